Background: an optimization exercise with open tools, aiming at a short achievable clock period and few clock cycles. Do not read the settings as production practice.
RTL that was checked went through simulation tests only; none was proved equivalent to the original.
The runs stand in the order in which they began. Some may have run side by side, so a run need not build on the results above it, and the first need not be the original design.
Not every run is shown, and edits may drop behaviour that the tests do not exercise.
Function not checked in run 2: the RTL went through the layout flow alone.
No activity file was given, so power comes from the tool's default toggle rates.

==> flow/design.v <==
`timescale 1ns / 1ps
module alu(a, b, fn_sub, fn_and, fn_xor, valE, newCC);
    input  [63:0] a;
    input  [63:0] b;
    input         fn_sub;
    input         fn_and;
    input         fn_xor;
    output [63:0] valE;
    output [2:0]  newCC;      
    wire [63:0] sum = b + (fn_sub ? ~a : a) + {63'd0, fn_sub};
    assign valE = fn_and ? (a & b) : fn_xor ? (a ^ b) : sum;
    assign newCC[2] = (valE == 64'd0);
    assign newCC[1] = valE[63];
    assign newCC[0] = !fn_and && !fn_xor &&
                      (fn_sub ? (a[63] != b[63]) && (valE[63] != b[63])
                              : (a[63] == b[63]) && (valE[63] != b[63]));
endmodule
`timescale 1ns / 1ps
module cond(ifun, cc, Cnd);
    input  [3:0] ifun;
    input  [2:0] cc;
    output       Cnd;
    wire zf = cc[2];
    wire sf = cc[1];
    wire of = cc[0];
    assign Cnd = (ifun == 4'h0) |
                 (ifun == 4'h1) & ((sf ^ of) | zf) |
                 (ifun == 4'h2) & (sf ^ of) |
                 (ifun == 4'h3) & zf |
                 (ifun == 4'h4) & ~zf |
                 (ifun == 4'h5) & ~(sf ^ of) |
                 (ifun == 4'h6) & ~(sf ^ of) & ~zf;
endmodule
`timescale 1ns / 1ps
module registerFile(clock, reset, srcA, srcB, valA, valB, dstE, valE, dstM, valM);
    input         clock;
    input         reset;       
    input  [3:0]  srcA;
    input  [3:0]  srcB;
    output [63:0] valA;
    output [63:0] valB;
    input  [3:0]  dstE;
    input  [63:0] valE;
    input  [3:0]  dstM;
    input  [63:0] valM;
    wire [64*16-1:0] rv;
    assign rv[64*15 +: 64] = 64'd0;
    genvar g;
    generate
        for (g = 0; g < 15; g = g + 1) begin : gr
            reg [63:0] q;
            always @(posedge clock) begin
                if (!reset)
                    q <= (g == 4) ? 64'd8 : 64'd0;
                else if (dstM == g)
                    q <= valM;
                else if (dstE == g)
                    q <= valE;
            end
            assign rv[64*g +: 64] = q;
        end
    endgenerate
    assign valA = rv[64*srcA +: 64];
    assign valB = rv[64*srcB +: 64];
endmodule
`timescale 1ns / 1ps
module y86_64
(
    input  wire         clk,
    input  wire         rst,             
    output wire [63:0]  instr_addr,
    input  wire [79:0]  instr_din,
    output wire [63:0]  data_addr,
    input  wire [63:0]  data_din,
    output wire [63:0]  data_dout,
    output wire         data_we,
    output wire [3:0]   stat
);
localparam  IHALT   = 4'h0,
            INOP    = 4'h1,
            IRRMOVQ = 4'h2,
            IIRMOVQ = 4'h3,
            IRMMOVQ = 4'h4,
            IMRMOVQ = 4'h5,
            IOPQ    = 4'h6,
            IJXX    = 4'h7,
            ICALL   = 4'h8,
            IRET    = 4'h9,
            IPUSHQ  = 4'hA,
            IPOPQ   = 4'hB;
localparam  RRSP    = 4'h4,
            RNONE   = 4'hF;
localparam  SAOK    = 4'h1,
            SADR    = 4'h2,
            SINS    = 4'h3,
            SHLT    = 4'h4;
localparam  [13:0] FETCH_MAX = 14'd8182;    
localparam  [12:0] DATA_MAX  = 13'd8184;    
reg  [12:0]  F_pc;
reg          F_bad;
reg  [13:0]  ras;           
reg          D_valid;
reg  [3:0]   D_stat;
reg  [3:0]   D_icode;
reg  [3:0]   D_ifun;
reg  [3:0]   D_rA;
reg  [3:0]   D_rB;
reg  [63:0]  D_valC;
reg  [13:0]  D_valP;        
reg  [13:0]  D_target;      
reg          D_jxx;         
reg          D_taken;       
reg          D_resolved;    
reg          E_valid;
reg  [3:0]   E_stat;
reg  [3:0]   E_icode;
reg  [3:0]   E_ifun;
reg  [63:0]  E_a;
reg  [63:0]  E_b;
reg  [63:0]  E_d;
reg          E_bypA;
reg          E_bypB;
reg          E_bypDe;
reg          E_bypDm;
reg          E_sub;
reg          E_and;
reg          E_xor;
reg  [3:0]   E_dstE;
reg  [3:0]   E_dstM;
reg  [13:0]  E_valP;
reg  [13:0]  E_target;
reg  [13:0]  E_retpred;     
reg          E_jxx;
reg          E_taken;
reg          E_resolved;
reg          M_valid;
reg  [63:0]  M_valE;
reg  [12:0]  M_addr;
reg          M_we;
reg  [63:0]  M_wdata;
reg  [3:0]   M_dstE;
reg  [3:0]   M_dstM;
reg          M_ret;
reg  [13:0]  M_retpred;
reg  [2:0]   CC;            
reg  [3:0]   S_stat;
wire         done = S_stat != SAOK;
assign stat       = S_stat;
assign instr_addr = {51'd0, F_pc};
assign data_addr  = {51'd0, M_addr};
assign data_dout  = M_wdata;
assign data_we    = M_we;
wire [3:0]   f_icode = F_bad ? INOP : instr_din[7:4];
wire [3:0]   f_ifun  = instr_din[3:0];
reg          f_valid_ins;
always @(*) begin
    case (f_icode)
        IOPQ   : f_valid_ins = f_ifun <= 4'h3;
        IJXX   : f_valid_ins = f_ifun <= 4'h6;
        4'hD   : f_valid_ins = 1'b0;
        4'hE   : f_valid_ins = 1'b0;
        4'hF   : f_valid_ins = 1'b0;
        default: f_valid_ins = 1'b1;
    endcase
end
wire [3:0]   f_stat = F_bad ? SADR : !f_valid_ins ? SINS : f_icode == IHALT ? SHLT : SAOK;
wire f_need_regids = f_icode == IRRMOVQ || f_icode == IIRMOVQ || f_icode == IRMMOVQ || f_icode == IMRMOVQ ||
                     f_icode == IOPQ || f_icode == IPUSHQ || f_icode == IPOPQ;
wire f_need_valC   = f_icode == IIRMOVQ || f_icode == IRMMOVQ || f_icode == IMRMOVQ ||
                     f_icode == IJXX || f_icode == ICALL;
wire [13:0]  pc1  = {1'b0, F_pc} + 14'd1;
wire [13:0]  pc2  = {1'b0, F_pc} + 14'd2;
wire [13:0]  pc9  = {1'b0, F_pc} + 14'd9;
wire [13:0]  pc10 = {1'b0, F_pc} + 14'd10;
wire [13:0]  f_valP = f_need_valC ? (f_need_regids ? pc10 : pc9) : (f_need_regids ? pc2 : pc1);
wire         f_valP_bad = f_valP > FETCH_MAX;
wire [63:0]  f_valC = f_need_regids ? instr_din[79:16] : instr_din[71:8];
wire         f_tgt_bad = (|instr_din[71:21]) || ({1'b0, instr_din[20:8]} > FETCH_MAX);
wire [13:0]  f_target = {f_tgt_bad, instr_din[20:8]};
wire         f_jxx  = !F_bad && f_icode == IJXX && f_ifun <= 4'h6;
wire         f_call = !F_bad && f_icode == ICALL;
wire         f_ret  = !F_bad && f_icode == IRET;
wire         cc_busy = (D_valid && D_icode == IOPQ) || (E_valid && E_icode == IOPQ);
wire         f_cnd;
cond f_cond(.ifun(f_ifun), .cc(CC), .Cnd(f_cnd));
wire         f_resolved = f_ifun == 4'h0 || !cc_busy;
wire         f_backward = instr_din[20:8] <= F_pc;
wire         f_guess    = f_backward || f_ifun == 4'h4 || f_ifun == 4'h5 || f_ifun == 4'h6;
wire         f_taken    = f_resolved ? f_cnd : f_guess;
wire [13:0]  f_pred = (f_jxx && f_taken) || f_call ? f_target :
                      f_ret ? ras :
                      {f_valP_bad, f_valP[12:0]};
wire [3:0] d_srcA = (D_icode == IRRMOVQ || D_icode == IRMMOVQ || D_icode == IOPQ || D_icode == IPUSHQ) ? D_rA : RNONE;
wire [3:0] d_srcB = (D_icode == IRMMOVQ || D_icode == IMRMOVQ || D_icode == IOPQ) ? D_rB :
                    (D_icode == ICALL || D_icode == IRET || D_icode == IPUSHQ || D_icode == IPOPQ) ? RRSP :
                    RNONE;
wire [3:0] d_dstE = (D_icode == IRRMOVQ || D_icode == IIRMOVQ || D_icode == IOPQ) ? D_rB :
                    (D_icode == ICALL || D_icode == IRET || D_icode == IPUSHQ || D_icode == IPOPQ) ? RRSP :
                    RNONE;
wire [3:0] d_dstM = (D_icode == IMRMOVQ || D_icode == IPOPQ) ? D_rA : RNONE;
wire       d_a_alu = D_icode == IRRMOVQ || D_icode == IOPQ;
wire [63:0] rf_valA, rf_valB;
wire [3:0]  e_dstE;
wire        m_fwdA_M = d_srcA != RNONE && d_srcA == M_dstM;
wire        m_fwdA_E = d_srcA != RNONE && d_srcA == M_dstE;
wire        m_fwdB_M = d_srcB != RNONE && d_srcB == M_dstM;
wire        m_fwdB_E = d_srcB != RNONE && d_srcB == M_dstE;
wire [63:0] d_valA = m_fwdA_M ? data_din : m_fwdA_E ? M_valE : rf_valA;
wire [63:0] d_valB = m_fwdB_M ? data_din : m_fwdB_E ? M_valE : rf_valB;
wire        e_hitA_M = d_srcA != RNONE && d_srcA == E_dstM;
wire        e_hitA_E = d_srcA != RNONE && d_srcA == e_dstE;
wire        e_hitB_M = d_srcB != RNONE && d_srcB == E_dstM;
wire        e_hitB_E = d_srcB != RNONE && d_srcB == e_dstE;
wire        load_use = D_valid && ((d_a_alu && e_hitA_M) || e_hitB_M);
wire        d_resolvable = D_jxx && !D_resolved && !(E_valid && E_icode == IOPQ);
wire        d_cnd;
cond d_cond(.ifun(D_ifun), .cc(CC), .Cnd(d_cnd));
wire [63:0] e_a = E_bypA ? M_valE : E_a;
wire [63:0] e_b = E_bypB ? M_valE : E_b;
wire [63:0] e_valE;
wire [2:0]  e_newCC;
alu alu(
    .a(e_a),
    .b(e_b),
    .fn_sub(E_sub),
    .fn_and(E_and),
    .fn_xor(E_xor),
    .valE(e_valE),
    .newCC(e_newCC)
);
wire        e_cnd;
cond e_cond(.ifun(E_ifun), .cc(CC), .Cnd(e_cnd));
assign      e_dstE = (E_icode == IRRMOVQ && !e_cnd) ? RNONE : E_dstE;
wire        e_addr_from_b = E_icode == IRET || E_icode == IPOPQ;
wire [63:0] e_addr  = e_addr_from_b ? e_b : e_valE;
wire        e_mem   = E_icode == IRMMOVQ || E_icode == IMRMOVQ || E_icode == ICALL ||
                      E_icode == IRET || E_icode == IPUSHQ || E_icode == IPOPQ;
wire        e_store = E_icode == IRMMOVQ || E_icode == ICALL || E_icode == IPUSHQ;
wire        e_addr_ok = ~|e_addr[63:13] && e_addr[12:0] <= DATA_MAX;
wire        e_dfault = E_stat == SAOK && e_mem && !e_addr_ok;
wire [3:0]  e_stat  = e_dfault ? SADR : E_stat;
wire        e_mispredict = E_valid && E_jxx && !E_resolved && e_cnd != E_taken;
wire [13:0] e_redirect_pc = e_cnd ? E_target : E_valP;
wire [63:0] e_wdata = E_bypDm ? data_din : E_bypDe ? M_valE : E_d;
wire        m_ret_bad  = (|data_din[63:13]) || ({1'b0, data_din[12:0]} > FETCH_MAX);
wire        m_ret_hit  = !M_retpred[13] && ~|data_din[63:13] && data_din[12:0] == M_retpred[12:0];
wire        redir_M    = M_valid && M_ret && !m_ret_hit;
wire        redir_E    = !redir_M && e_mispredict;
wire        redir_D    = !redir_M && !e_mispredict && D_valid && d_resolvable && d_cnd != D_taken;
wire        stall      = load_use;
wire        e_declare = E_valid && e_stat != SAOK && !redir_M;
wire        d_declare = D_valid && D_stat != SAOK && !redir_M && !e_mispredict &&
                        !(E_valid && E_icode == IRET);
always @(posedge clk) begin
    if (!rst)
        S_stat <= SAOK;
    else if (!done) begin
        if (e_declare)
            S_stat <= e_stat;
        else if (d_declare)
            S_stat <= D_stat;
    end
end
always @(posedge clk) begin
    if (!rst) begin
        F_pc  <= 13'd0;
        F_bad <= 1'b0;
    end else if (redir_M) begin
        F_pc  <= data_din[12:0];
        F_bad <= m_ret_bad;
    end else if (redir_E) begin
        F_pc  <= e_redirect_pc[12:0];
        F_bad <= e_redirect_pc[13];
    end else if (redir_D) begin
        F_pc  <= d_cnd ? D_target[12:0] : D_valP[12:0];
        F_bad <= d_cnd ? D_target[13] : (D_valP > FETCH_MAX);
    end else if (!stall) begin
        F_pc  <= f_pred[12:0];
        F_bad <= f_pred[13];
    end
end
always @(posedge clk) begin
    if (!rst)
        ras <= 14'd0;
    else if (f_call && !stall)
        ras <= {f_valP_bad, f_valP[12:0]};
end
always @(posedge clk) begin
    if (!rst || redir_M || redir_E || redir_D) begin
        D_valid    <= 1'b0;
        D_stat     <= SAOK;
        D_icode    <= INOP;
        D_ifun     <= 4'h0;
        D_rA       <= RNONE;
        D_rB       <= RNONE;
        D_jxx      <= 1'b0;
        D_taken    <= 1'b0;
        D_resolved <= 1'b0;
    end else if (!stall) begin
        D_valid    <= 1'b1;
        D_stat     <= f_stat;
        D_icode    <= f_icode;
        D_ifun     <= f_ifun;
        D_rA       <= f_need_regids ? instr_din[15:12] : RNONE;
        D_rB       <= f_need_regids ? instr_din[11:8] : RNONE;
        D_jxx      <= f_jxx;
        D_taken    <= f_taken;
        D_resolved <= f_resolved;
    end
end
always @(posedge clk) begin
    if (!stall) begin
        D_valC   <= f_valC;
        D_valP   <= f_valP;
        D_target <= f_target;
    end
end
always @(posedge clk) begin
    if (!rst || redir_M || redir_E || stall) begin
        E_valid    <= 1'b0;
        E_stat     <= SAOK;
        E_icode    <= INOP;
        E_ifun     <= 4'h0;
        E_dstE     <= RNONE;
        E_dstM     <= RNONE;
        E_jxx      <= 1'b0;
        E_resolved <= 1'b0;
        E_bypA     <= 1'b0;
        E_bypB     <= 1'b0;
        E_bypDe    <= 1'b0;
        E_bypDm    <= 1'b0;
        E_sub      <= 1'b0;
        E_and      <= 1'b0;
        E_xor      <= 1'b0;
    end else begin
        E_valid    <= D_valid;
        E_stat     <= D_stat;
        E_icode    <= D_icode;
        E_ifun     <= D_ifun;
        E_dstE     <= d_dstE;
        E_dstM     <= d_dstM;
        E_jxx      <= D_jxx;
        E_resolved <= D_resolved || d_resolvable;
        E_bypA     <= d_a_alu && e_hitA_E;
        E_bypB     <= e_hitB_E;
        E_bypDe    <= !d_a_alu && e_hitA_E && !e_hitA_M;
        E_bypDm    <= !d_a_alu && e_hitA_M;
        E_sub      <= D_icode == IOPQ && D_ifun == 4'h1;
        E_and      <= D_icode == IOPQ && D_ifun == 4'h2;
        E_xor      <= D_icode == IOPQ && D_ifun == 4'h3;
    end
end
always @(posedge clk) begin
    E_a <= d_a_alu ? d_valA :
           (D_icode == IIRMOVQ || D_icode == IRMMOVQ || D_icode == IMRMOVQ) ? D_valC :
           (D_icode == ICALL || D_icode == IPUSHQ) ? 64'hFFFF_FFFF_FFFF_FFF8 :
           (D_icode == IRET || D_icode == IPOPQ) ? 64'd8 :
           64'd0;
    E_b <= (D_icode == IRRMOVQ || D_icode == IIRMOVQ) ? 64'd0 : d_valB;
    E_d <= D_icode == ICALL ? {50'd0, D_valP} : d_valA;
    E_valP    <= {D_valP > FETCH_MAX, D_valP[12:0]};
    E_target  <= D_target;
    E_taken   <= D_taken ^ (d_resolvable && d_cnd != D_taken);
end
reg [13:0] d_retpred;
always @(posedge clk) begin
    if (!stall)
        d_retpred <= f_pred;
end
always @(posedge clk) begin
    E_retpred <= d_retpred;
end
always @(posedge clk) begin
    if (!rst || redir_M) begin
        M_valid <= 1'b0;
        M_dstE  <= RNONE;
        M_dstM  <= RNONE;
        M_we    <= 1'b0;
        M_ret   <= 1'b0;
    end else begin
        M_valid <= E_valid;
        M_dstE  <= E_valid ? e_dstE : RNONE;
        M_dstM  <= E_valid ? E_dstM : RNONE;
        M_we    <= E_valid && e_store && E_stat == SAOK && e_addr_ok && !done;
        M_ret   <= E_valid && E_icode == IRET && E_stat == SAOK;
    end
end
always @(posedge clk) begin
    M_valE    <= e_valE;
    M_addr    <= e_addr[12:0];
    M_wdata   <= e_wdata;
    M_retpred <= E_retpred;
end
always @(posedge clk) begin
    if (!rst)
        CC <= 3'b100;
    else if (E_valid && E_icode == IOPQ && E_stat == SAOK && !redir_M)
        CC <= e_newCC;
end
registerFile rf(
    .clock(clk),
    .reset(rst),
    .srcA(d_srcA),
    .srcB(d_srcB),
    .valA(rf_valA),
    .valB(rf_valB),
    .dstE(M_dstE),
    .valE(M_valE),
    .dstM(M_dstM),
    .valM(data_din)
);
endmodule
`timescale 1ns / 1ps
module y86_64_top
(
    input  wire         clk,
    input  wire         rst_n,           
    output wire [63:0]  imem_addr,       
    input  wire [79:0]  imem_data,       
    output wire [63:0]  dmem_addr,       
    input  wire [63:0]  dmem_rdata,      
    output wire [63:0]  dmem_wdata,      
    output wire         dmem_we,         
    output wire [3:0]   stat             
);
y86_64 y86_64_pipe (
    .clk(clk),
    .rst(rst_n),
    .instr_addr(imem_addr),
    .instr_din(imem_data),
    .data_addr(dmem_addr),
    .data_din(dmem_rdata),
    .data_dout(dmem_wdata),
    .data_we(dmem_we),
    .stat(stat)
);
endmodule
==> flow/run.sh <==
#!/bin/bash
# synth_recipe.tcl (not shown) runs the flow's synth.tcl, then flattens the netlist and writes it again
# the make line also repeats each setting of config.mk as NAME=value (left out here)
make -C /OpenROAD-flow-scripts/flow DESIGN_CONFIG=/design/flow/config.mk WORK_HOME=/design/flow/orfs CLKGATE_MAP_FILE= SYNTH_SCRIPT=/design/flow/synth_recipe.tcl finish
==> flow/config.mk <==
export PLATFORM = sky130hd
export DESIGN_NAME = y86_64_top
export DESIGN_NICKNAME = y86_64_top
export VERILOG_FILES = /design/flow/design.v
export SDC_FILE = /design/flow/constraint.sdc
export NUM_CORES = 4
export LEC_CHECK = 0
export CAP_MARGIN = 20
export CORE_MARGIN = 2
export CORE_UTILIZATION = 40
export PLACE_DENSITY = 0.6
export SLEW_MARGIN = 20
==> flow/constraint.sdc <==
create_clock -name core_clock -period 10.0 [get_ports {clk}]
set_input_delay 2.0000 -clock core_clock [delete_from_list [all_inputs] [get_ports {clk}]]
set_output_delay 2.0000 -clock core_clock [all_outputs]
set_load 0.01 [all_outputs]
==> metrics.cfg, run 1 <==
[hold_path]
hp-start = y86_64_pipe.E_retpred[5]
min_path_type = flop to flop
whs_endpoint = y86_64_pipe.M_retpred[5]
hold_path_depth = 0

[sta]
fin_crit_ns = 7.25
fin_setup_tns_ns = 0
final_max_slew_viol_count = 0
fmax_ghz = 0.138
rsz0062_at_grt = false
fin_skew_ns = 0.0393
finalHoldViolations = 0
max-slew-margin-rel_pct = 13.6
tightest_slew_ns = 1.29
hold_slack_ns = 0.325
setup_viol = 0
period_share_pct = 72.5

[clock_network]
clkSinkCount = 1553
cts_resized = 0
cts_setup_buffers = 0
cts_tree = done
ctsHtreeMaxLevel = 4
cts.clk_slew.worst_paths_ns = 0.07
cts_root_buffer = clkbuf_16
clock_latency_ns = 0.90
cts_buffers = 180
clk_path_buf_depth = 3
holdBufCountCts = 0

[layout]
fillers = 21937
syn2layout_area_growth_pct = 10.8
final_util_pct = 44.6
regArea_um2 = 32200
drive_gt1_share_pct = 8.30
multi_input_area_um2 = 54500
layout.nets = 10737
final_area_um2 = 101000

[synth]
synth.top_cells.by_count = mux2i_1 (1467), dfxtp_1 (1447), nor2_1 (1352)
ys_warn_count = 2
syn_avg_cell_area_um2 = 8.29
synth_seq_cells = 1553
syn_inst = 11054
async_flop_share_pct = 0
synthTopCellsByArea = dfxtp_1 (32%), mux2i_1 (16%), a211oi_1 (8.3%)
synth_edf_count = 106
yosysMostFrequentCell = mux2i_1
ys.flop_type = dfxtp_1
synth_cell_types = 101
yosys.area.top_type = dfxtp_1
synth_top_area_share_pct = 31.6
syn_area_um2 = 91600
ys_seq_area_share_pct = 35.1

[drt]
wl_per_cell_um = 31.8
drc = 0
drt-total-wl_mm = 434
drtIter0Drc = 13002
viasPerCell = 6.64
vias = 90599
drt-pass1-iter-count = 8
drtAntennaViolNets = 0

[setup_path]
r2r_start = y86_64_pipe.M_valE[0]
required_ns = 10.76
crit_type = flop to flop
critical_path_arrival_ns = 8.02
critPathLaunchType = flop
critPathCaptureType = flop
ff2ff_setup_slack_ns = 2.75
crit_fanout = 21
r2r-end = y86_64_pipe.S_stat[1]
rr_worst_depth = 19

[floorplan]
core_um2 = 227000
io_pins = 343
dieWidth_um = 483
die_area_um2 = 233000
start_util_pct = 40.3
dieHeight_um = 483
num_rows = 175

[global_route]
grt_max_degree = 190
grt_usage_pct = 35.6
antenna_found_initial = 29
grt_pass1_vias = 85204
grt_overflow = 0
grt_pass1_wl_mm = 612

[placed_design]
place_congestion = 1.01
place_area_um2 = 95100
io_buffer_count = 239
hpwl_mm = 263

[power_and_ir_drop]
p_per_area_nw_per_um2 = 192
leakage_nw = 36.8
ir_drop_uv = 170
total_power_mw = 19.5

[outcome]
outcome = timing/DRC/antenna clean

[flow_run]
maxCapViolations = 0

[registers in the layout, indices dropped and copies added (netlist names), 13 cells and up]
name / cells
y86_64_pipe.D_valC: 64
y86_64_pipe.D_valP: 14
y86_64_pipe.M_addr: 13
y86_64_pipe.M_wdata: 64
y86_64_pipe.E_b: 64
y86_64_pipe.E_target: 14
y86_64_pipe.ras: 14
y86_64_pipe.F_pc: 13
y86_64_pipe.rf.gr.q: 960
y86_64_pipe.M_valE: 64
y86_64_pipe.d_retpred: 14
y86_64_pipe.E_d: 64
y86_64_pipe.E_a: 64
y86_64_pipe.D_target: 14
y86_64_pipe.M_retpred: 14
y86_64_pipe.E_retpred: 14
y86_64_pipe.E_valP: 14
[cells in the final DEF, fill, tap and decap left out, drive strengths merged, types with 53 or more instances in the layout]
cell | netlist | final
a211oi | 1014 | 1014
a21oi | 574 | 574
a311oi | 75 | 75
a31oi | 217 | 217
and3 | 79 | 79
buf | 341 | 223
clkbuf | 1006 | 255
clkdlybuf4s50 | 0 | 239
conb | 1 | 103
dfxtp | 1447 | 1447
edfxtp | 106 | 106
ha | 137 | 137
inv | 106 | 120
mux2 | 182 | 182
mux2i | 1468 | 1468
nand2 | 1133 | 1133
nand3 | 53 | 53
nor2 | 1352 | 1352
nor3 | 255 | 255
nor4 | 67 | 67
o21ai | 277 | 277
o221ai | 251 | 251
o22ai | 165 | 165
o32ai | 66 | 66
xnor2 | 94 | 94
xor2 | 112 | 112
[worst max path at each step]
stage | startpoint | endpoint | cells past startpoint | slack [ns]
after detailed placement | dmem_rdata[21] | y86_64_pipe.M_we | 10 | 2.44
after floorplan | y86_64_pipe.E_bypB | y86_64_pipe.S_stat[1] | 23 | 3.64
final | y86_64_pipe.M_valE[0] | y86_64_pipe.S_stat[1] | 19 | 2.75
after global routing | y86_64_pipe.M_valE[0] | y86_64_pipe.S_stat[1] | 19 | 2.34
after global placement | dmem_rdata[21] | y86_64_pipe.CC[2] | 11 | 2.39
after CTS | y86_64_pipe.E_bypB | y86_64_pipe.S_stat[1] | 19 | 2.86
[where the power goes]
part	switching [mW]	leakage (nW)	internal [mW]	total, mW
clock network	3.04	3.03	4.02	7.06
logic	3.00	20.9	1.53	4.53
registers	1.14	12.9	6.76	7.90
[stage by stage]
| stage | cells | setup slack, ns |
|---|---|---|
| floorplan | 11156 | 3.64 |
| global placement | 13278 | 2.39 |
| detailed placement | 13278 | 2.44 |
| CTS | 13611 | 2.86 |
| global route | 13642 | 2.34 |
| finish | 13647 | 2.75 |
[cells by family after synthesis]
| logic type | Yosys count | share of synthesized area (%) |
|---|---|---|
| simple gates | 3159 | 14.6 |
| xor+xnor | 207 | 1.99 |
| mux | 1650 | 18.3 |
| compound gates | 2889 | 21.6 |
| fa+ha+maj | 141 | 1.93 |
| flops | 1553 | 35.1 |
| other cells | 1 | 0.00409 |
| buf+inv | 1454 | 6.45 |
[critical path, cell delays in order (launching register included)]
cell and delay (ns):
dfxtp_1 0.93, mux2_2 0.40, mux2_2 0.38, fa_1 0.47
a21o_1 0.19, a221oi_1 0.78, nor2_1 0.13, o311a_1 0.39
o2111ai_1 0.27, nand3_1 0.25, a31oi_1 0.55, o21ai_0 0.22
xnor2_1 0.17, a21oi_1 0.15, or4_1 0.57, or4b_1 0.49
nor4_2 0.18, buf_4 0.24, nand2_1 0.09, o211a_1 0.24
[layout make-up]
| class | instances | share of cell area [%] |
|---|---|---|
| antenna | 34 | 0.0838 |
| clock buffer | 255 | 5.15 |
| clock inverter | 78 | 1.01 |
| inverter | 107 | 0.403 |
| multi-input combinational | 8149 | 53.7 |
| sequential | 1553 | 31.7 |
| tap | 3009 | 3.71 |
| timing repair buffer | 462 | 4.24 |
[metal layers]
metal	vias to the layer above	track usage, %	part of all wire [%]
li1	38906	-	-
met1	43538	45.0	39
met2	6439	53.1	42
met3	1704	8.11	11
met4	12	25.9	8.3
met5	-	0	0.018
Testbench counts, summed over its fixed seeds: cycles 121,568.
==> run 2: changes to the inputs <==
--- a/flow/design.v
+++ b/flow/design.v
@@ -8,11 +8,16 @@
     output [63:0] valE;
     output [2:0]  newCC;      
-    wire [63:0] sum = b + (fn_sub ? ~a : a) + {63'd0, fn_sub};
+    wire [63:0] ai = fn_sub ? ~a : a;
+    wire [64:0] s65 = {b, 1'b1} + {ai, fn_sub};
+    wire [63:0] sum = s65[64:1];
     assign valE = fn_and ? (a & b) : fn_xor ? (a ^ b) : sum;
-    assign newCC[2] = (valE == 64'd0);
+    wire zf_add = ((a ^ b) ^ {(a[62:0] | b[62:0]), 1'b0}) == 64'd0;
+    wire zf_eq  = (a ^ b) == 64'd0;
+    wire zf_and = (a & b) == 64'd0;
+    assign newCC[2] = fn_and ? zf_and : (fn_sub | fn_xor) ? zf_eq : zf_add;
     assign newCC[1] = valE[63];
     assign newCC[0] = !fn_and && !fn_xor &&
-                      (fn_sub ? (a[63] != b[63]) && (valE[63] != b[63])
-                              : (a[63] == b[63]) && (valE[63] != b[63]));
+                      (fn_sub ? (a[63] != b[63]) && (sum[63] != b[63])
+                              : (a[63] == b[63]) && (sum[63] != b[63]));
 endmodule
 `timescale 1ns / 1ps
@@ -121,4 +126,6 @@
 reg          E_bypA;
 reg          E_bypB;
+reg          E_bypAm;
+reg          E_bypBm;
 reg          E_bypDe;
 reg          E_bypDm;
@@ -151,4 +158,7 @@
 assign data_dout  = M_wdata;
 assign data_we    = M_we;
+wire [2:0]   e_newCC;
+wire         e_sets_cc = E_valid && E_icode == IOPQ;
+wire [2:0]   d_cc = e_sets_cc ? {e_newCC[2], CC[1:0]} : CC;
 wire [3:0]   f_icode = F_bad ? INOP : instr_din[7:4];
 wire [3:0]   f_ifun  = instr_din[3:0];
@@ -181,8 +191,8 @@
 wire         f_call = !F_bad && f_icode == ICALL;
 wire         f_ret  = !F_bad && f_icode == IRET;
-wire         cc_busy = (D_valid && D_icode == IOPQ) || (E_valid && E_icode == IOPQ);
 wire         f_cnd;
-cond f_cond(.ifun(f_ifun), .cc(CC), .Cnd(f_cnd));
-wire         f_resolved = f_ifun == 4'h0 || !cc_busy;
+cond f_cond(.ifun(f_ifun), .cc(d_cc), .Cnd(f_cnd));
+wire         f_resolved = f_ifun == 4'h0 ||
+                          (!(D_valid && D_icode == IOPQ) && (!e_sets_cc || f_ifun == 4'h3 || f_ifun == 4'h4));
 wire         f_backward = instr_din[20:8] <= F_pc;
 wire         f_guess    = f_backward || f_ifun == 4'h4 || f_ifun == 4'h5 || f_ifun == 4'h6;
@@ -212,12 +222,11 @@
 wire        e_hitB_M = d_srcB != RNONE && d_srcB == E_dstM;
 wire        e_hitB_E = d_srcB != RNONE && d_srcB == e_dstE;
-wire        load_use = D_valid && ((d_a_alu && e_hitA_M) || e_hitB_M);
-wire        d_resolvable = D_jxx && !D_resolved && !(E_valid && E_icode == IOPQ);
+wire        d_zf_only = D_ifun == 4'h3 || D_ifun == 4'h4;
+wire        d_resolvable = D_jxx && !D_resolved && (!e_sets_cc || d_zf_only);
 wire        d_cnd;
-cond d_cond(.ifun(D_ifun), .cc(CC), .Cnd(d_cnd));
-wire [63:0] e_a = E_bypA ? M_valE : E_a;
-wire [63:0] e_b = E_bypB ? M_valE : E_b;
+cond d_cond(.ifun(D_ifun), .cc(d_cc), .Cnd(d_cnd));
+wire [63:0] e_a = E_bypAm ? data_din : E_bypA ? M_valE : E_a;
+wire [63:0] e_b = E_bypBm ? data_din : E_bypB ? M_valE : E_b;
 wire [63:0] e_valE;
-wire [2:0]  e_newCC;
 alu alu(
     .a(e_a),
@@ -233,9 +242,17 @@
 assign      e_dstE = (E_icode == IRRMOVQ && !e_cnd) ? RNONE : E_dstE;
 wire        e_addr_from_b = E_icode == IRET || E_icode == IPOPQ;
-wire [63:0] e_addr  = e_addr_from_b ? e_b : e_valE;
+wire        e_addr_down   = E_icode == ICALL || E_icode == IPUSHQ;
+wire [12:0] e_addr  = e_addr_from_b ? e_b[12:0] : e_valE[12:0];
 wire        e_mem   = E_icode == IRMMOVQ || E_icode == IMRMOVQ || E_icode == ICALL ||
                       E_icode == IRET || E_icode == IPUSHQ || E_icode == IPOPQ;
 wire        e_store = E_icode == IRMMOVQ || E_icode == ICALL || E_icode == IPUSHQ;
-wire        e_addr_ok = ~|e_addr[63:13] && e_addr[12:0] <= DATA_MAX;
+wire [13:0] e_lo    = {1'b0, e_b[12:0]} + {1'b0, E_a[12:0]};
+wire [50:0] e_hx    = e_b[63:13] ^ E_a[63:13];
+wire [50:0] e_ho    = e_b[63:13] | E_a[63:13];
+wire        e_hi_zero = (e_hx ^ {e_ho[49:0], e_lo[13]}) == 51'd0;
+wire        e_ok_disp = e_hi_zero && e_lo[12:0] <= DATA_MAX;
+wire        e_ok_down = ~|e_b[63:14] && (e_b[13] ? e_b[12:0] == 13'd0 : e_b[12:3] != 10'd0);
+wire        e_ok_b    = ~|e_b[63:13] && e_b[12:0] <= DATA_MAX;
+wire        e_addr_ok = e_addr_from_b ? e_ok_b : e_addr_down ? e_ok_down : e_ok_disp;
 wire        e_dfault = E_stat == SAOK && e_mem && !e_addr_ok;
 wire [3:0]  e_stat  = e_dfault ? SADR : E_stat;
@@ -248,5 +265,5 @@
 wire        redir_E    = !redir_M && e_mispredict;
 wire        redir_D    = !redir_M && !e_mispredict && D_valid && d_resolvable && d_cnd != D_taken;
-wire        stall      = load_use;
+wire        stall      = 1'b0;
 wire        e_declare = E_valid && e_stat != SAOK && !redir_M;
 wire        d_declare = D_valid && D_stat != SAOK && !redir_M && !e_mispredict &&
@@ -328,4 +345,6 @@
         E_bypA     <= 1'b0;
         E_bypB     <= 1'b0;
+        E_bypAm    <= 1'b0;
+        E_bypBm    <= 1'b0;
         E_bypDe    <= 1'b0;
         E_bypDm    <= 1'b0;
@@ -342,6 +361,8 @@
         E_jxx      <= D_jxx;
         E_resolved <= D_resolved || d_resolvable;
-        E_bypA     <= d_a_alu && e_hitA_E;
-        E_bypB     <= e_hitB_E;
+        E_bypA     <= d_a_alu && e_hitA_E && !e_hitA_M;
+        E_bypB     <= e_hitB_E && !e_hitB_M;
+        E_bypAm    <= d_a_alu && e_hitA_M;
+        E_bypBm    <= e_hitB_M;
         E_bypDe    <= !d_a_alu && e_hitA_E && !e_hitA_M;
         E_bypDm    <= !d_a_alu && e_hitA_M;
@@ -388,5 +409,5 @@
 always @(posedge clk) begin
     M_valE    <= e_valE;
-    M_addr    <= e_addr[12:0];
+    M_addr    <= e_addr;
     M_wdata   <= e_wdata;
     M_retpred <= E_retpred;
==> flow/flow/run.sh (new file) <==
#!/bin/bash
set -euo pipefail
MARGIN=${MARGIN:-6.5}
bash standard.sh SETUP_SLACK_MARGIN=$MARGIN finish > standard_make.log 2>&1
==> flow/standard.sh (new file) <==
#!/bin/bash
# synth_recipe.tcl (not shown) runs the flow's synth.tcl, then flattens the netlist and writes it again
# the make line also repeats each setting of config.mk as NAME=value (left out here)
make -C /OpenROAD-flow-scripts/flow DESIGN_CONFIG=/design/flow/config.mk WORK_HOME=/design/flow/orfs CLKGATE_MAP_FILE= SYNTH_SCRIPT=/design/flow/synth_recipe.tcl "${@:-finish}"
--- a/flow/config.mk
+++ b/flow/config.mk
@@ -6,4 +6,5 @@
 export NUM_CORES = 4
 export LEC_CHECK = 0
+export ABC_CLOCK_PERIOD_IN_PS = 3500
 export CAP_MARGIN = 20
 export CORE_MARGIN = 2
removed: flow/run.sh
==> run 2 against run 1 <==
Still clean on timing, DRC and antenna. Die area grew 2.5%. Sequential cell count increased by 2. Register-to-register slack better by 2.1 ns. Design area up 14%. Combinational power up 46%. Final cell count grew 8.0%. Non-clock buffer count is 427 higher. Sequential share of layout area shrank 4.6 points. Largest cell class unchanged.
==> metrics.cfg, run 2 <==
[sta]
final_max_slew_viol_count = 0  ; unchanged
finalHoldViolations = 0  ; unchanged
fin_ws_ns = 4.81  ; +2.06 ns
rsz0062_at_grt = true
fin_setup_tns_ns = 0  ; unchanged
fmax_ghz = 0.193  ; +40%
setup_viol = 0  ; unchanged
hold_slack_ns = 0.332  ; +0.00704 ns
period_share_pct = 51.9  ; -21 points
max-slew-margin-rel_pct = 2.14  ; -12 points
fin_skew_ns = 0.0817  ; +0.0424 ns
tightest_slew_ns = 1.46  ; +0.166 ns
fin_crit_ns = 5.19  ; -2.06 ns

[floorplan]
io_pins = 343  ; unchanged
core_um2 = 233000  ; +2.4%
dieWidth_um = 489  ; +1.2%
num_rows = 177  ; +1.1%
dieHeight_um = 489  ; +1.2%
die_area_um2 = 239000  ; +2.5%
start_util_pct = 40.3  ; about the same

[synth]
synth_seq_cells = 1555  ; +0.13%
ys_seq_area_share_pct = 33.1  ; -1.9 points
synth_cell_types = 96  ; -5.0%
yosys.area.top_type = dfxtp_1
syn_inst = 11590  ; +4.8%
synthTopCellsByArea = dfxtp_1 (33%), mux2i_1 (16%), a211oi_1 (8.9%)
ys.flop_type = dfxtp_1
synth.top_cells.by_count = dfxtp_1 (1555), mux2i_1 (1506), nor2_1 (1280)
synth_top_area_share_pct = 33.1  ; +1.5 points
yosysMostFrequentCell = dfxtp_1
synth_edf_count = 0  ; -100%
async_flop_share_pct = 0  ; unchanged
syn_area_um2 = 93900  ; +2.5%
ys_warn_count = 2  ; unchanged
syn_avg_cell_area_um2 = 8.10  ; -2.2%

[hold_path]
min_path_type = flop to flop
hold_path_depth = 0  ; unchanged

[layout]
top_register = y86_64_pipe.rf.gr.q
final_common_cell = dfxtp_1
fin_cells = 14735  ; +8.0%
final_util_pct = 49.5  ; +4.9 points
syn2layout_area_growth_pct = 22.9
layout.nets = 11823  ; +10%
drive_gt1_share_pct = 16.0  ; +7.7 points
fillers = 21938  ; +0.0046%
largest_register_ffs = 960  ; unchanged
final_cell_mix = dfxtp_1 (1504), mux2i_1 (1500), nor2_1 (1248), nand2_1 (1247), a211oi_1 (1094)

[placed_design]
pre_cts_slack_ns = 2.09  ; -0.348 ns
hpwl_mm = 292  ; +11%
io_buffer_count = 239  ; unchanged
placed_cells_incl_taps = 13911  ; +4.8%
place_congestion = 1.01  ; +0.16%

[drt]
vias = 98493  ; +8.7%
wl_per_cell_um = 34.8  ; +9.3%
drt-total-wl_mm = 512  ; +18%
viasPerCell = 6.68  ; +0.69%
drc = 0  ; unchanged
drt-pass1-iter-count = 9  ; +1
drtIter0Drc = 15390  ; +18%
drtAntennaViolNets = 0  ; unchanged

[setup_path]
crit_fanout = 13  ; -38%
critPathMaxStageDelay_ns = 0.57  ; -0.36 ns
critPathCaptureType = flop
crit_chain = buf_12 -> buf_12 -> a21oi_4 -> ha_4 -> a22oi_2 -> nand4_1 -> or4_4 -> or4_4 -> o211ai_4 -> buf_12 -> buf_6 -> and4_4 -> o21ai_4 -> and2_4 -> o21ai_4 -> buf_12 -> mux2_2 -> o211a_1
worstPathBufferInverterCount = 5  ; +4
critPathLaunchType = primary input
crit_type = primary input to flop
cp.depth = 18  ; -1
critical_path_arrival_ns = 6.00  ; -2.02 ns
required_ns = 10.82  ; +0.06 ns
path_common_cell = buf_12
cp_top_family = simple AND/OR/NAND/NOR gates
rr_worst_depth = 17  ; -2
cpMaxStageDelayCell = or4_4

[clock_network]
cts_buffers = 181  ; +0.56%
clock_latency_ns = 0.93  ; +0.03 ns
cts_tree = done
cts_root_buffer = clkbuf_16
clk_path_buf_depth = 3  ; unchanged
ctsHtreeMaxLevel = 4  ; unchanged
cts.clk_slew.worst_paths_ns = 0.06  ; about the same
clkSinkCount = 1555  ; +0.13%

[global_route]
grt_pass1_wl_mm = 701  ; +14%
antenna_found_initial = 66  ; +130%
grt_max_degree = 206  ; +8.4%
grt_pass1_vias = 91847  ; +7.8%
grt_usage_pct = 40.6  ; +5.0 points
grt_overflow = 0  ; unchanged

[power_and_ir_drop]
swShare_pct = 37.6  ; +0.73 points
leakage_nw = 41.7  ; +13%
p_per_area_nw_per_um2 = 184  ; -4.0%
combPwrFrac_pct = 31.2  ; +8.0 points
p_sw_mw = 8.00  ; +11%
p_clk_share_pct = 33.5  ; -2.7 points
p_seq_share_pct = 35.4  ; -5.1 points
p_int_mw = 13.3  ; +7.9%
ir_drop_uv = 158  ; -7.3%

[outcome]
outcome = timing/DRC/antenna clean

[flow_run]
maxCapViolations = 0  ; unchanged

[run 2: worst register-to-register path, stage by stage, from the launching register on]
cell	delay, ns
dfxtp_1	0.94
mux2i_1	0.34
o21a_4	0.30
ha_4	0.18
a22oi_2	0.17
nand4_1	0.11
or4_4	0.56
or4_4	0.57
o211ai_4	0.22
buf_12	0.16
buf_6	0.09
and4_4	0.23
o21ai_4	0.08
and2_4	0.21
o21ai_4	0.14
buf_12	0.17
mux2_2	0.36
o211a_1	0.22
[run 2: power groups by stage]
stage | Combinational [mW] | Sequential, mW | Clock [mW]
floorplan | 3.91 | 6.83 | 0
global placement | 5.12 | 7.57 | 0
detailed placement | 5.14 | 7.59 | 0
CTS | 6.23 | 7.45 | 7.12
global route | 6.92 | 7.54 | 7.38
finish | 6.63 | 7.53 | 7.12
[run 2: kinds of logic after synthesis]
logic type | after synthesis | share of synthesized area, %
AO/OA/AOI/OAI | 3153 | 22.9
XOR/XNOR | 272 | 2.54
adder cells (fa/ha/maj) | 269 | 3.59
buffers and inverters | 1611 | 6.91
flip-flops | 1555 | 33.1
multiplexers | 1550 | 16.6
other | 1 | 0.00399
AND/OR/NAND/NOR | 3179 | 14.3
[run 2: cell type report]
| type | count | area [um^2] | share of cell area, % |
|---|---|---|---|
| Multi-Input combinational cell | 8537 | 62000 | 53.7 |
| Sequential cell | 1555 | 31300 | 27.1 |
| Timing Repair Buffer | 889 | 10800 | 9.37 |
| Clock buffer | 273 | 5430 | 4.70 |
| Tap cell | 3132 | 3920 | 3.40 |
| Inverter | 243 | 950 | 0.823 |
| Clock inverter | 60 | 905 | 0.784 |
| Antenna cell | 45 | 113 | 0.0976 |
| Timing Repair inverter | 1 | 11.3 | 0.00976 |
[run 2: path summary, 6_finish.rpt]
kind | start | slack, ns | endpoint
setup / recovery | dmem_rdata[54] | 4.81 | y86_64_pipe.F_pc[7]
hold / removal | y86_64_pipe.E_retpred[11] | 0.33 | y86_64_pipe.M_retpred[11]
setup reg to reg | y86_64_pipe.M_valE[13] | 4.83 | y86_64_pipe.F_pc[7]
hold reg to reg | y86_64_pipe.E_retpred[11] | 0.33 | y86_64_pipe.M_retpred[11]
[run 2: metal layers]
| metal | wire length (um) | global-route usage (%) |
|---|---|---|
| met5 | 436 | 0 |
| met4 | 42300 | 28.0 |
| met3 | 70700 | 15.0 |
| met2 | 206000 | 57.5 |
| met1 | 193000 | 50.6 |
[run 2: through the flow]
stage	area [um^2]	total power, mW
2_1_floorplan	95700	10.7
3_3_place_gp	98500	12.7
3_5_place_dp	98500	12.7
4_1_cts	114000	20.8
5_1_grt	115000	21.8
6_report	115000	21.3
[run 2: what timing repair did]
action | in CTS | in global routing
pin swaps | 248 | 86
endpoints found under the setup margin | 1165 | 777
gates cloned | 68 | 9
gates resized for setup | 1626 | 202
setup buffers | 298 | 70
hold buffers | 0 | 0
==> run 3: changes to the inputs <==
==> flow/design.v: back to that of run 1 <==
==> flow/run.sh (new file) <==
#!/bin/bash
# synth_recipe.tcl (not shown) runs the flow's synth.tcl, then flattens the netlist and writes it again
# the make line also repeats each setting of config.mk as NAME=value (left out here)
make -C /OpenROAD-flow-scripts/flow DESIGN_CONFIG=/design/flow/config.mk WORK_HOME=/design/flow/orfs CLKGATE_MAP_FILE= SYNTH_SCRIPT=/design/flow/synth_recipe.tcl finish
--- a/flow/config.mk
+++ b/flow/config.mk
@@ -6,8 +6,9 @@
 export NUM_CORES = 4
 export LEC_CHECK = 0
-export ABC_CLOCK_PERIOD_IN_PS = 3500
+export ABC_CLOCK_PERIOD_IN_PS = 4000
 export CAP_MARGIN = 20
 export CORE_MARGIN = 2
 export CORE_UTILIZATION = 40
 export PLACE_DENSITY = 0.6
+export SETUP_SLACK_MARGIN = 5
 export SLEW_MARGIN = 20
removed: flow/flow/run.sh
removed: flow/standard.sh
==> run 3 against run 2 <==
Clock skew down 0.033 ns. Count of clock-buffer cells in the layout shrank 20. Core utilization is 3.5 points lower. Power decreased by 4.7%. Via count fell by 6.4%. Register-to-register slack lost 0.48 ns. Non-clock buffer count is 318 lower. Global-route usage decreased by 4.1 points. Critical path type is now flop to flop. Critical endpoint is now y86_64_pipe.S_stat[1]. Largest power group unchanged. Highest routed layer unchanged.
==> metrics.cfg, run 3 <==
[setup_path]
cpMaxStageDelayCell = or4_1
worstSetupStartpoint = y86_64_pipe.E_bypA
critPathLaunchType = flop
crit_chain = buf_12 -> buf_16 -> mux2_4 -> xor2_4 -> fa_2 -> a21o_1 -> a221oi_4 -> buf_4 -> buf_4 -> o22a_1 -> nand2_2 -> a31oi_1 -> a22oi_2 -> buf_6 -> o211ai_1 -> nand2b_1 -> a21boi_2 -> xor2_1 -> a21oi_1 -> or4_1 -> nor4_4 -> buf_12 -> nand2_2 -> o211a_1
cp.depth = 24  ; +6
ff2ff_setup_slack_ns = 4.35  ; -0.48 ns
crit_type = flop to flop
cp_top_family = compound AO/OA/AOI/OAI gates
worstPathBufferInverterCount = 6  ; +1
critPathCaptureType = flop
crit_fanout = 7  ; -6
critical_path_arrival_ns = 6.41  ; +0.41 ns
r2r_start = y86_64_pipe.E_bypA
critPathMaxStageDelay_ns = 0.62  ; +0.05 ns
required_ns = 10.76  ; -0.06 ns
rr_worst_depth = 24  ; +7

[sta]
fmax_ghz = 0.177  ; -8.2%
fin_crit_ns = 5.65  ; +0.462 ns
period_share_pct = 56.5  ; +4.6 points
fin_ws_ns = 4.35  ; -0.462 ns
hold_slack_ns = 0.328  ; -0.00404 ns
setup_viol = 0  ; unchanged
fin_skew_ns = 0.0491  ; -0.0326 ns
tightest_slew_ns = 1.33  ; -0.130 ns
max-slew-margin-rel_pct = 11.5  ; +9.3 points
finalHoldViolations = 0  ; unchanged
fin_setup_tns_ns = 0  ; unchanged
final_max_slew_viol_count = 0  ; unchanged
rsz0062_at_grt = true

[layout]
final_area_um2 = 105000  ; -9.3%
top_register = y86_64_pipe.rf.gr.q
final_cell_mix = mux2i_1 (1460), dfxtp_1 (1404), nor2_1 (1333), nand2_1 (1109), a211oi_1 (997)
syn2layout_area_growth_pct = 14.2
layout.nets = 10852  ; -8.2%
largest_register_ffs = 960  ; unchanged
final_common_cell = mux2i_1
drive_gt1_share_pct = 11.5  ; -4.4 points

[floorplan]
start_util_pct = 40.3  ; about the same
num_rows = 175  ; -1.1%
core_um2 = 227000  ; -2.4%
dieHeight_um = 483  ; -1.2%
die_area_um2 = 233000  ; -2.4%
io_pins = 343  ; unchanged
dieWidth_um = 483  ; -1.2%

[clock_network]
clock_latency_ns = 0.88  ; -0.05 ns
cts_root_buffer = clkbuf_16
cts.clk_slew.worst_paths_ns = 0.06  ; about the same
clkSinkCount = 1553  ; -0.13%
holdBufCountCts = 0  ; unchanged
cts_buffers = 180  ; -0.55%
cts_tree = done
clk_path_buf_depth = 3  ; unchanged
ctsHtreeMaxLevel = 4  ; unchanged

[power_and_ir_drop]
total_power_mw = 20.3  ; -4.7%
p_clk_share_pct = 36.2  ; +2.7 points
swShare_pct = 37.0  ; -0.64 points
leakage_nw = 38.1  ; -8.5%
p_sw_mw = 7.49  ; -6.4%
combPwrFrac_pct = 24.6  ; -6.6 points
p_int_mw = 12.8  ; -3.7%
p_per_area_nw_per_um2 = 194  ; +5.1%
ir_drop_uv = 187  ; +18%
p_seq_share_pct = 39.1  ; +3.7 points

[synth]
yosys.area.top_type = dfxtp_1
ys_warn_count = 2  ; unchanged
syn_area_um2 = 91600  ; -2.4%
synth_seq_cells = 1553  ; -0.13%
synth_top_area_share_pct = 31.6  ; -1.5 points
syn_avg_cell_area_um2 = 8.29  ; +2.3%
yosysMostFrequentCell = mux2i_1
synth.top_cells.by_count = mux2i_1 (1467), dfxtp_1 (1447), nor2_1 (1352)
synthTopCellsByArea = dfxtp_1 (32%), mux2i_1 (16%), a211oi_1 (8.3%)
synth_cell_types = 101  ; +5.2%
async_flop_share_pct = 0  ; unchanged
ys.flop_type = dfxtp_1
syn_inst = 11054  ; -4.6%
ys_seq_area_share_pct = 35.1  ; +1.9 points
synth_edf_count = 106  ; +106

[drt]
drtIter0Drc = 14052  ; -8.7%
wl_per_cell_um = 32.6  ; -6.3%
vias = 92225  ; -6.4%
drc = 0  ; unchanged
drtAntennaViolNets = 0  ; unchanged
drt-pass1-iter-count = 7  ; -2
viasPerCell = 6.70  ; +0.23%
drt-total-wl_mm = 448  ; -12%

[global_route]
grt_pass1_vias = 86817  ; -5.5%
grt_overflow = 0  ; unchanged
grt_max_degree = 201  ; -2.4%
antenna_found_initial = 43  ; -35%
grt_usage_pct = 36.5  ; -4.1 points
grt_pass1_wl_mm = 627  ; -11%

[hold_path]
hold_path_depth = 0  ; unchanged
min_path_type = flop to flop
hp-start = y86_64_pipe.E_retpred[8]

[placed_design]
place_area_um2 = 95300  ; -3.2%
pre_cts_slack_ns = 1.96  ; -0.136 ns
io_buffer_count = 239  ; unchanged
hpwl_mm = 259  ; -11%
place_congestion = 1.04  ; +3.2%

[outcome]
outcome = timing/DRC/antenna clean

[flow_run]
maxCapViolations = 0  ; unchanged

[run 3: final timing paths]
| path | to |
|---|---|
| setup / recovery | y86_64_pipe.S_stat[1] |
| hold / removal | y86_64_pipe.M_retpred[8] |
| setup reg to reg | y86_64_pipe.S_stat[1] |
| hold reg to reg | y86_64_pipe.M_retpred[8] |
[run 3: kinds of logic after synthesis]
kind of cell               after synthesis  share of synthesized area, %
other                                    1                       0.00409
muxes                                 1650                          18.3
buffers and inverters                 1454                          6.45
xor gates and xnor gates               207                          1.99
adders and majority gates              141                          1.93
and+or+nand+nor                       3159                          14.6
DFF                                   1553                          35.1
AOI/OAI and AO/OA                     2889                          21.6
[run 3: metal layers]
| layer | GRT usage [%] | share of wire, % |
|---|---|---|
| met1 | 45.3 | 37 |
| met2 | 53.8 | 42 |
| met3 | 9.76 | 12 |
| met4 | 27.5 | 8.8 |
| met5 | 0 | 0.037 |
[run 3: power groups by stage]
stage | Sequential (mW) | Combinational [mW] | Clock, mW
after floorplan | 7.09 | 3.23 | 0
after global placement | 7.96 | 4.46 | 0
after detailed placement | 7.97 | 4.46 | 0
after CTS | 7.85 | 4.68 | 7.37
after global routing | 7.93 | 5.17 | 7.62
final | 7.94 | 5.00 | 7.34
[run 3: stage by stage]
step,util [%],std cells
6_report,46.0,13766
3_5_place_dp,41.9,13278
4_1_cts,45.5,13693
2_1_floorplan,-,11156
3_3_place_gp,41.9,13277
5_1_grt,46.0,13751
[run 3: timing repair]
item,4_1_cts,5_1_grt
resized for setup,266,207
gates cloned,9,5
endpoints found under the setup margin,219,124
setup buffers,68,33
pin swaps,55,58
[run 3: area by class of cell]
type                       count  area, um^2
antenna                       33        82.6
fill                       21497      123000
sequential                  1553       32200
inverter                     107         412
clock buffer                 253        5300
timing repair buffer         571        5830
multi-input combinational   8155       55800
tap                         3009        3760
clock inverter                85        1230
Testbench counts for the RTL of run 3, summed over its fixed seeds: cycles 121,568.
==> run 4: changes to the inputs <==
==> flow/design.v (replaced) <==
`timescale 1ns / 1ps
module alu(a, b, fn_sub, fn_and, fn_xor, valE, newCC);
    input  [63:0] a;
    input  [63:0] b;
    input         fn_sub;
    input         fn_and;
    input         fn_xor;
    output [63:0] valE;
    output [2:0]  newCC;      
    wire [63:0] ai = a ^ {64{fn_sub}};
    wire [63:0] sum;
    add64 add(.a(ai), .b(b), .cin(fn_sub), .s(sum));
    assign valE = fn_and ? (a & b) : fn_xor ? (a ^ b) : sum;
    wire zf_add = ((a ^ b) ^ {(a[62:0] | b[62:0]), 1'b0}) == 64'd0;
    wire zf_eq  = (a ^ b) == 64'd0;
    wire zf_and = (a & b) == 64'd0;
    assign newCC[2] = fn_and ? zf_and : (fn_sub | fn_xor) ? zf_eq : zf_add;
    assign newCC[1] = valE[63];
    assign newCC[0] = !fn_and && !fn_xor &&
                      (fn_sub ? (a[63] != b[63]) && (sum[63] != b[63])
                              : (a[63] == b[63]) && (sum[63] != b[63]));
endmodule
module add64(a, b, cin, s);
    input  [63:0] a;
    input  [63:0] b;
    input         cin;
    output [63:0] s;
    wire [63:0] p = a ^ b;
    wire [63:0] g = (a & b) | {63'd0, p[0] & cin};
    wire [64*7-1:0] G;
    wire [64*7-1:0] P;
    assign G[63:0] = g;
    assign P[63:0] = p;
    genvar l, i;
    generate
        for (l = 0; l < 6; l = l + 1) begin : lv
            for (i = 0; i < 64; i = i + 1) begin : bt
                if (i >= (1 << l)) begin : comb
                    assign G[64*(l+1) + i] = G[64*l + i] | (P[64*l + i] & G[64*l + i - (1 << l)]);
                    assign P[64*(l+1) + i] = P[64*l + i] & P[64*l + i - (1 << l)];
                end else begin : pass
                    assign G[64*(l+1) + i] = G[64*l + i];
                    assign P[64*(l+1) + i] = P[64*l + i];
                end
            end
        end
    endgenerate
    assign s = p ^ {G[64*6 +: 63], cin};
endmodule
`timescale 1ns / 1ps
module cond(ifun, cc, Cnd);
    input  [3:0] ifun;
    input  [2:0] cc;
    output       Cnd;
    wire zf = cc[2];
    wire sf = cc[1];
    wire of = cc[0];
    assign Cnd = (ifun == 4'h0) |
                 (ifun == 4'h1) & ((sf ^ of) | zf) |
                 (ifun == 4'h2) & (sf ^ of) |
                 (ifun == 4'h3) & zf |
                 (ifun == 4'h4) & ~zf |
                 (ifun == 4'h5) & ~(sf ^ of) |
                 (ifun == 4'h6) & ~(sf ^ of) & ~zf;
endmodule
`timescale 1ns / 1ps
module registerFile(clock, reset, selA, selB, valA, valB, dstE, valE, dstM, valM);
    input         clock;
    input         reset;       
    input  [14:0] selA;
    input  [14:0] selB;
    output [63:0] valA;
    output [63:0] valB;
    input  [3:0]  dstE;
    input  [63:0] valE;
    input  [3:0]  dstM;
    input  [63:0] valM;
    wire [64*16-1:0] accA;
    wire [64*16-1:0] accB;
    assign accA[63:0] = 64'd0;
    assign accB[63:0] = 64'd0;
    genvar g;
    generate
        for (g = 0; g < 15; g = g + 1) begin : gr
            reg [63:0] q;
            always @(posedge clock) begin
                if (!reset)
                    q <= (g == 4) ? 64'd8 : 64'd0;
                else if (dstM == g)
                    q <= valM;
                else if (dstE == g)
                    q <= valE;
            end
            assign accA[64*(g+1) +: 64] = accA[64*g +: 64] | ({64{selA[g]}} & q);
            assign accB[64*(g+1) +: 64] = accB[64*g +: 64] | ({64{selB[g]}} & q);
        end
    endgenerate
    assign valA = accA[64*15 +: 64];
    assign valB = accB[64*15 +: 64];
endmodule
`timescale 1ns / 1ps
module y86_64
(
    input  wire         clk,
    input  wire         rst,             
    output wire [63:0]  instr_addr,
    input  wire [79:0]  instr_din,
    output wire [63:0]  data_addr,
    input  wire [63:0]  data_din,
    output wire [63:0]  data_dout,
    output wire         data_we,
    output wire [3:0]   stat
);
localparam  IHALT   = 4'h0,
            INOP    = 4'h1,
            IRRMOVQ = 4'h2,
            IIRMOVQ = 4'h3,
            IRMMOVQ = 4'h4,
            IMRMOVQ = 4'h5,
            IOPQ    = 4'h6,
            IJXX    = 4'h7,
            ICALL   = 4'h8,
            IRET    = 4'h9,
            IPUSHQ  = 4'hA,
            IPOPQ   = 4'hB;
localparam  RRSP    = 4'h4,
            RNONE   = 4'hF;
localparam  SAOK    = 4'h1,
            SADR    = 4'h2,
            SINS    = 4'h3,
            SHLT    = 4'h4;
localparam  [13:0] FETCH_MAX = 14'd8182;    
localparam  [12:0] DATA_MAX  = 13'd8184;    
reg  [12:0]  F_pc;
reg          F_bad;
reg  [13:0]  ras;           
reg          D_valid;
reg  [3:0]   D_stat;
reg  [3:0]   D_icode;
reg  [3:0]   D_ifun;
reg  [3:0]   D_dstE;
reg  [3:0]   D_dstM;
reg  [14:0]  D_selA;        
reg  [14:0]  D_selB;
reg          D_mA_M;        
reg          D_mA_E;        
reg          D_mB_M;
reg          D_mB_E;
reg          D_eA_M;        
reg          D_eA_E;        
reg          D_eB_M;
reg          D_eB_E;
reg          D_a_alu;       
reg          D_k_valC;      
reg          D_k_down;      
reg          D_k_up;        
reg          D_call;
reg  [63:0]  D_valC;
reg  [13:0]  D_valP;        
reg  [13:0]  D_target;      
reg          D_jxx;         
reg          D_taken;       
reg          D_resolved;    
reg  [13:0]  D_retpred;     
reg          E_valid;
reg  [3:0]   E_stat;
reg  [3:0]   E_icode;
reg  [3:0]   E_ifun;
reg  [63:0]  E_a;
reg  [63:0]  E_b;
reg  [63:0]  E_d;
reg          E_bypA;
reg          E_bypB;
reg          E_bypDe;
reg          E_bypDm;
reg          E_sub;
reg          E_and;
reg          E_xor;
reg  [3:0]   E_dstE;
reg  [3:0]   E_dstM;
reg  [13:0]  E_valP;
reg  [13:0]  E_target;
reg  [13:0]  E_retpred;
reg          E_jxx;
reg          E_taken;
reg          E_resolved;
reg          M_valid;
reg  [63:0]  M_valE;
reg  [12:0]  M_addr;
reg          M_we;
reg  [63:0]  M_wdata;
reg  [3:0]   M_dstE;
reg  [3:0]   M_dstM;
reg          M_ret;
reg  [13:0]  M_retpred;
reg          R_mis;
reg  [13:0]  R_tgt;         
reg  [2:0]   CC_old;        
reg          CC_upd;        
reg          P_pend;        
reg  [3:0]   P_stat;
reg  [2:0]   CC;            
reg  [3:0]   S_stat;
wire         done = S_stat != SAOK;
assign stat       = S_stat;
assign instr_addr = {51'd0, F_pc};
assign data_addr  = {51'd0, M_addr};
assign data_dout  = M_wdata;
assign data_we    = M_we && !R_mis;
wire        e_cnd;
cond e_cond(.ifun(E_ifun), .cc(CC), .Cnd(e_cnd));
wire        e_cmov_off = E_icode == IRRMOVQ && !e_cnd;
wire [3:0]  e_dstE = (!E_valid || e_cmov_off) ? RNONE : E_dstE;
wire [3:0]  e_dstM = E_valid ? E_dstM : RNONE;
wire [3:0]  d_dstE = D_valid ? D_dstE : RNONE;
wire [3:0]  d_dstM = D_valid ? D_dstM : RNONE;
wire [2:0]  e_newCC;
wire        e_sets_cc = E_valid && E_icode == IOPQ;
wire        e_zf_early = 1'b1;
wire [2:0]  d_cc = e_sets_cc ? {e_newCC[2], CC[1:0]} : CC;
wire [3:0]   f_icode = F_bad ? INOP : instr_din[7:4];
wire [3:0]   f_ifun  = instr_din[3:0];
wire [3:0]   f_rA    = instr_din[15:12];
wire [3:0]   f_rB    = instr_din[11:8];
reg          f_valid_ins;
always @(*) begin
    case (f_icode)
        IOPQ   : f_valid_ins = f_ifun <= 4'h3;
        IJXX   : f_valid_ins = f_ifun <= 4'h6;
        4'hD   : f_valid_ins = 1'b0;
        4'hE   : f_valid_ins = 1'b0;
        4'hF   : f_valid_ins = 1'b0;
        default: f_valid_ins = 1'b1;
    endcase
end
wire [3:0]   f_stat = F_bad ? SADR : !f_valid_ins ? SINS : f_icode == IHALT ? SHLT : SAOK;
wire f_need_regids = f_icode == IRRMOVQ || f_icode == IIRMOVQ || f_icode == IRMMOVQ || f_icode == IMRMOVQ ||
                     f_icode == IOPQ || f_icode == IPUSHQ || f_icode == IPOPQ;
wire f_need_valC   = f_icode == IIRMOVQ || f_icode == IRMMOVQ || f_icode == IMRMOVQ ||
                     f_icode == IJXX || f_icode == ICALL;
wire [13:0]  pc1  = {1'b0, F_pc} + 14'd1;
wire [13:0]  pc2  = {1'b0, F_pc} + 14'd2;
wire [13:0]  pc9  = {1'b0, F_pc} + 14'd9;
wire [13:0]  pc10 = {1'b0, F_pc} + 14'd10;
wire [13:0]  f_valP = f_need_valC ? (f_need_regids ? pc10 : pc9) : (f_need_regids ? pc2 : pc1);
wire         f_valP_bad = f_valP > FETCH_MAX;
wire [63:0]  f_valC = f_need_regids ? instr_din[79:16] : instr_din[71:8];
wire         f_tgt_bad = (|instr_din[71:21]) || ({1'b0, instr_din[20:8]} > FETCH_MAX);
wire [13:0]  f_target = {f_tgt_bad, instr_din[20:8]};
wire         f_jxx  = !F_bad && f_icode == IJXX && f_ifun <= 4'h6;
wire         f_call = !F_bad && f_icode == ICALL;
wire         f_ret  = !F_bad && f_icode == IRET;
wire         f_cnd;
cond f_cond(.ifun(f_ifun), .cc(d_cc), .Cnd(f_cnd));
wire         f_resolved = f_ifun == 4'h0 ||
                          (!(D_valid && D_icode == IOPQ) &&
                           (!e_sets_cc || (e_zf_early && (f_ifun == 4'h3 || f_ifun == 4'h4))));
wire         f_backward = instr_din[20:8] <= F_pc;
wire         f_guess    = f_backward || f_ifun == 4'h4 || f_ifun == 4'h5 || f_ifun == 4'h6;
wire         f_taken    = f_resolved ? f_cnd : f_guess;
wire [13:0]  f_pred = (f_jxx && f_taken) || f_call ? f_target :
                      f_ret ? ras :
                      {f_valP_bad, f_valP[12:0]};
wire [3:0] f_srcA = (f_icode == IRRMOVQ || f_icode == IRMMOVQ || f_icode == IOPQ || f_icode == IPUSHQ) ? f_rA : RNONE;
wire [3:0] f_srcB = (f_icode == IRMMOVQ || f_icode == IMRMOVQ || f_icode == IOPQ) ? f_rB :
                    (f_icode == ICALL || f_icode == IRET || f_icode == IPUSHQ || f_icode == IPOPQ) ? RRSP :
                    RNONE;
wire [3:0] f_dstE = (f_icode == IRRMOVQ || f_icode == IIRMOVQ || f_icode == IOPQ) ? f_rB :
                    (f_icode == ICALL || f_icode == IRET || f_icode == IPUSHQ || f_icode == IPOPQ) ? RRSP :
                    RNONE;
wire [3:0] f_dstM = (f_icode == IMRMOVQ || f_icode == IPOPQ) ? f_rA : RNONE;
wire       f_hasA = f_srcA != RNONE;
wire       f_hasB = f_srcB != RNONE;
wire [63:0] rf_valA, rf_valB;
wire [63:0] d_valA = D_mA_M ? data_din : D_mA_E ? M_valE : rf_valA;
wire [63:0] d_valB = D_mB_M ? data_din : D_mB_E ? M_valE : rf_valB;
wire        d_zf_only = D_ifun == 4'h3 || D_ifun == 4'h4;
wire        d_resolvable = D_jxx && !D_resolved && (!e_sets_cc || (e_zf_early && d_zf_only));
wire        d_cnd;
cond d_cond(.ifun(D_ifun), .cc(d_cc), .Cnd(d_cnd));
wire [63:0] e_a = E_bypA ? M_valE : E_a;
wire [63:0] e_b = E_bypB ? M_valE : E_b;
wire [63:0] e_valE;
alu alu(
    .a(e_a),
    .b(e_b),
    .fn_sub(E_sub),
    .fn_and(E_and),
    .fn_xor(E_xor),
    .valE(e_valE),
    .newCC(e_newCC)
);
wire        e_addr_from_b = E_icode == IRET || E_icode == IPOPQ;
wire        e_addr_down   = E_icode == ICALL || E_icode == IPUSHQ;
wire [12:0] e_addr  = e_addr_from_b ? e_b[12:0] : e_valE[12:0];
wire        e_mem   = E_icode == IRMMOVQ || E_icode == IMRMOVQ || E_icode == ICALL ||
                      E_icode == IRET || E_icode == IPUSHQ || E_icode == IPOPQ;
wire        e_store = E_icode == IRMMOVQ || E_icode == ICALL || E_icode == IPUSHQ;
wire [13:0] e_lo    = {1'b0, e_b[12:0]} + {1'b0, E_a[12:0]};
wire [50:0] e_hx    = e_b[63:13] ^ E_a[63:13];
wire [50:0] e_ho    = e_b[63:13] | E_a[63:13];
wire        e_hi_zero = (e_hx ^ {e_ho[49:0], e_lo[13]}) == 51'd0;
wire        e_ok_disp = e_hi_zero && e_lo[12:0] <= DATA_MAX;
wire        e_ok_down = ~|e_b[63:14] && (e_b[13] ? e_b[12:0] == 13'd0 : e_b[12:3] != 10'd0);
wire        e_ok_b    = ~|e_b[63:13] && e_b[12:0] <= DATA_MAX;
wire        e_addr_ok = e_addr_from_b ? e_ok_b : e_addr_down ? e_ok_down : e_ok_disp;
wire        e_dfault = E_stat == SAOK && e_mem && !e_addr_ok;
wire [3:0]  e_stat  = e_dfault ? SADR : E_stat;
wire        e_mispredict = E_valid && E_jxx && !E_resolved && e_cnd != E_taken;
wire [13:0] e_redirect_pc = e_cnd ? E_target : E_valP;
wire [63:0] e_wdata = E_bypDm ? data_din : E_bypDe ? M_valE : E_d;
wire        m_ret_bad  = (|data_din[63:13]) || ({1'b0, data_din[12:0]} > FETCH_MAX);
wire        m_ret_hit  = !M_retpred[13] && ~|data_din[63:13] && data_din[12:0] == M_retpred[12:0];
wire        m_ret_mis  = M_valid && M_ret && !m_ret_hit && !R_mis;
wire        m_ret_wait = M_valid && M_ret && !R_mis;     
wire        redir_M    = R_mis;
wire        redir_E    = !redir_M && e_mispredict;
wire        redir_D    = !redir_M && !e_mispredict && D_valid && d_resolvable && d_cnd != D_taken;
wire        stall      = D_valid && ((D_a_alu && D_eA_M) || D_eB_M);
wire        e_fault   = E_valid && e_stat != SAOK && !redir_M;
wire        e_declare = e_fault && !m_ret_wait;
wire        p_declare = P_pend && !redir_M;
wire        d_declare = D_valid && D_stat != SAOK && !redir_M && !e_mispredict &&
                        !(E_valid && E_icode == IRET) && !m_ret_wait;
always @(posedge clk) begin
    if (!rst)
        S_stat <= SAOK;
    else if (!done) begin
        if (p_declare)
            S_stat <= P_stat;
        else if (e_declare)
            S_stat <= e_stat;
        else if (d_declare)
            S_stat <= D_stat;
    end
end
always @(posedge clk) begin
    if (!rst) begin
        P_pend <= 1'b0;
        R_mis  <= 1'b0;
    end else begin
        P_pend <= e_fault && m_ret_wait;
        R_mis  <= m_ret_mis;
    end
    P_stat <= e_stat;
    R_tgt  <= {m_ret_bad, data_din[12:0]};
end
always @(posedge clk) begin
    if (!rst) begin
        F_pc  <= 13'd0;
        F_bad <= 1'b0;
    end else if (redir_M) begin
        F_pc  <= R_tgt[12:0];
        F_bad <= R_tgt[13];
    end else if (redir_E) begin
        F_pc  <= e_redirect_pc[12:0];
        F_bad <= e_redirect_pc[13];
    end else if (redir_D) begin
        F_pc  <= d_cnd ? D_target[12:0] : D_valP[12:0];
        F_bad <= d_cnd ? D_target[13] : (D_valP > FETCH_MAX);
    end else if (!stall) begin
        F_pc  <= f_pred[12:0];
        F_bad <= f_pred[13];
    end
end
always @(posedge clk) begin
    if (!rst)
        ras <= 14'd0;
    else if (f_call && !stall)
        ras <= {f_valP_bad, f_valP[12:0]};
end
integer k;
always @(posedge clk) begin
    if (!rst || redir_M || redir_E || redir_D) begin
        D_valid    <= 1'b0;
    end else if (!stall) begin
        D_valid    <= 1'b1;
    end
end
always @(posedge clk) begin
    if (!stall) begin
        D_stat     <= f_stat;
        D_icode    <= f_icode;
        D_ifun     <= f_ifun;
        D_dstE     <= f_dstE;
        D_dstM     <= f_dstM;
        D_jxx      <= f_jxx;
        D_taken    <= f_taken;
        D_resolved <= f_resolved;
    end
end
always @(posedge clk) begin
    if (stall) begin
        D_mA_M   <= D_eA_M;
        D_mA_E   <= D_eA_E;
        D_mB_M   <= D_eB_M;
        D_mB_E   <= D_eB_E;
        D_eA_M   <= 1'b0;
        D_eA_E   <= 1'b0;
        D_eB_M   <= 1'b0;
        D_eB_E   <= 1'b0;
    end else begin
        D_mA_M   <= f_hasA && f_srcA == e_dstM;
        D_mA_E   <= f_hasA && f_srcA == e_dstE;
        D_mB_M   <= f_hasB && f_srcB == e_dstM;
        D_mB_E   <= f_hasB && f_srcB == e_dstE;
        D_eA_M   <= f_hasA && f_srcA == d_dstM;
        D_eA_E   <= f_hasA && f_srcA == d_dstE;
        D_eB_M   <= f_hasB && f_srcB == d_dstM;
        D_eB_E   <= f_hasB && f_srcB == d_dstE;
    end
end
always @(posedge clk) if (!stall) begin
    for (k = 0; k < 15; k = k + 1) begin
        D_selA[k] <= f_srcA == k;
        D_selB[k] <= f_srcB == k;
    end
    D_a_alu  <= f_icode == IRRMOVQ || f_icode == IOPQ;
    D_k_valC <= f_icode == IIRMOVQ || f_icode == IRMMOVQ || f_icode == IMRMOVQ;
    D_k_down <= f_icode == ICALL || f_icode == IPUSHQ;
    D_k_up   <= f_icode == IRET || f_icode == IPOPQ;
    D_call   <= f_icode == ICALL;
    D_valC   <= f_valC;
    D_valP   <= f_valP;
    D_target <= f_target;
    D_retpred <= f_pred;
end
always @(posedge clk) begin
    if (!rst || redir_M || redir_E || stall)
        E_valid    <= 1'b0;
    else
        E_valid    <= D_valid;
end
always @(posedge clk) begin
    begin
        E_stat     <= D_stat;
        E_icode    <= D_icode;
        E_ifun     <= D_ifun;
        E_dstE     <= D_dstE;
        E_dstM     <= D_dstM;
        E_jxx      <= D_jxx;
        E_resolved <= D_resolved || d_resolvable;
        E_bypA     <= D_a_alu && D_eA_E && !e_cmov_off;
        E_bypB     <= D_eB_E && !e_cmov_off;
        E_bypDe    <= !D_a_alu && D_eA_E && !D_eA_M && !e_cmov_off;
        E_bypDm    <= !D_a_alu && D_eA_M;
        E_sub      <= D_icode == IOPQ && D_ifun == 4'h1;
        E_and      <= D_icode == IOPQ && D_ifun == 4'h2;
        E_xor      <= D_icode == IOPQ && D_ifun == 4'h3;
    end
end
always @(posedge clk) begin
    E_a <= ({64{D_a_alu}} & d_valA) |
           ({64{D_k_valC}} & D_valC) |
           ({64{D_k_down}} & 64'hFFFF_FFFF_FFFF_FFF8) |
           ({64{D_k_up}} & 64'd8);
    E_b <= d_valB;
    E_d <= D_call ? {50'd0, D_valP} : d_valA;
    E_valP    <= {D_valP > FETCH_MAX, D_valP[12:0]};
    E_target  <= D_target;
    E_taken   <= D_taken;
    E_retpred <= D_retpred;
end
always @(posedge clk) begin
    if (!rst || redir_M) begin
        M_valid <= 1'b0;
        M_dstE  <= RNONE;
        M_dstM  <= RNONE;
        M_we    <= 1'b0;
        M_ret   <= 1'b0;
    end else begin
        M_valid <= E_valid;
        M_dstE  <= e_dstE;
        M_dstM  <= e_dstM;
        M_we    <= E_valid && e_store && E_stat == SAOK && e_addr_ok && !done && !P_pend;
        M_ret   <= E_valid && E_icode == IRET && E_stat == SAOK;
    end
end
always @(posedge clk) begin
    M_valE    <= e_valE;
    M_addr    <= e_addr;
    M_wdata   <= e_wdata;
    M_retpred <= E_retpred;
end
wire        cc_en = E_valid && E_icode == IOPQ && E_stat == SAOK && !redir_M;
always @(posedge clk) begin
    if (!rst)
        CC <= 3'b100;
    else if (redir_M) begin
        if (CC_upd)
            CC <= CC_old;
    end else if (cc_en)
        CC <= e_newCC;
end
always @(posedge clk) begin
    CC_old <= CC;
    CC_upd <= cc_en;
end
registerFile rf(
    .clock(clk),
    .reset(rst),
    .selA(D_selA),
    .selB(D_selB),
    .valA(rf_valA),
    .valB(rf_valB),
    .dstE(R_mis ? RNONE : M_dstE),
    .valE(M_valE),
    .dstM(R_mis ? RNONE : M_dstM),
    .valM(data_din)
);
endmodule
`timescale 1ns / 1ps
module y86_64_top
(
    input  wire         clk,
    input  wire         rst_n,           
    output wire [63:0]  imem_addr,       
    input  wire [79:0]  imem_data,       
    output wire [63:0]  dmem_addr,       
    input  wire [63:0]  dmem_rdata,      
    output wire [63:0]  dmem_wdata,      
    output wire         dmem_we,         
    output wire [3:0]   stat             
);
y86_64 y86_64_pipe (
    .clk(clk),
    .rst(rst_n),
    .instr_addr(imem_addr),
    .instr_din(imem_data),
    .data_addr(dmem_addr),
    .data_din(dmem_rdata),
    .data_dout(dmem_wdata),
    .data_we(dmem_we),
    .stat(stat)
);
endmodule
==> flow/flow/run.sh (new file) <==
#!/bin/bash
# The standard layout, with these changes to how it is made:
set -euo pipefail
MARGIN=${MARGIN:-6.5}
bash standard.sh SETUP_SLACK_MARGIN=$MARGIN \
    'BUFFER_PORTS_ARGS=-buffer_cell sky130_fd_sc_hd__buf_4' \
    MATCH_CELL_FOOTPRINT=0 \
    finish > standard_make.log 2>&1
==> flow/standard.sh (new file) <==
#!/bin/bash
# synth_recipe.tcl (not shown) runs the flow's synth.tcl, then flattens the netlist and writes it again
# the make line also repeats each setting of config.mk as NAME=value (left out here)
make -C /OpenROAD-flow-scripts/flow DESIGN_CONFIG=/design/flow/config.mk WORK_HOME=/design/flow/orfs CLKGATE_MAP_FILE= SYNTH_SCRIPT=/design/flow/synth_recipe.tcl "${@:-finish}"
--- a/flow/config.mk
+++ b/flow/config.mk
@@ -6,9 +6,8 @@
 export NUM_CORES = 4
 export LEC_CHECK = 0
-export ABC_CLOCK_PERIOD_IN_PS = 4000
+export ABC_CLOCK_PERIOD_IN_PS = 3500
 export CAP_MARGIN = 20
 export CORE_MARGIN = 2
 export CORE_UTILIZATION = 40
 export PLACE_DENSITY = 0.6
-export SETUP_SLACK_MARGIN = 5
 export SLEW_MARGIN = 20
removed: flow/run.sh
==> run 4 against run 3 <==
Setup slack gained 0.82 ns. Synthesized area shrank 1.7%. Critical endpoint is now y86_64_pipe.F_pc[1]. Global-route usage grew 2.7 points. Clock skew grew 0.0021 ns. Routed wire length grew 5.4%. Largest power group unchanged. Critical path type unchanged. Core utilization grew 1.6 points. Power grew 17%.
==> metrics.cfg, run 4 <==
[layout]
multi_input_area_um2 = 55300  ; -0.95%
final_area_um2 = 107000  ; +2.1%
top_register = y86_64_pipe.rf.gr.q
layout.nets = 10314  ; -5.0%
final_cell_mix = dfxtp_1 (1404), nor2_1 (1114), mux2i_1 (1051), a211oi_1 (977), a22oi_1 (843)
fin_cells = 13055  ; -5.2%
final_common_cell = dfxtp_1
fillers = 20738  ; -3.5%
syn2layout_area_growth_pct = 18.6
largest_register_ffs = 960  ; unchanged
drive_gt1_share_pct = 17.3  ; +5.8 points
regArea_um2 = 34200  ; +6.0%
final_util_pct = 47.6  ; +1.6 points

[synth]
synthTopCellsByArea = dfxtp_1 (32%), mux2i_1 (13%), a211oi_1 (8.2%)
synth_cell_types = 90  ; -11%
ys_seq_area_share_pct = 37.8  ; +2.7 points
yosysMostFrequentCell = dfxtp_1
ys_warn_count = 2  ; unchanged
async_flop_share_pct = 0  ; unchanged
ys.flop_type = dfxtp_1
synth_top_area_share_pct = 32.4  ; +0.75 points
syn_area_um2 = 90100  ; -1.7%
yosys.area.top_type = dfxtp_1
synth_seq_cells = 1619  ; +4.2%
syn_avg_cell_area_um2 = 8.88  ; +7.2%
synth.top_cells.by_count = dfxtp_1 (1456), mux2i_1 (1167), nor2_1 (1131)
syn_inst = 10138  ; -8.3%
synth_edf_count = 163  ; +54%

[setup_path]
worstPathBufferInverterCount = 4  ; -2
required_ns = 10.80  ; +0.04 ns
critical_path_arrival_ns = 5.63  ; -0.78 ns
r2r_start = y86_64_pipe.E_bypB
crit_chain = buf_4 -> buf_12 -> clkbuf_16 -> mux2_4 -> ha_4 -> nor4_4 -> and4_1 -> nand4_1 -> or4_4 -> o221ai_4 -> and2_4 -> a31oi_1 -> a31oi_1 -> o21a_4 -> buf_12 -> mux2i_4 -> a221o_1 -> a21oi_1
critPathLaunchType = flop
cpMaxStageDelayCell = or4_4
crit_type = flop to flop
critPathMaxStageDelay_ns = 0.59  ; -0.03 ns
cp_top_family = simple AND/OR/NAND/NOR gates
crit_fanout = 7  ; unchanged
critPathCaptureType = flop
ff2ff_setup_slack_ns = 5.17  ; +0.82 ns
worstSetupStartpoint = y86_64_pipe.E_bypB

[global_route]
antenna_found_initial = 29  ; -33%
grt_pass1_wl_mm = 649  ; +3.5%
grt_overflow = 0  ; unchanged
grt_pass1_vias = 84175  ; -3.0%
grt_max_degree = 167  ; -17%
grt_usage_pct = 39.2  ; +2.7 points

[power_and_ir_drop]
p_per_area_nw_per_um2 = 222  ; +15%
p_seq_share_pct = 34.8  ; -4.3 points
leakage_nw = 43.4  ; +14%
total_power_mw = 23.8  ; +17%
p_int_mw = 14.4  ; +13%
p_clk_share_pct = 30.9  ; -5.3 points
p_sw_mw = 9.33  ; +25%
combPwrFrac_pct = 34.3  ; +9.7 points
swShare_pct = 39.3  ; +2.3 points
ir_drop_uv = 161  ; -14%

[drt]
drtIter0Drc = 16103  ; +15%
vias = 89592  ; -2.9%
drc = 0  ; unchanged
wl_per_cell_um = 36.2  ; +11%
drt-total-wl_mm = 472  ; +5.4%
viasPerCell = 6.86  ; +2.4%
drtAntennaViolNets = 0  ; unchanged
drt-pass1-iter-count = 8  ; +1

[sta]
fin_ws_ns = 5.17  ; +0.818 ns
rsz0062_at_grt = true
fin_setup_tns_ns = 0  ; unchanged
fin_crit_ns = 4.83  ; -0.818 ns
final_max_slew_viol_count = 0  ; unchanged
max-slew-margin-rel_pct = 13.2  ; +1.7 points
hold_slack_ns = 0.328  ; -0.000293 ns
fmax_ghz = 0.207  ; +17%
fin_skew_ns = 0.0512  ; +0.00208 ns
finalHoldViolations = 0  ; unchanged
setup_viol = 0  ; unchanged
tightest_slew_ns = 1.30  ; -0.0259 ns
period_share_pct = 48.3  ; -8.2 points

[floorplan]
core_um2 = 224000  ; -1.4%
dieWidth_um = 479  ; -0.85%
die_area_um2 = 229000  ; -1.7%
start_util_pct = 40.2  ; -0.11 points
io_pins = 343  ; unchanged
dieHeight_um = 479  ; -0.85%
num_rows = 174  ; -0.57%

[clock_network]
clk_path_buf_depth = 3  ; unchanged
clkSinkCount = 1619  ; +4.2%
cts_root_buffer = clkbuf_16
cts_buffers = 181  ; +0.56%
cts.clk_slew.worst_paths_ns = 0.07  ; about the same
clock_latency_ns = 0.89  ; about the same
ctsHtreeMaxLevel = 4  ; unchanged
cts_tree = done

[outcome]
outcome = timing/DRC/antenna clean

[hold_path]
hp-start = y86_64_pipe.E_retpred[6]
min_path_type = flop to flop

[placed_design]
place_area_um2 = 94200  ; -1.1%
placed_cells_incl_taps = 12466  ; -6.1%
pre_cts_slack_ns = 3.39  ; +1.43 ns
io_buffer_count = 239  ; unchanged
place_congestion = 1.03  ; -1.7%
hpwl_mm = 280  ; +8.2%

[flow_run]
maxCapViolations = 0  ; unchanged

-- run 4: changes by cell type after synthesis, moves of 81 or more --
cell / before / now
mux2i_1: 1467 / 1167
a31oi_1: 217 / 19
o221ai_1: 251 / 11
xnor2_1: 94 / 209
nor2_1: 1352 / 1131
buf_1: 223 / 142
nor3_1: 255 / 63
nand4_1: 48 / 276
nand2_1: 1133 / 412
ha_1: 137 / 267
a22oi_1: 7 / 843
inv_1: 105 / 256
a21oi_1: 573 / 291
-- run 4: cell families (layout without fill, tap and decap cells) --
| logic type | count (synthesis) | in the layout | synth area share, % |
|---|---|---|---|
| compound gates | 2940 | 2941 | 23.1 |
| xor+xnor | 267 | 267 | 2.60 |
| fa+ha+maj | 269 | 269 | 3.75 |
| buf+inv | 1463 | 1268 | 6.58 |
| flops | 1619 | 1619 | 37.8 |
| mux | 1323 | 1323 | 14.9 |
| other cells | 1 | 114 | 0.00416 |
| simple gates | 2256 | 2262 | 11.3 |
-- run 4: routing by layer --
layer	vias to the layer above	wire [um]	track usage (%)
met3	2269	59500	12.2
met5	-	305	0.228
met1	42953	174000	48.6
li1	37014	-	-
met4	32	44500	29.7
met2	7324	194000	56.4
-- run 4: path summary, 6_finish.rpt --
check / to / cells past startpoint
max: y86_64_pipe.F_pc[1] / 18
min: y86_64_pipe.M_retpred[6] / 0
max reg2reg: y86_64_pipe.F_pc[1] / 18
min reg2reg: y86_64_pipe.M_retpred[6] / 0
-- run 4: area by class of cell --
| class | instances | area share [%] |
|---|---|---|
| Multi-Input combinational cell | 7165 | 51.7 |
| Sequential cell | 1619 | 32.0 |
| Timing Repair Buffer | 669 | 5.78 |
| Clock buffer | 259 | 5.05 |
| Tap cell | 2992 | 3.50 |
| Clock inverter | 77 | 0.985 |
| Inverter | 263 | 0.956 |
| Antenna cell | 11 | 0.0258 |
-- run 4: power groups by stage --
stage	logic, mW	registers (mW)	clock network (mW)
CTS	7.40	8.19	7.36
global route	8.31	8.25	7.61
detailed placement	6.54	8.26	0
global placement	6.55	8.27	0
floorplan	4.16	7.53	0
finish	8.14	8.27	7.35
-- run 4: what timing repair did --
item                                    4_1_cts  5_1_grt
endpoints found under the setup margin      824      534
pin swaps                                   138      122
gates resized for setup                     559      220
hold buffers                                  0        0
gates cloned                                 14        4
buffers inserted                            148       75
Testbench counts for the RTL of run 4, summed over its fixed seeds: cycles 120,098.
==> run 5: changes to the inputs <==
--- a/flow/design.v
+++ b/flow/design.v
@@ -170,7 +170,4 @@
 reg  [63:0]  E_b;
 reg  [63:0]  E_d;
-reg          E_bypA;
-reg          E_bypB;
-reg          E_bypDe;
 reg          E_bypDm;
 reg          E_sub;
@@ -279,6 +276,6 @@
 wire        d_cnd;
 cond d_cond(.ifun(D_ifun), .cc(d_cc), .Cnd(d_cnd));
-wire [63:0] e_a = E_bypA ? M_valE : E_a;
-wire [63:0] e_b = E_bypB ? M_valE : E_b;
+wire [63:0] e_a = E_a;
+wire [63:0] e_b = E_b;
 wire [63:0] e_valE;
 alu alu(
@@ -309,5 +306,5 @@
 wire        e_mispredict = E_valid && E_jxx && !E_resolved && e_cnd != E_taken;
 wire [13:0] e_redirect_pc = e_cnd ? E_target : E_valP;
-wire [63:0] e_wdata = E_bypDm ? data_din : E_bypDe ? M_valE : E_d;
+wire [63:0] e_wdata = E_bypDm ? data_din : E_d;
 wire        m_ret_bad  = (|data_din[63:13]) || ({1'b0, data_din[12:0]} > FETCH_MAX);
 wire        m_ret_hit  = !M_retpred[13] && ~|data_din[63:13] && data_din[12:0] == M_retpred[12:0];
@@ -441,7 +438,4 @@
         E_jxx      <= D_jxx;
         E_resolved <= D_resolved || d_resolvable;
-        E_bypA     <= D_a_alu && D_eA_E && !e_cmov_off;
-        E_bypB     <= D_eB_E && !e_cmov_off;
-        E_bypDe    <= !D_a_alu && D_eA_E && !D_eA_M && !e_cmov_off;
         E_bypDm    <= !D_a_alu && D_eA_M;
         E_sub      <= D_icode == IOPQ && D_ifun == 4'h1;
@@ -450,11 +444,14 @@
     end
 end
+wire        d_fwdA_e = D_eA_E && !D_eA_M && !e_cmov_off;
+wire        d_fwdB_e = D_eB_E && !e_cmov_off;
 always @(posedge clk) begin
-    E_a <= ({64{D_a_alu}} & d_valA) |
+    E_a <= (D_a_alu && d_fwdA_e) ? e_valE :
+           ({64{D_a_alu}} & d_valA) |
            ({64{D_k_valC}} & D_valC) |
            ({64{D_k_down}} & 64'hFFFF_FFFF_FFFF_FFF8) |
            ({64{D_k_up}} & 64'd8);
-    E_b <= d_valB;
-    E_d <= D_call ? {50'd0, D_valP} : d_valA;
+    E_b <= d_fwdB_e ? e_valE : d_valB;
+    E_d <= D_call ? {50'd0, D_valP} : d_fwdA_e ? e_valE : d_valA;
     E_valP    <= {D_valP > FETCH_MAX, D_valP[12:0]};
     E_target  <= D_target;
==> run 5 against run 4 <==
Still clean on timing, DRC and antenna. First-iteration DRC count up 13%. Sequential cell count decreased by 3. Final cell count is 2.8% higher. Setup slack gained 0.83 ns. Design area shrank 0.50%. Fmax is 21% higher. Non-clock buffer count up 31. Critical path type unchanged. Largest power group is now combinational logic.
==> metrics.cfg, run 5 <==
[sta]
fin_skew_ns = 0.0382  ; -0.0130 ns
final_max_slew_viol_count = 0  ; unchanged
setup_viol = 0  ; unchanged
tightest_slew_ns = 1.26  ; -0.0382 ns
fin_setup_tns_ns = 0  ; unchanged
fmax_ghz = 0.250  ; +21%
hold_slack_ns = 0.322  ; -0.00549 ns
fin_ws_ns = 6.00  ; +0.827 ns
max-slew-margin-rel_pct = 15.7  ; +2.5 points
finalHoldViolations = 0  ; unchanged
fin_crit_ns = 4.00  ; -0.827 ns
rsz0062_at_grt = true
period_share_pct = 40.0  ; -8.3 points

[placed_design]
place_area_um2 = 92100  ; -2.2%
place_congestion = 1.02  ; -0.67%
io_buffer_count = 239  ; unchanged
hpwl_mm = 276  ; -1.3%
pre_cts_slack_ns = 4.56  ; +1.18 ns

[synth]
synth_top_family_by_area = compound AO/OA/AOI/OAI gates
synth_cell_types = 105  ; +17%
syn_area_um2 = 89100  ; -1.1%
yosysMostFrequentCell = dfxtp_1
syn_avg_cell_area_um2 = 8.40  ; -5.4%
async_flop_share_pct = 0  ; unchanged
ys.flop_type = dfxtp_1
synthMuxAreaShare_pct = 8.72  ; -6.2 points
synthTopCellsByArea = dfxtp_1 (33%), mux2i_1 (7.6%), a22oi_1 (6.4%)
ys_warn_count = 2  ; unchanged
synth_compound_area_share_pct = 25.4  ; +2.3 points
synth_seq_cells = 1616  ; -0.19%
synth_simple_gate_area_share_pct = 15.5  ; +4.2 points
synth_top_area_share_pct = 32.7  ; +0.30 points
synth_xor_area_share_pct = 2.18  ; -0.42 points
synthAdderAreaFrac_pct = 2.92  ; -0.83 points
syn_inst = 10600  ; +4.6%
synth_edf_count = 163  ; unchanged
ys_seq_area_share_pct = 38.2  ; +0.36 points
synth.top_cells.by_count = dfxtp_1 (1453), nor2_1 (1210), clkbuf_1 (1052)
yosys.area.top_type = dfxtp_1

[clock_network]
clock_latency_ns = 0.87  ; -0.02 ns
cts_root_buffer = clkbuf_16
clk_path_buf_depth = 3  ; unchanged
cts_buffers = 178  ; -1.7%
ctsHtreeMaxLevel = 4  ; unchanged
clkSinkCount = 1616  ; -0.19%
holdBufCountCts = 0  ; unchanged
cts_tree = done
cts.clk_slew.worst_paths_ns = 0.07  ; about the same

[layout]
final_cell_mix = dfxtp_1 (1335), nor2_1 (1193), nand2_1 (810), a22oi_1 (763), a211oi_1 (695)
layout.nets = 10620  ; +3.0%
drive_gt1_share_pct = 18.4  ; +1.1 points
largest_register_ffs = 960  ; unchanged
top_register = y86_64_pipe.rf.gr.q
syn2layout_area_growth_pct = 19.4
final_common_cell = dfxtp_1
final_area_um2 = 106000  ; -0.50%

[hold_path]
hp-start = y86_64_pipe.E_retpred[4]
min_path_type = flop to flop
hold_path_depth = 0  ; unchanged
whs_endpoint = y86_64_pipe.M_retpred[4]

[setup_path]
critical_path_arrival_ns = 4.76  ; -0.87 ns
rr_worst_depth = 14  ; -4
r2r-end = y86_64_pipe.F_pc[11]
required_ns = 10.76  ; -0.04 ns
critPathLaunchType = flop
crit_type = flop to flop
ff2ff_setup_slack_ns = 6.00  ; +0.83 ns
critPathCaptureType = flop
r2r_start = y86_64_pipe.E_b[49]
crit_fanout = 6  ; -1

[outcome]
outcome = timing/DRC/antenna clean

[floorplan]
die_area_um2 = 226000  ; -1.1%
io_pins = 343  ; unchanged
start_util_pct = 40.1  ; about the same
dieHeight_um = 476  ; -0.56%
num_rows = 173  ; -0.57%
core_um2 = 222000  ; -1.1%
dieWidth_um = 476  ; -0.56%

[drt]
drt-pass1-iter-count = 10  ; +2
drc = 0  ; unchanged
viasPerCell = 7.05  ; +2.7%
drtAntennaViolNets = 0  ; unchanged
drtIter0Drc = 18227  ; +13%
vias = 94602  ; +5.6%
drt-total-wl_mm = 482  ; +2.0%
wl_per_cell_um = 35.9  ; -0.73%

[power_and_ir_drop]
leakage_nw = 39.0  ; -10%
p_per_area_nw_per_um2 = 256  ; +15%
ir_drop_uv = 175  ; +8.6%

[global_route]
grt_max_degree = 189  ; +13%
grt_overflow = 0  ; unchanged
grt_usage_pct = 40.3  ; +1.1 points
grt_pass1_vias = 87164  ; +3.6%
grt_pass1_wl_mm = 660  ; +1.7%
antenna_found_initial = 38  ; +31%

[flow_run]
maxCapViolations = 0  ; unchanged

==> run 5: cell count changes after synthesis, sizes merged, moves of 77 or more <==
cell	change
mux2i	-490
nand2	+427
a221oi	+103
a311oi	+316
nor2	+79
clkbuf	+114
a211oi	-273
xnor2	-134
a22oi	-79
o21ai	-127
a21oi	+133
xor2	+87
nand3	+366
o211ai	+77
==> run 5: how the worst max path moves through the flow <==
stage | end | slack (ns) | cells after the start | from
finish | y86_64_pipe.F_pc[11] | 6.00 | 14 | y86_64_pipe.E_b[49]
global placement | y86_64_pipe.E_a[57] | 4.18 | 15 | y86_64_pipe.E_sub
global route | y86_64_pipe.F_pc[3] | 5.92 | 13 | y86_64_pipe.E_b[53]
detailed placement | y86_64_pipe.E_a[57] | 4.56 | 15 | y86_64_pipe.E_sub
CTS | y86_64_pipe.F_pc[4] | 6.10 | 15 | y86_64_pipe.E_a[56]
floorplan | y86_64_pipe.F_pc[10] | 5.75 | 13 | imem_data[9]
==> run 5: critical path, stage by stage, from the launching register on <==
cell and delay (ns):
dfxtp_4 0.37, inv_4 0.04, ha_4 0.25, buf_6 0.13
nor4_4 0.44, nand4_1 0.19, or4_4 0.65, o21ai_4 0.25
or3_4 0.18, a221oi_4 0.06, or4_4 0.60, buf_8 0.19
o221a_4 0.26, o221a_4 0.21, o31a_1 0.10
==> run 5: cell families after synthesis <==
logic type / after synthesis
multiplexers: 765
flip-flops: 1616
AND/OR/NAND/NOR: 3098
other: 1
XOR/XNOR: 220
AO/OA/AOI/OAI: 3117
buffers and inverters: 1576
adder cells (fa/ha/maj): 207
==> run 5: final cells by class <==
| class | instances | area [um^2] |
|---|---|---|
| multi-input combinational | 7517 | 54300 |
| clock buffer | 248 | 5150 |
| tap | 2975 | 3720 |
| sequential | 1616 | 34200 |
| fill | 20856 | 116000 |
| antenna | 28 | 70.1 |
| timing repair buffer | 700 | 6860 |
| clock inverter | 81 | 972 |
| inverter | 255 | 1010 |
==> run 5: where the power goes <==
part,internal (mW),switching [mW],leakage [nW]
registers,7.36,1.46,13.6
clock network,3.97,3.08,3.00
logic,4.20,7.16,22.3
==> run 5: metrics by stage <==
step | total power, mW | util [%] | cells
final | 27.2 | 47.9 | 13420
after global placement | 17.0 | 41.5 | 12790
after global routing | 27.7 | 47.9 | 13404
after CTS | 25.5 | 46.4 | 13275
after floorplan | 13.2 | - | 10702
after detailed placement | 17.0 | 41.5 | 12794
==> run 5: repair_timing <==
item	CTS	global route
resized for setup	733	458
endpoints found under the setup margin	1008	974
gates cloned	11	9
buffers inserted	141	99
pin swaps	181	223
==> run 5: routing by layer <==
| metal | vias up | share of wire, % | track usage [%] |
|---|---|---|---|
| met5 | - | 0.049 | 0.576 |
| met2 | 8522 | 40 | 56.1 |
| met4 | 22 | 9.7 | 31.1 |
| met3 | 2438 | 15 | 13.0 |
| li1 | 38473 | - | - |
| met1 | 45147 | 36 | 51.1 |
Testbench counts for the RTL of run 5, summed over its fixed seeds: cycles 120,098.
==> run 6: changes to the inputs <==
--- a/flow/design.v
+++ b/flow/design.v
@@ -1,5 +1,5 @@
 `timescale 1ns / 1ps
-module alu(a, b, fn_sub, fn_and, fn_xor, valE, newCC);
-    input  [63:0] a;
+module alu(ai, b, fn_sub, fn_and, fn_xor, valE, newCC);
+    input  [63:0] ai;
     input  [63:0] b;
     input         fn_sub;
@@ -8,16 +8,15 @@
     output [63:0] valE;
     output [2:0]  newCC;      
-    wire [63:0] ai = a ^ {64{fn_sub}};
     wire [63:0] sum;
     add64 add(.a(ai), .b(b), .cin(fn_sub), .s(sum));
-    assign valE = fn_and ? (a & b) : fn_xor ? (a ^ b) : sum;
-    wire zf_add = ((a ^ b) ^ {(a[62:0] | b[62:0]), 1'b0}) == 64'd0;
-    wire zf_eq  = (a ^ b) == 64'd0;
-    wire zf_and = (a & b) == 64'd0;
-    assign newCC[2] = fn_and ? zf_and : (fn_sub | fn_xor) ? zf_eq : zf_add;
+    wire [63:0] x = ai ^ b;
+    assign valE = fn_and ? (ai & b) : fn_xor ? x : sum;
+    wire zf_add = (x ^ {(ai[62:0] | b[62:0]), 1'b0}) == 64'd0;
+    wire zf_sub = &x;
+    wire zf_xor = x == 64'd0;
+    wire zf_and = (ai & b) == 64'd0;
+    assign newCC[2] = fn_and ? zf_and : fn_sub ? zf_sub : fn_xor ? zf_xor : zf_add;
     assign newCC[1] = valE[63];
-    assign newCC[0] = !fn_and && !fn_xor &&
-                      (fn_sub ? (a[63] != b[63]) && (sum[63] != b[63])
-                              : (a[63] == b[63]) && (sum[63] != b[63]));
+    assign newCC[0] = !fn_and && !fn_xor && (ai[63] == b[63]) && (sum[63] != b[63]);
 endmodule
 module add64(a, b, cin, s);
@@ -253,6 +252,5 @@
                           (!(D_valid && D_icode == IOPQ) &&
                            (!e_sets_cc || (e_zf_early && (f_ifun == 4'h3 || f_ifun == 4'h4))));
-wire         f_backward = instr_din[20:8] <= F_pc;
-wire         f_guess    = f_backward || f_ifun == 4'h4 || f_ifun == 4'h5 || f_ifun == 4'h6;
+wire         f_guess    = f_ifun == 4'h4 || f_ifun == 4'h5 || f_ifun == 4'h6;
 wire         f_taken    = f_resolved ? f_cnd : f_guess;
 wire [13:0]  f_pred = (f_jxx && f_taken) || f_call ? f_target :
@@ -280,5 +278,5 @@
 wire [63:0] e_valE;
 alu alu(
-    .a(e_a),
+    .ai(e_a),
     .b(e_b),
     .fn_sub(E_sub),
@@ -439,5 +437,5 @@
         E_resolved <= D_resolved || d_resolvable;
         E_bypDm    <= !D_a_alu && D_eA_M;
-        E_sub      <= D_icode == IOPQ && D_ifun == 4'h1;
+        E_sub      <= d_sub;
         E_and      <= D_icode == IOPQ && D_ifun == 4'h2;
         E_xor      <= D_icode == IOPQ && D_ifun == 4'h3;
@@ -446,10 +444,12 @@
 wire        d_fwdA_e = D_eA_E && !D_eA_M && !e_cmov_off;
 wire        d_fwdB_e = D_eB_E && !e_cmov_off;
+wire        d_sub = D_icode == IOPQ && D_ifun == 4'h1;
+wire [63:0] d_inv = {64{d_sub}};
 always @(posedge clk) begin
-    E_a <= (D_a_alu && d_fwdA_e) ? e_valE :
-           ({64{D_a_alu}} & d_valA) |
-           ({64{D_k_valC}} & D_valC) |
-           ({64{D_k_down}} & 64'hFFFF_FFFF_FFFF_FFF8) |
-           ({64{D_k_up}} & 64'd8);
+    E_a <= (D_a_alu && d_fwdA_e) ? (e_valE ^ d_inv) :
+           (({64{D_a_alu}} & d_valA) |
+            ({64{D_k_valC}} & D_valC) |
+            ({64{D_k_down}} & 64'hFFFF_FFFF_FFFF_FFF8) |
+            ({64{D_k_up}} & 64'd8)) ^ d_inv;
     E_b <= d_fwdB_e ? e_valE : d_valB;
     E_d <= D_call ? {50'd0, D_valP} : d_fwdA_e ? e_valE : d_valA;
==> run 6 against run 5 <==
Combinational power is essentially flat. Still clean. Power down 0.79%. Final cell count down 2.7%. Core utilization is 0.45 points lower. Synthesized cell count fell by 2.8%. Synthesized area down 1.3%. Routed wire length down 1.8%. Critical path depth rose by 1. Hold slack better by 0.0021 ns. Critical endpoint is now y86_64_pipe.F_bad.
==> metrics.cfg, run 6 <==
[synth]
yosysMostFrequentCell = dfxtp_1
syn_inst = 10303  ; -2.8%
synth_cell_types = 92  ; -12%
ys_seq_area_share_pct = 38.7  ; +0.51 points
yosys.area.top_type = dfxtp_1
synth_seq_cells = 1616  ; unchanged
ys_warn_count = 2  ; unchanged
syn_area_um2 = 87900  ; -1.3%
synthTopCellsByArea = dfxtp_1 (33%), mux2i_1 (8.6%), a22oi_1 (6.7%)
ys.flop_type = dfxtp_1
synth.top_cells.by_count = dfxtp_1 (1453), nor2_1 (1225), clkbuf_1 (987)
async_flop_share_pct = 0  ; unchanged
synth_top_area_share_pct = 33.1  ; +0.44 points
syn_avg_cell_area_um2 = 8.53  ; +1.5%
synth_edf_count = 163  ; unchanged

[global_route]
grt_overflow = 0  ; unchanged
antenna_found_initial = 44  ; +16%
grt_max_degree = 204  ; +7.9%
grt_pass1_vias = 85856  ; -1.5%
grt_pass1_wl_mm = 650  ; -1.5%
grt_usage_pct = 40.0  ; -0.27 points

[floorplan]
start_util_pct = 40.1  ; about the same
io_pins = 343  ; unchanged
dieWidth_um = 473  ; -0.66%
die_area_um2 = 223000  ; -1.3%
dieHeight_um = 473  ; -0.66%
core_um2 = 219000  ; -1.3%
num_rows = 172  ; -0.58%

[clock_network]
clkSinkCount = 1616  ; unchanged
cts_root_buffer = clkbuf_16
cts_buffers = 179  ; +0.56%
cts_tree = done
holdBufCountCts = 0  ; unchanged
clock_latency_ns = 0.89  ; +0.02 ns
cts.clk_slew.worst_paths_ns = 0.06  ; about the same
clk_path_buf_depth = 3  ; unchanged
ctsHtreeMaxLevel = 4  ; unchanged

[layout]
fillers = 20564  ; -1.4%
final_cell_mix = dfxtp_1 (1365), nor2_1 (1205), a22oi_1 (786), a211oi_1 (764), mux2i_1 (736)
top_register = y86_64_pipe.rf.gr.q
final_util_pct = 47.5  ; -0.45 points
layout.nets = 10279  ; -3.2%
final_common_cell = dfxtp_1
largest_register_ffs = 960  ; unchanged
syn2layout_area_growth_pct = 18.3
drive_gt1_share_pct = 18.2  ; -0.22 points

[sta]
period_share_pct = 39.6  ; -0.42 points
rsz0062_at_grt = true
fin_setup_tns_ns = 0  ; unchanged
fin_crit_ns = 3.96  ; -0.0419 ns
setup_viol = 0  ; unchanged
fin_skew_ns = 0.0310  ; -0.00722 ns
max-slew-margin-rel_pct = 13.5  ; -2.1 points
finalHoldViolations = 0  ; unchanged
final_max_slew_viol_count = 0  ; unchanged
fmax_ghz = 0.252  ; +1.1%
tightest_slew_ns = 1.30  ; +0.0330 ns

[placed_design]
hpwl_mm = 272  ; -1.3%
io_buffer_count = 239  ; unchanged
place_congestion = 1.05  ; +3.0%

[setup_path]
r2r_start = y86_64_pipe.E_b[61]
r2r-end = y86_64_pipe.F_pc[1]
rr_worst_depth = 16  ; +2
critPathLaunchType = primary input
critPathCaptureType = flop
required_ns = 10.80  ; +0.04 ns
crit_type = primary input to flop
critical_path_arrival_ns = 4.76  ; about the same
crit_fanout = 11  ; +5
ff2ff_setup_slack_ns = 6.08  ; +0.08 ns

[drt]
drt-total-wl_mm = 474  ; -1.8%
viasPerCell = 7.12  ; +0.98%
wl_per_cell_um = 36.3  ; +0.92%
drt-pass1-iter-count = 9  ; -1
drtIter0Drc = 16956  ; -7.0%
vias = 92980  ; -1.7%
drtAntennaViolNets = 0  ; unchanged
drc = 0  ; unchanged

[hold_path]
whs_endpoint = y86_64_pipe.M_retpred[8]
hp-start = y86_64_pipe.E_retpred[8]
min_path_type = flop to flop
hold_path_depth = 0  ; unchanged

[flow_run]
maxCapViolations = 0  ; unchanged

[outcome]
outcome = timing/DRC/antenna clean

[power_and_ir_drop]
ir_drop_uv = 173  ; -1.2%
p_per_area_nw_per_um2 = 260  ; +1.4%
leakage_nw = 39.0  ; +0.22%

run 6: metrics by stage:
stage                     std cells  cell area, um^2  power, mW  setup slack (ns)  hold WS (ns)
after floorplan               10405            88500       13.0              5.39         0.310
after CTS                     12916           101000       25.4              6.12         0.325
after global placement        12374            90400       16.7              4.54         0.311
final                         13062           104000       27.0              6.04         0.325
after detailed placement      12374            90500       16.7              4.83         0.312
after global routing          13030           104000       27.5              5.98         0.332
run 6: logic make-up after synthesis:
| group | count (synthesis) | share of synthesized area (%) |
|---|---|---|
| muxes | 913 | 10.6 |
| adders and majority gates | 133 | 1.92 |
| AOI/OAI and AO/OA | 3063 | 25.1 |
| other | 1 | 0.00427 |
| DFF | 1616 | 38.7 |
| xor gates and xnor gates | 211 | 2.11 |
| buffers and inverters | 1577 | 7.29 |
| and+or+nand+nor | 2789 | 14.3 |
run 6: worst max path at each step:
stage | from | to | slack (ns) | cells past startpoint
2_1_floorplan | imem_data[4] | y86_64_pipe.F_bad | 5.39 | 13
4_1_cts | imem_data[5] | y86_64_pipe.F_bad | 6.12 | 15
5_1_grt | imem_data[5] | y86_64_pipe.F_bad | 5.98 | 14
6_report | imem_data[4] | y86_64_pipe.F_bad | 6.04 | 15
3_5_place_dp | y86_64_pipe.CC[0] | y86_64_pipe.F_pc[0] | 4.83 | 12
3_3_place_gp | y86_64_pipe.E_b[59] | y86_64_pipe.F_pc[7] | 4.54 | 14
run 6: metal layers:
metal / part of all wire, % / GRT usage, % / vias up / wire (um)
met3: 14 / 13.7 / 2382 / 66800
met2: 40 / 55.5 / 8356 / 188000
met1: 37 / 50.3 / 44668 / 173000
li1: - / - / 37548 / -
met4: 9.6 / 31.4 / 26 / 45300
met5: 0.094 / 0.324 / - / 445
run 6: what timing repair did:
action,in CTS,in global routing
pin swaps,184,181
cloned,12,4
buffers inserted,205,94
gates resized for setup,667,366
setup endpoints to repair,1212,625
run 6: report_power, final:
| part | internal (mW) | switching (mW) |
|---|---|---|
| clock network | 3.81 | 3.05 |
| logic | 4.39 | 7.02 |
| registers | 7.34 | 1.40 |
run 6: layout make-up:
type	count	area (um^2)	share of cell area [%]
inverters	251	996	0.958
repair inverters	1	5.00	0.00481
repair buffers	730	6730	6.47
diodes	46	115	0.111
clock buffers	266	5260	5.06
multi-input cells	7222	52400	50.4
flip-flops and latches	1616	34200	32.9
well taps	2871	3590	3.45
clock inverters	59	717	0.690
run 6: critical path, stage by stage:
cell	delay, ns
buf_12	0.12
o31a_1	0.31
a311oi_4	0.22
buf_6	0.18
nor2_2	0.04
o31a_1	0.28
buf_6	0.14
buf_4	0.13
or3_4	0.37
a21oi_2	0.17
a41oi_2	0.17
a21oi_2	0.18
mux2_4	0.20
o311ai_4	0.08
a21oi_1	0.15
Testbench counts for the RTL of run 6, summed over its fixed seeds: cycles 120,098.
==> run 7: changes to the inputs <==
--- a/flow/config.mk
+++ b/flow/config.mk
@@ -9,5 +9,5 @@
 export CAP_MARGIN = 20
 export CORE_MARGIN = 2
-export CORE_UTILIZATION = 40
-export PLACE_DENSITY = 0.6
+export CORE_UTILIZATION = 55
+export PLACE_DENSITY = 0.7
 export SLEW_MARGIN = 20
==> run 7 against run 6 <==
Fmax rose by 0.86%. Design area shrank 2.7%. First-iteration DRC count grew 23%. Sequential power decreased by 0.8%. Non-clock buffer count shrank 69. Clock power hardly changed. Global-route usage is 14 points higher. Synthesized area did not move. Setup slack improved by 0.034 ns. Via count is 2.3% higher. Critical path type is now flop to flop. Largest power group unchanged.
==> metrics.cfg, run 7 <==
[synth]
syn_inst = 10303  ; unchanged
synth_top_area_share_pct = 33.1  ; unchanged
synthTopCellsByArea = dfxtp_1 (33%), mux2i_1 (8.6%), a22oi_1 (6.7%)
synth_seq_cells = 1616  ; unchanged
ys_seq_area_share_pct = 38.7  ; unchanged
ys_warn_count = 2  ; unchanged
synthAdderAreaFrac_pct = 1.92  ; unchanged
syn_avg_cell_area_um2 = 8.53  ; unchanged
synth.top_cells.by_count = dfxtp_1 (1453), nor2_1 (1225), clkbuf_1 (987)
synth_xor_area_share_pct = 2.11  ; unchanged
synthMuxAreaShare_pct = 10.6  ; unchanged
synth_compound_area_share_pct = 25.1  ; unchanged
syn_area_um2 = 87900  ; unchanged
synth_edf_count = 163  ; unchanged
synth_top_family_by_area = compound AO/OA/AOI/OAI gates
synth_cell_types = 92  ; unchanged
yosysMostFrequentCell = dfxtp_1
async_flop_share_pct = 0  ; unchanged
synth_simple_gate_area_share_pct = 14.3  ; unchanged
yosys.area.top_type = dfxtp_1
ys.flop_type = dfxtp_1

[setup_path]
critPathCaptureType = flop
critical_path_arrival_ns = 4.63  ; -0.13 ns
crit_fanout = 10  ; -1
critPathMaxStageDelay_ns = 0.60  ; +0.23 ns
crit_chain = inv_1 -> ha_4 -> nand3_1 -> o311ai_1 -> a32o_1 -> a31oi_4 -> buf_12 -> buf_6 -> o21bai_4 -> buf_6 -> a21oi_4 -> buf_6 -> or3_4 -> a31oi_4 -> o21ai_1 -> xnor2_1
cpMaxStageDelayCell = o311ai_1
critPathLaunchType = flop
path_common_cell = buf_6
crit_type = flop to flop
required_ns = 10.70  ; -0.10 ns

[sta]
fin_skew_ns = 0.0482  ; +0.0172 ns
max-slew-margin-rel_pct = 11.9  ; -1.7 points
setup_viol = 0  ; unchanged
fin_setup_tns_ns = 0  ; unchanged
period_share_pct = 39.3  ; -0.34 points
finalHoldViolations = 0  ; unchanged
fmax_ghz = 0.255  ; +0.86%
rsz0062_at_grt = true
fin_crit_ns = 3.93  ; -0.0337 ns
final_max_slew_viol_count = 0  ; unchanged
tightest_slew_ns = 1.32  ; +0.0248 ns

[drt]
drc = 0  ; unchanged
drt-pass1-iter-count = 17  ; +8
viasPerCell = 7.82  ; +9.9%
drt-total-wl_mm = 463  ; -2.3%
vias = 95109  ; +2.3%
drtIter0Drc = 20916  ; +23%
drtAntennaViolNets = 0  ; unchanged
wl_per_cell_um = 38.0  ; +4.9%

[placed_design]
hpwl_mm = 257  ; -5.6%
place_congestion = 1.05  ; +0.33%
placed_cells_incl_taps = 11560  ; -6.6%
io_buffer_count = 239  ; unchanged
place_area_um2 = 89400  ; -1.2%

[layout]
final_util_pct = 63.8  ; +16 points
fillers = 13264  ; -35%
drive_gt1_share_pct = 16.0  ; -2.2 points
fin_cells = 12162  ; -6.9%
layout.nets = 10202  ; -0.75%
final_common_cell = dfxtp_1
final_cell_mix = dfxtp_1 (1385), nor2_1 (1212), a22oi_1 (787), a211oi_1 (764), mux2i_1 (735)
syn2layout_area_growth_pct = 15.2
largest_register_ffs = 960  ; unchanged
top_register = y86_64_pipe.rf.gr.q
final_area_um2 = 101000  ; -2.7%

[power_and_ir_drop]
p_per_area_nw_per_um2 = 260  ; about the same
total_power_mw = 26.3  ; -2.6%
leakage_nw = 38.3  ; -1.8%
ir_drop_uv = 210  ; +21%

[flow_run]
maxCapViolations = 0  ; unchanged

[hold_path]
min_path_type = flop to flop

[global_route]
grt_pass1_vias = 86954  ; +1.3%
antenna_found_initial = 37  ; -16%
grt_pass1_wl_mm = 640  ; -1.5%
grt_overflow = 0  ; unchanged
grt_usage_pct = 53.9  ; +14 points
grt_max_degree = 132  ; -35%

[floorplan]
num_rows = 146  ; -15%
die_area_um2 = 163000  ; -27%
start_util_pct = 55.4  ; +15 points
core_um2 = 159000  ; -28%
dieWidth_um = 404  ; -15%
dieHeight_um = 404  ; -15%
io_pins = 343  ; unchanged

[clock_network]
cts_buffers = 172  ; -3.9%
cts_tree = done
cts.clk_slew.worst_paths_ns = 0.06  ; about the same
cts_root_buffer = clkbuf_16
ctsHtreeMaxLevel = 4  ; unchanged
clk_path_buf_depth = 3  ; unchanged
clock_latency_ns = 0.87  ; -0.02 ns
clkSinkCount = 1616  ; unchanged
holdBufCountCts = 0  ; unchanged

[outcome]
outcome = timing/DRC/antenna clean

## run 7: final timing paths
| check | start | endpoint | slack, ns | cells past startpoint |
|---|---|---|---|---|
| setup reg to reg | y86_64_pipe.E_b[28] | y86_64_pipe.E_a[52] | 6.07 | 16 |
| hold reg to reg | y86_64_pipe.E_retpred[8] | y86_64_pipe.M_retpred[8] | 0.33 | 0 |
| setup / recovery | y86_64_pipe.E_b[28] | y86_64_pipe.E_a[52] | 6.07 | 16 |
| hold / removal | y86_64_pipe.E_retpred[8] | y86_64_pipe.M_retpred[8] | 0.33 | 0 |
## run 7: report_power, final
group	total [mW]	leakage (nW)	internal, mW	switching (mW)
combinational	10.7	21.8	3.93	6.82
clock	6.88	2.91	3.96	2.93
sequential	8.67	13.6	7.32	1.34
## run 7: critical path, delay by kind of cell, from the launching register on
family / cells / cell delay [ns]
xor gates and xnor gates: 1 / 0.14
adders and majority gates: 1 / 0.39
buffers and inverters: 5 / 0.70
AOI/OAI and AO/OA: 7 / 1.61
DFF: 1 / 0.39
and+or+nand+nor: 2 / 0.54
## run 7: cell families (layout without fill, tap and decap cells)
logic type,count (synthesis),in the layout
buf+inv,1577,1227
fa+ha+maj,133,133
flops,1616,1616
mux,913,913
compound gates,3063,3067
xor+xnor,211,211
other cells,1,129
simple gates,2789,2794
## run 7: area by class of cell
cell class                 instances  area [um^2]  share of cell area (%)
tap                             2072         2590                    2.56
sequential                      1616        34100                    33.7
clock inverter                    57          779                   0.770
timing repair buffer             661         6070                    6.00
multi-input combinational       7221        51400                    50.8
inverter                         251          980                   0.968
clock buffer                     257         5190                    5.12
timing repair inverter             1         5.00                 0.00495
antenna                           26         65.1                  0.0643
## run 7: stage by stage
stage               setup slack, ns  hold WS [ns]
floorplan                      5.39         0.310
global placement               4.86         0.312
detailed placement             4.92         0.312
CTS                            6.18         0.326
global route                   5.98         0.335
finish                         6.07         0.327
## run 7: per-layer routing
layer	global-route usage, %	vias to the layer above	share of wire, %
met5	0.565	-	0.050
met4	46.3	32	12
met3	25.2	3409	17
met2	70.9	9952	38
met1	65.5	44377	34
li1	-	37339	-
## run 7: what timing repair did
action	4_1_cts	5_1_grt
buffers inserted	189	53
gates resized for setup	593	183
pin swaps	172	84
gates cloned	14	3
endpoints found under the setup margin	958	598
==> run 8: changes to the inputs <==
--- a/flow/design.v
+++ b/flow/design.v
@@ -240,5 +240,6 @@
 wire [13:0]  pc10 = {1'b0, F_pc} + 14'd10;
 wire [13:0]  f_valP = f_need_valC ? (f_need_regids ? pc10 : pc9) : (f_need_regids ? pc2 : pc1);
-wire         f_valP_bad = f_valP > FETCH_MAX;
+wire         f_valP_bad = f_need_valC ? (f_need_regids ? F_pc > 13'd8172 : F_pc > 13'd8173)
+                                      : (f_need_regids ? F_pc > 13'd8180 : F_pc > 13'd8181);
 wire [63:0]  f_valC = f_need_regids ? instr_din[79:16] : instr_din[71:8];
 wire         f_tgt_bad = (|instr_din[71:21]) || ({1'b0, instr_din[20:8]} > FETCH_MAX);
--- a/flow/config.mk
+++ b/flow/config.mk
@@ -9,5 +9,5 @@
 export CAP_MARGIN = 20
 export CORE_MARGIN = 2
-export CORE_UTILIZATION = 55
-export PLACE_DENSITY = 0.7
+export CORE_UTILIZATION = 40
+export PLACE_DENSITY = 0.6
 export SLEW_MARGIN = 20
==> run 8 against run 7 <==
Global-route usage down 14 points. Power fell by 2.7%. Clock skew is 0.015 ns lower. Setup slack better by 0.11 ns. Register-to-register slack better by 0.11 ns. Sequential share of layout area fell by 1.7 points. Count of clock-buffer cells in the layout grew 2. Fmax up 3.0%. Synthesized cell count rose by 0.57%.
==> metrics.cfg, run 8 <==
[outcome]
outcome = timing/DRC/antenna clean

[global_route]
grt_overflow = 0  ; unchanged
grt_max_degree = 129  ; -2.3%
antenna_found_initial = 36  ; -2.7%
grt_usage_pct = 39.5  ; -14 points
grt_pass1_wl_mm = 662  ; +3.4%
grt_pass1_vias = 87295  ; +0.39%

[layout]
final_common_cell = nand2_1
largest_register_ffs = 960  ; unchanged
drive_gt1_share_pct = 16.8  ; +0.80 points
top_register = y86_64_pipe.rf.gr.q
final_cell_mix = nand2_1 (1429), dfxtp_1 (1347), o211a_1 (980), mux2i_1 (868), a22oi_1 (793)
syn2layout_area_growth_pct = 17.3
layout.nets = 10320  ; +1.2%
final_util_pct = 47.1  ; -17 points

[sta]
rsz0062_at_grt = true
period_share_pct = 38.1  ; -1.1 points
tightest_slew_ns = 1.41  ; +0.0844 ns
finalHoldViolations = 0  ; unchanged
fin_setup_tns_ns = 0  ; unchanged
fin_crit_ns = 3.81  ; -0.114 ns
max-slew-margin-rel_pct = 6.26  ; -5.6 points
fin_skew_ns = 0.0337  ; -0.0145 ns
fmax_ghz = 0.262  ; +3.0%
final_max_slew_viol_count = 0  ; unchanged
setup_viol = 0  ; unchanged

[setup_path]
crit_type = flop to flop
crit_fanout = 6  ; -4
required_ns = 10.76  ; +0.06 ns
critPathCaptureType = flop
critPathLaunchType = flop
critical_path_arrival_ns = 4.58  ; -0.05 ns

[clock_network]
clock_latency_ns = 0.88  ; about the same
clk_path_buf_depth = 3  ; unchanged
ctsHtreeMaxLevel = 4  ; unchanged
cts_buffers = 178  ; +3.5%
cts_root_buffer = clkbuf_16
cts.clk_slew.worst_paths_ns = 0.06  ; about the same
cts_tree = done
holdBufCountCts = 0  ; unchanged
clkSinkCount = 1616  ; unchanged

[synth]
synth_cell_types = 103  ; +12%
synth_seq_cells = 1616  ; unchanged
syn_area_um2 = 90900  ; +3.5%
ys_warn_count = 2  ; unchanged
synth.top_cells.by_count = dfxtp_1 (1453), nand2_1 (1442), o211a_1 (980)
yosys.area.top_type = dfxtp_1
ys_seq_area_share_pct = 37.4  ; -1.3 points
syn_avg_cell_area_um2 = 8.78  ; +2.9%
synth_top_area_share_pct = 32.0  ; -1.1 points
ys.flop_type = dfxtp_1
synth_edf_count = 163  ; unchanged
async_flop_share_pct = 0  ; unchanged
synthTopCellsByArea = dfxtp_1 (32%), o211a_1 (11%), mux2i_1 (9.8%)
yosysMostFrequentCell = dfxtp_1
syn_inst = 10362  ; +0.57%

[drt]
drtIter0Drc = 17964  ; -14%
vias = 94102  ; -1.1%
drtAntennaViolNets = 0  ; unchanged
drt-pass1-iter-count = 10  ; -7
wl_per_cell_um = 36.7  ; -3.6%
drc = 0  ; unchanged
drt-total-wl_mm = 485  ; +4.8%
viasPerCell = 7.12  ; -9.0%

[power_and_ir_drop]
p_clk_share_pct = 27.7  ; +1.5 points
p_seq_share_pct = 33.0  ; about the same
ir_drop_uv = 189  ; -9.8%
p_per_area_nw_per_um2 = 240  ; -7.8%
total_power_mw = 25.6  ; -2.7%
combPwrFrac_pct = 39.3  ; -1.6 points
swShare_pct = 41.5  ; -0.69 points
p_sw_mw = 10.6  ; -4.4%
p_int_mw = 15.0  ; -1.6%
leakage_nw = 53.1  ; +39%

[floorplan]
num_rows = 175  ; +20%
core_um2 = 227000  ; +43%
die_area_um2 = 231000  ; +42%
start_util_pct = 40.1  ; -15 points
io_pins = 343  ; unchanged
dieHeight_um = 481  ; +19%
dieWidth_um = 481  ; +19%

[hold_path]
min_path_type = flop to flop

[placed_design]
io_buffer_count = 239  ; unchanged
place_congestion = 1.01  ; -3.9%
hpwl_mm = 273  ; +6.1%

[flow_run]
maxCapViolations = 0  ; unchanged

run 8: metal layers:
layer | GRT usage [%] | share of wire, % | wire, um
met1 | 49.2 | 36 | 175000
met2 | 55.2 | 40 | 193000
met3 | 13.7 | 14 | 69400
met4 | 31.0 | 9.8 | 47300
met5 | 0 | 0.047 | 229
run 8: critical path, stage by stage (launching register included):
cell	delay [ns]
dfxtp_2	0.32
buf_4	0.15
ha_4	0.22
nor4_2	0.25
and4_4	0.34
nand3_2	0.10
or4_4	0.64
and3_4	0.25
a211oi_4	0.28
buf_4	0.16
buf_6	0.09
o21ai_4	0.06
a211oi_4	0.30
buf_6	0.19
a211oi_1	0.07
o31ai_2	0.25
run 8: path summary, 6_finish.rpt:
path                                 start                        to  slack, ns  depth (start not counted)
hold reg to reg   y86_64_pipe.E_retpred[9]  y86_64_pipe.M_retpred[9]       0.32                          0
setup reg to reg       y86_64_pipe.E_b[15]       y86_64_pipe.F_pc[9]       6.19                         15
hold / removal    y86_64_pipe.E_retpred[9]  y86_64_pipe.M_retpred[9]       0.32                          0
setup / recovery       y86_64_pipe.E_b[15]       y86_64_pipe.F_pc[9]       6.19                         15
run 8: stage by stage:
step                      setup slack [ns]  hold slack (ns)  instances  instance area, um^2
after floorplan                       6.10            0.310      10464                91600
after global placement                4.78            0.311      12579                93800
after detailed placement              4.79            0.314      12579                93800
after CTS                             6.09            0.328      13116               105000
after global routing                  6.15            0.331      13206               107000
final                                 6.19            0.325      13217               107000
run 8: kinds of logic after synthesis:
kind of cell / after synthesis / synth area share (%)
AOI/OAI and AO/OA: 3151 / 27.3
xor gates and xnor gates: 224 / 2.17
DFF: 1616 / 37.4
muxes: 962 / 10.7
and+or+nand+nor: 2717 / 13.6
adders and majority gates: 138 / 1.92
other: 1 / 0.00412
buffers and inverters: 1553 / 6.97
run 8: final cells by class:
class | count | area, um^2
clock buffers | 259 | 5200
inverters | 244 | 931
repair buffers | 696 | 6500
well taps | 3009 | 3760
clock inverters | 71 | 928
flip-flops and latches | 1616 | 34200
diodes | 19 | 47.5
multi-input cells | 7303 | 55100
fillers | 21258 | 120000
run 8: what timing repair did:
item / in CTS / in global routing
setup buffers: 195 / 73
endpoints found under the setup margin: 1099 / 602
gates cloned: 12 / 7
resized for setup: 664 / 273
pin swaps: 168 / 145
run 8: power groups by stage:
stage          Clock, mW  Sequential [mW]  Combinational [mW]
2_1_floorplan          0             7.60                4.85
6_report            7.07             8.44                10.1
5_1_grt             7.31             8.48                10.3
3_5_place_dp           0             8.45                7.44
4_1_cts             7.06             8.35                9.03
3_3_place_gp           0             8.44                7.42
Testbench counts for the RTL of run 8, summed over its fixed seeds: cycles 120,098.
==> run 9: changes to the inputs <==
--- a/flow/design.v
+++ b/flow/design.v
@@ -64,5 +64,5 @@
 endmodule
 `timescale 1ns / 1ps
-module registerFile(clock, reset, selA, selB, valA, valB, dstE, valE, dstM, valM);
+module registerFile(clock, reset, selA, selB, valA, valB, weE, valE, weM, valM);
     input         clock;
     input         reset;       
@@ -71,7 +71,7 @@
     output [63:0] valA;
     output [63:0] valB;
-    input  [3:0]  dstE;
+    input  [14:0] weE;
     input  [63:0] valE;
-    input  [3:0]  dstM;
+    input  [14:0] weM;
     input  [63:0] valM;
     wire [64*16-1:0] accA;
@@ -86,7 +86,7 @@
                 if (!reset)
                     q <= (g == 4) ? 64'd8 : 64'd0;
-                else if (dstM == g)
+                else if (weM[g])
                     q <= valM;
-                else if (dstE == g)
+                else if (weE[g])
                     q <= valE;
             end
@@ -186,6 +186,6 @@
 reg          M_we;
 reg  [63:0]  M_wdata;
-reg  [3:0]   M_dstE;
-reg  [3:0]   M_dstM;
+reg  [14:0]  M_weE;         
+reg  [14:0]  M_weM;
 reg          M_ret;
 reg  [13:0]  M_retpred;
@@ -463,12 +463,14 @@
     if (!rst || redir_M) begin
         M_valid <= 1'b0;
-        M_dstE  <= RNONE;
-        M_dstM  <= RNONE;
+        M_weE   <= 15'd0;
+        M_weM   <= 15'd0;
         M_we    <= 1'b0;
         M_ret   <= 1'b0;
     end else begin
         M_valid <= E_valid;
-        M_dstE  <= e_dstE;
-        M_dstM  <= e_dstM;
+        for (k = 0; k < 15; k = k + 1) begin
+            M_weE[k] <= e_dstE == k;
+            M_weM[k] <= e_dstM == k;
+        end
         M_we    <= E_valid && e_store && E_stat == SAOK && e_addr_ok && !done && !P_pend;
         M_ret   <= E_valid && E_icode == IRET && E_stat == SAOK;
@@ -502,7 +504,7 @@
     .valA(rf_valA),
     .valB(rf_valB),
-    .dstE(R_mis ? RNONE : M_dstE),
+    .weE(M_weE & {15{!R_mis}}),
     .valE(M_valE),
-    .dstM(R_mis ? RNONE : M_dstM),
+    .weM(M_weM & {15{!R_mis}}),
     .valM(data_din)
 );
==> run 9 against run 8 <==
Via count rose by 7.1%. Setup slack got worse by 0.19 ns. First-iteration DRC count grew 8.4%. Critical endpoint is now y86_64_pipe.F_pc[0]. Routed wire length rose by 11%. Still clean on timing, DRC and antenna.
==> metrics.cfg, run 9 <==
[outcome]
outcome = timing/DRC/antenna clean

[sta]
finalHoldViolations = 0  ; unchanged
fin_skew_ns = 0.0593  ; +0.0256 ns
fin_crit_ns = 4.00  ; +0.189 ns
period_share_pct = 40.0  ; +1.9 points
hold_slack_ns = 0.310  ; -0.0147 ns
setup_viol = 0  ; unchanged
rsz0062_at_grt = true
max-slew-margin-rel_pct = 13.5  ; +7.3 points
tightest_slew_ns = 1.30  ; -0.109 ns
final_max_slew_viol_count = 0  ; unchanged
fin_setup_tns_ns = 0  ; unchanged
fmax_ghz = 0.250  ; -4.7%

[global_route]
grt_pass1_vias = 93272  ; +6.8%
grt_pass1_wl_mm = 734  ; +11%
grt_overflow = 0  ; unchanged
grt_usage_pct = 42.7  ; +3.2 points
grtUsageMet2_pct = 58.6  ; +3.4 points
busiest_layer = met2
use_met1_pct = 54.0  ; +4.8 points
grt_max_degree = 199  ; +54%
antenna_found_initial = 35  ; -2.8%
use_met3_pct = 15.4  ; +1.6 points

[synth]
yosys.area.top_type = dfxtp_1
synth_top_area_share_pct = 31.5  ; -0.53 points
syn_inst = 11198  ; +8.1%
synth_seq_cells = 1638  ; +1.4%
synth_edf_count = 163  ; unchanged
syn_area_um2 = 93900  ; +3.2%
ys_seq_area_share_pct = 36.7  ; -0.70 points
synth_cell_types = 96  ; -6.8%
async_flop_share_pct = 0  ; unchanged
ys_warn_count = 2  ; unchanged
synthTopCellsByArea = dfxtp_1 (31%), o221a_2 (12%), a21oi_1 (7.3%)
synth.top_cells.by_count = dfxtp_1 (1475), a21oi_1 (1374), nor2_1 (1286)
ys.flop_type = dfxtp_1
syn_avg_cell_area_um2 = 8.38  ; -4.5%
yosysMostFrequentCell = dfxtp_1

[placed_design]
hpwl_mm = 306  ; +12%
place_congestion = 0.966  ; -4.6%
io_buffer_count = 239  ; unchanged

[layout]
drive_gt1_share_pct = 24.4  ; +7.6 points
regArea_um2 = 34700  ; +1.5%
final_common_cell = dfxtp_1
top_register = y86_64_pipe.rf.gr.q
fillers = 22230  ; +4.6%
layout.nets = 10979  ; +6.4%
largest_register_ffs = 960  ; unchanged
syn2layout_area_growth_pct = 15.3
final_cell_mix = dfxtp_1 (1366), a21oi_1 (1332), nor2_1 (1250), nor2b_1 (971), o221a_2 (962)
multi_input_area_um2 = 56500  ; +2.5%

[setup_path]
crit_type = flop to flop
ff2ff_setup_slack_ns = 6.00  ; -0.19 ns
required_ns = 10.77  ; about the same
crit_fanout = 7  ; +1
critPathLaunchType = flop
r2r_start = y86_64_pipe.E_b[59]
worstSetupStartpoint = y86_64_pipe.E_b[59]
critPathCaptureType = flop
critical_path_arrival_ns = 4.77  ; +0.19 ns

[floorplan]
dieWidth_um = 488  ; +1.6%
io_pins = 343  ; unchanged
num_rows = 177  ; +1.1%
start_util_pct = 40.3  ; +0.16 points
die_area_um2 = 239000  ; +3.2%
dieHeight_um = 488  ; +1.6%
core_um2 = 233000  ; +2.8%

[power_and_ir_drop]
total_power_mw = 26.0  ; +1.6%
ir_drop_uv = 186  ; -1.5%
swShare_pct = 42.6  ; +1.1 points
p_seq_share_pct = 33.9  ; +0.9 points
combPwrFrac_pct = 38.9  ; -0.4 points
p_clk_share_pct = 27.2  ; -0.5 points
p_per_area_nw_per_um2 = 240  ; +0.19%
p_int_mw = 14.9  ; -0.34%
p_sw_mw = 11.1  ; +4.5%
leakage_nw = 38.9  ; -27%

[clock_network]
clkSinkCount = 1638  ; +1.4%
cts_buffers = 182  ; +2.2%
holdBufCountCts = 0  ; unchanged
cts_tree = done
clock_latency_ns = 0.90  ; +0.02 ns
cts.clk_slew.worst_paths_ns = 0.06  ; about the same
clk_path_buf_depth = 3  ; unchanged
ctsHtreeMaxLevel = 4  ; unchanged
cts_root_buffer = clkbuf_16

[flow_run]
maxCapViolations = 0  ; unchanged

[drt]
drt-pass1-iter-count = 11  ; +1
wl_per_cell_um = 38.3  ; +4.4%
drt-total-wl_mm = 536  ; +11%
drtIter0Drc = 19464  ; +8.4%
viasPerCell = 7.20  ; +1.1%
vias = 100814  ; +7.1%
drtAntennaViolNets = 0  ; unchanged
drc = 0  ; unchanged

[hold_path]
min_path_type = flop to flop
hp-start = y86_64_pipe.E_retpred[1]

## run 9: cell types whose count changed in the layout (fill, tap and decap cells not counted), moves of 24 or more
cell | previous run | this run
mux2i_1 | 868 | 36
o221a_2 | 1 | 962
dfxtp_4 | 27 | 54
a211oi_2 | 35 | 11
nand3_1 | 348 | 104
dfxtp_2 | 79 | 55
nor2_1 | 262 | 1250
nand2_1 | 1429 | 324
o21ai_0 | 156 | 114
nor2b_1 | 16 | 971
mux2_2 | 68 | 143
o211a_1 | 980 | 16
a21oi_1 | 355 | 1332
## run 9: worst paths after layout
| check | end | cells past startpoint |
|---|---|---|
| max | y86_64_pipe.F_pc[0] | 12 |
| min | y86_64_pipe.M_retpred[1] | 0 |
| max reg2reg | y86_64_pipe.F_pc[0] | 12 |
| min reg2reg | y86_64_pipe.M_retpred[1] | 0 |
## run 9: worst max-delay path, cell delays in order, from the launching register on
cell and delay [ns]:
dfxtp_2 0.36, ha_1 0.32, nor4_1 0.96, nand4_1 0.36, o2111ai_4 0.18, buf_12 0.16
o21bai_4 0.06, o221a_4 0.28, buf_12 0.13, mux2_4 0.34, and3_4 0.23, a221o_1 0.33
a21o_1 0.17
## run 9: stage by stage
stage	setup WS [ns]	instance area [um^2]	util, %	instances
2_1_floorplan	5.79	94500	-	11300
3_3_place_gp	5.03	96200	41.3	13417
3_5_place_dp	5.05	96200	41.3	13417
4_1_cts	6.22	107000	45.8	13920
5_1_grt	6.04	108000	46.4	13994
6_report	6.00	108000	46.5	14010
## run 9: area by class of cell
cell class / count / share of cell area, %
multi-input combinational: 7960 / 52.2
sequential: 1638 / 32.1
timing repair buffer: 673 / 5.52
clock buffer: 268 / 4.85
tap: 3132 / 3.62
inverter: 243 / 0.858
clock inverter: 70 / 0.812
antenna: 26 / 0.0601
## run 9: power by group through the flow
stage / Sequential [mW] / Combinational, mW / Clock [mW]
finish: 8.81 / 10.1 / 7.08
global route: 8.81 / 10.3 / 7.31
global placement: 8.80 / 7.59 / 0
CTS: 8.70 / 9.16 / 7.04
detailed placement: 8.80 / 7.54 / 0
floorplan: 7.74 / 5.02 / 0
## run 9: cells by family (layout without fill, tap and decap cells)
family	count (synthesis)	count (layout)	synth area share, %
AO/OA/AOI/OAI	3987	3987	31.9
XOR/XNOR	228	228	2.17
other	1	129	0.00400
AND/OR/NAND/NOR	3292	3296	17.5
buffers and inverters	1706	1254	7.43
flip-flops	1638	1638	36.7
adder cells (fa/ha/maj)	138	138	1.86
multiplexers	208	208	2.43
## run 9: per-layer routing
metal | vias to the layer above | wire (um)
met3 | 2820 | 78000
met5 | - | 325
met4 | 22 | 51000
met1 | 48186 | 196000
met2 | 9590 | 211000
li1 | 40196 | -
## run 9: timing repair
item	in CTS	in global routing
setup buffers	158	61
resized for setup	577	220
setup endpoints to repair	692	525
pin swaps	154	99
cloned	7	3
hold endpoints to repair	0	0
Testbench counts for the RTL of run 9, summed over its fixed seeds: cycles 120,098.

==> what the ideal ports hide <==
The flow's constraints put no driver on any port. The routed layouts listed below were extracted and timed again, unchanged, in two steps.
Step 1 sets driving cells, clkbuf_16 on the clock port and buf_2 on the other inputs (assumed; they add their load-dependent delay and slew).
Step 2 also shifts input and output timing later by t, the mid clock arrival at the registers, as if the neighbouring blocks saw the same clock.
a / b / c = ideal / step 1 / step 2; a / b = the first two.
| run | t (ns) | slack for setup (ns) | clock arrival spread, ns | pins driven straight from the clock port |
|---|---|---|---|---|
| run 1 | 0.974 | 2.748 / 2.748 / 2.205 | 0.040 / 0.041 | 1 |
| run 2 | 0.989 | 4.812 / 4.697 / 3.708 | 0.087 / 0.086 | 1 |
| run 3 | 0.970 | 4.350 / 4.350 / 3.646 | 0.057 / 0.057 | 1 |
| run 4 | 0.959 | 5.169 / 5.169 / 4.976 | 0.055 / 0.055 | 1 |
| run 5 | 0.952 | 5.996 / 5.996 / 5.309 | 0.046 / 0.046 | 1 |
| run 6 | 0.970 | 6.038 / 6.060 / 5.090 | 0.040 / 0.040 | 1 |
| run 7 | 0.940 | 6.071 / 6.071 / 5.221 | 0.051 / 0.051 | 1 |
| run 8 | 0.964 | 6.186 / 6.186 / 5.443 | 0.037 / 0.037 | 1 |
| run 9 | 0.972 | 5.996 / 5.996 / 5.271 | 0.060 / 0.060 | 1 |
After both steps setup and hold are still met in every run listed. The setup slack of run 2, which loses most, moves by -0.115 ns with the drivers and by -1.104 ns with both steps.
